This design comes from an exercise in tuning for small area and a short achievable clock period on the open sky130 flow, not from production work.
Function was checked by simulation only, so behaviour that the tests miss may differ from the original.
Order is by start time. A run may have started before the one above it ended, and the first run may already hold edits.
The series may have gaps, and a smaller design here may also do less where the tests do not look.
Power is estimated from default activity; no workload was simulated.

[flow/config.mk]
export PLATFORM = sky130hd
export DESIGN_NAME = CPU
export DESIGN_NICKNAME = CPU
export VERILOG_FILES = /design/flow/design.v
export SDC_FILE = /design/flow/constraint.sdc
export NUM_CORES = 4
export LEC_CHECK = 0
export CAP_MARGIN = 20
export CORE_MARGIN = 2
export CORE_UTILIZATION = 40
export SLEW_MARGIN = 20
[flow/constraint.sdc]
create_clock -name core_clock -period 11.0 [get_ports {Clk}]
set_input_delay 2.2000 -clock core_clock [delete_from_list [all_inputs] [get_ports {Clk}]]
set_output_delay 2.2000 -clock core_clock [all_outputs]
set_load 0.01 [all_outputs]
[flow/design.v]
module nbit_mux(MuxIn,    
                MuxOut,   
					 MuxSel);  
parameter SELECT_WIDTH = 1;
input  [2 ** SELECT_WIDTH-1:0] MuxIn;
input  [SELECT_WIDTH-1:0] MuxSel;
output MuxOut;
assign MuxOut = MuxIn[MuxSel];
endmodule
module nbit_demux(DeMuxIn,    
                  DeMuxOut,   
						DeMuxSel);  
parameter SELECT_WIDTH = 3;
input  DeMuxIn;
input  [SELECT_WIDTH-1:0] DeMuxSel;
output [2 ** SELECT_WIDTH-1:0] DeMuxOut;
wire [2 ** SELECT_WIDTH-1:0] select;
generate
	genvar i;  
	assign select[2 ** SELECT_WIDTH-1:0] = 2 ** DeMuxSel[SELECT_WIDTH-1:0];
	for(i= 0;i< 2 ** SELECT_WIDTH;i= i+1)
	begin:demux_loop
		assign DeMuxOut[i] = DeMuxIn & select[i];
	end	
endgenerate
endmodule
module DFF(D,      
           Q,      
			  Write,  
			  Reset,  
			  Clk);   
	input D;
	input Write;
	input Reset;
	input Clk;
	output Q;
	reg data;
	assign Q= data;
	always @ (posedge Clk)
	if (Reset) begin
		data <= 1'b0;
	end  else begin
		if(Write)
			data <= D; 
	end
endmodule
module nbit_reg(nD,     
                nQ,     
					 Write,  
					 Reset,  
					 Clk);   
	parameter DATA_WIDTH = 32;
	input signed [DATA_WIDTH-1:0] nD;
	input Write;
	input Reset;
	input Clk;
	output signed [DATA_WIDTH-1:0] nQ;
	DFF DFFs[DATA_WIDTH-1:0] (nD, nQ, Write, Reset, Clk);
endmodule
module nbit_register_file(WriteData,    
                          ReadData1,    
                          ReadData2,    
                          ReadSelect1,  
                          ReadSelect2,  
                          WriteSelect,  
                          WriteEnable,  
                          Reset,        
                          Clk);         
parameter REG_SELECT_WIDTH = 5;
parameter DATA_WIDTH = 32;
input [DATA_WIDTH-1:0]       WriteData;
input [REG_SELECT_WIDTH-1:0] ReadSelect1;
input [REG_SELECT_WIDTH-1:0] ReadSelect2;
input [REG_SELECT_WIDTH-1:0] WriteSelect;
input WriteEnable;
input Reset;
input Clk;
output [DATA_WIDTH-1:0] ReadData1;
output [DATA_WIDTH-1:0] ReadData2;
wire [2 ** REG_SELECT_WIDTH-1:0] w_reg_to_outmux [DATA_WIDTH-1:0];
wire [2 ** REG_SELECT_WIDTH-1:0] w_write_select;
generate
	genvar k;  
	for(k= 0;k< DATA_WIDTH;k= k+1)
	begin:mux_loop
		nbit_mux #(REG_SELECT_WIDTH) nbitmuxes1 (w_reg_to_outmux[k], ReadData1[k], ReadSelect1);
		nbit_mux #(REG_SELECT_WIDTH) nbitmuxes2 (w_reg_to_outmux[k], ReadData2[k], ReadSelect2);
	end
endgenerate
nbit_demux #(REG_SELECT_WIDTH) writeselect (WriteEnable, w_write_select, WriteSelect);
generate
	genvar i,j;  
	for(i= 0;i< DATA_WIDTH;i= i+1)
	begin:reg_loop1
		 for(j= 0;j< 2 ** REG_SELECT_WIDTH;j= j+1)
		 begin:reg_loop2
			 DFF DFFS (WriteData[i],w_reg_to_outmux[i][j],w_write_select[j],Reset,Clk);
		 end
	end
endgenerate
endmodule
`timescale 1ns / 1ps
module sign_extender(
	input[15:0] numberIn,
	output[31:0] numberOut
    );
	assign numberOut[31:16] = {16{numberIn[15]}};
	assign numberOut[15:0] = numberIn[15:0];
endmodule
`timescale 1ns / 1ps
module pcSourceMUX(currentPC, ID_PC, PCSource, newPC);
	input signed [31:0] currentPC, ID_PC;
	input PCSource;
	output [31:0] newPC;
	function	signed [31:0] f_newPC;
		input signed [31:0] currentPC, ID_PC;
		input PCSource;
		begin
			case(PCSource)
				0: f_newPC = currentPC;
				1: f_newPC = ID_PC;
			endcase
		end
	endfunction
	assign newPC = f_newPC(currentPC,ID_PC,PCSource);
endmodule
`timescale 1ns / 1ps
module JumpAndBranchLogic(
	input[31:0] instructions,Rs,Rt,
	input signed [31:0] PCplusOne,
	input signed [31:0] SE_Imm,
	output signed [31:0] ID_PC,
	output PCSource
    );
	function f_PCSource;
		input[31:0]Rs;
		input[31:0]Rt;
		input[5:0] opcode;
		begin
			f_PCSource = 1'b0;  
			if(opcode == 6'b000001) begin
				f_PCSource = 1'b1;
			end else if(opcode[5:2] == 4'b1000) begin
				if(opcode[1:0] == 2'b00 && Rs == Rt) begin  
					f_PCSource = 1'b1;
				end else if(opcode[1:0] == 2'b01 && Rs != Rt) begin  
					f_PCSource = 1'b1;
				end else if(opcode[1:0] == 2'b10 && Rs < Rt) begin  
					f_PCSource = 1'b1;
				end else if(opcode[1:0] == 2'b11 && Rs <= Rt) begin  
					f_PCSource = 1'b1;
				end
			end else begin
				f_PCSource = 1'b0;
			end
		end
	endfunction
	assign PCSource= f_PCSource(Rs,Rt,instructions[31:26]);
	function   signed [31:0]f_ID_PC;
		input[31:0] instructions;
		input signed [31:0]  PCplusOne;
		input signed [31:0]  SE_Imm;
		begin 
			f_ID_PC = 0;  
			if(instructions[31:26] == 6'b000001) begin
				f_ID_PC = {PCplusOne[31:26], instructions[25:0]};
			end else if(instructions[31:28] == 4'b1000) begin
				if(instructions[27:26] == 2'b00 && Rs == Rt) begin  
					f_ID_PC = $signed(PCplusOne) + $signed(SE_Imm);
				end else if(instructions[27:26] == 2'b01 && Rs != Rt) begin  
					f_ID_PC = $signed(PCplusOne) + $signed(SE_Imm);
				end else if(instructions[27:26] == 2'b10 && Rs < Rt) begin  
					f_ID_PC = $signed(PCplusOne) + $signed(SE_Imm);
				end else if(instructions[27:26] == 2'b11 && Rs <= Rt) begin  
					f_ID_PC = $signed(PCplusOne) + $signed(SE_Imm);
				end
			end else begin
				f_ID_PC = 0;  
			end
		end
	endfunction
	assign ID_PC = f_ID_PC(instructions,PCplusOne,SE_Imm);
endmodule
`timescale 1ns / 1ps
module ID_Controller(
	input [31:0] instructions,
	output [31:0] controls
	);
	 function [31:0] f_controls;
		input [31:0] instructions;
		begin
			if(instructions[31:29] == 3'b010) begin
				f_controls[31:28] = instructions[29:26];
				f_controls[27:25] = 0;
				f_controls[24:22] = 0;
				f_controls[21] = 0;
				f_controls[20] = 0;
				f_controls[19] = 1;
				f_controls[18:0] = 0;
			end else if(instructions[31:29] == 3'b100) begin
				f_controls = 0;
			end else if(instructions[31:29] == 3'b110) begin
				f_controls[31:28] = instructions[29:26];
				f_controls[27:25] = 3'b000;
				if(instructions[28] == 0 || instructions[28:26] == 3'b111) begin
					f_controls[24:22] = 3'b010;
				end else begin
					f_controls[24:22] = 3'b001;
				end
				f_controls[21] = 0;
				f_controls[20] = 0;
				f_controls[19] = 1;
				f_controls[18:0] = 0;
			end else if(instructions[31:29] == 3'b111) begin  
				f_controls[31:28] = instructions[29:26];
				f_controls[27:25] = 3'b000;
				f_controls[24:22] = 3'b001;
				f_controls[21:0] = 0;
				if(instructions[28] == 1) begin
					f_controls[21] = 1;
				end else begin
					f_controls[19] = 1;
				end
				if(instructions[31:26] == 6'b111011) begin
					f_controls[20] = 1;
				end
			end else begin
				f_controls = 0;
			end
		end
	 endfunction
	assign controls = f_controls(instructions);
endmodule
`timescale 1ns / 1ps
module readSelect_SELECTOR(
	input[31:0] instructions,
	output[4:0] readSelect1, readSelect2
    );
	function[4:0] f_RS1;
		input[31:0] instructions;
		begin
			if(instructions[31:29] == 3'b010 || instructions[31:29] == 3'b110) begin
				f_RS1 = instructions[20:16];
			end else begin
				f_RS1 = instructions[25:21];
			end
		end
	endfunction
	function[4:0] f_RS2;
		input[31:0] instructions;
		begin
			if(instructions[31:29] == 3'b010) begin
				f_RS2 = instructions[15:11];
			end else begin
				f_RS2 = instructions[20:16];
			end
		end
	endfunction
	assign readSelect1 = f_RS1(instructions);
	assign readSelect2 = f_RS2(instructions);
endmodule
`timescale 1ns / 1ps
module EX_MUX(
	input[31:0] i0,i1,i2,i3,i4,
	input [2:0] control,
	output[31:0] out
    );
	 function [31:0] f_out;
		input [31:0] i0,i1,i2,i3,i4;
		input[2:0] control;
		begin
			if(control == 3'b000) begin
				f_out = i0;	
			end else if(control == 3'b001) begin
				f_out = i1;
			end else if(control == 3'b010) begin
				f_out = i2;
			end else if(control == 3'b011) begin
				f_out = i3;
			end else begin
				f_out = i4;
			end
		end
	endfunction
	assign out = f_out(i0,i1,i2,i3,i4,control);
endmodule
`timescale 1ns / 1ps
module ALU(
	input[31:0] A,B,
	input [3:0]ALUOp,
	output [31:0] C
    );
	 function[31:0] f_ALU;
	 input[31:0] A,B;
	 input[3:0] ALUOp;
		begin
			if(ALUOp[3] == 1'b0) begin
				if(ALUOp == 4'b0000) begin
					f_ALU = A;
				end else if(ALUOp == 4'b0001) begin
					f_ALU = ~A;
				end else if(ALUOp == 4'b0010) begin
					f_ALU = A + B;
				end else if(ALUOp == 4'b0011) begin
					f_ALU = A - B;
				end else if(ALUOp == 4'b0100) begin
					f_ALU = A | B;
				end else if(ALUOp == 4'b0101) begin
					f_ALU = A & B;
				end else if(ALUOp == 4'b0110) begin
					f_ALU = A ^ B;
				end else if(ALUOp == 4'b0111) begin
					f_ALU = (($signed(A) < $signed(B))? 1:0);	
				end
			end else if(ALUOp[3] == 1'b1) begin
				if(ALUOp == 4'b1001) begin  
					f_ALU = {A[31:16],B[15:0]};
				end else if(ALUOp == 4'b1010) begin  
					f_ALU = {B[15:0],A[15:0]};
				end else if(ALUOp == 4'b1011) begin  
					f_ALU = B;
				end else begin  
					f_ALU = A;
				end
			end 
		end
	 endfunction
	assign C = f_ALU(A,B,ALUOp);
endmodule
module DMem(WriteData,    
            MemData,      
            Address,      
            MemWrite,     
            Clk);         
parameter ADDRESS_WIDTH = 16;
parameter DATA_WIDTH = 32;
input [DATA_WIDTH-1:0]       WriteData;
input [ADDRESS_WIDTH-1:0]    Address;
input MemWrite;
input Clk;
output [DATA_WIDTH-1:0] MemData;
reg [DATA_WIDTH-1:0] mem_contents [ADDRESS_WIDTH-1:0];
integer i;
assign MemData= mem_contents[Address[3:0]];
always @(posedge Clk)
begin
	if(MemWrite)
	begin
		mem_contents[Address[3:0]]<= WriteData;
	end
end
endmodule
`timescale 1ns / 1ps
module IF(
	input PCWrite,  
	input Reset,Clk,
	input PCSource,  
	input signed [31:0]ID_PC,  
	input [31:0] IMemData,  
	output signed [31:0] PCtoID,
	output [31:0] instructions,
	output signed [31:0] PCtoInsMem
    );
	wire	[31:0]	PCInput;
	nbit_reg	#(32)	PC (PCInput,PCtoInsMem,PCWrite,Reset,Clk);
	assign instructions = IMemData;
	assign PCtoID = $signed(PCtoInsMem) + 1'b1; 
	pcSourceMUX		PCMUX	(PCtoID, ID_PC, PCSource, PCInput);  
endmodule
`timescale 1ns / 1ps
module ID(writeData,readData1,readData2,writeSelect,writeEnable,Reset,Clk,instructions,IF_ID_PC,ID_PC,controls,locations,PCSource,SE_Imm,readSelect1,readSelect2);
	parameter REG_SELECT_WIDTH = 5;
	parameter DATA_WIDTH = 32;
	input [DATA_WIDTH-1:0]       writeData,instructions;
	input[4:0] readSelect1,readSelect2;
	input [REG_SELECT_WIDTH-1:0] writeSelect;
	input	[31:0] IF_ID_PC;
	input writeEnable;
	input Reset;
	input Clk;
	output [DATA_WIDTH-1:0] readData1;
	output [DATA_WIDTH-1:0] readData2;
	output [31:0] ID_PC;
	output [31:0] controls;
	output [25:0] locations;
	output [31:0] SE_Imm;
	output PCSource;
	nbit_register_file REG_FILE (writeData,readData1,readData2,readSelect1,
											readSelect2,writeSelect,writeEnable,Reset,Clk);
	ID_Controller CONTROL(instructions,controls);
	wire [31:0] SE_Imm;
	sign_extender SE (instructions[15:0], SE_Imm);
	JumpAndBranchLogic JABL(instructions,readData1,readData2,IF_ID_PC,SE_Imm,ID_PC,PCSource);
	assign locations = instructions[25:0];
endmodule
`timescale 1ns / 1ps
module EX(
	input [31:0] data1,data2,controls,
	input [25:0] locations,
	output[31:0] ALUOut,
	output[31:0] ImmMemAddress,
	output[31:0] MUXA_OUT,
	output[4:0] EX_DEST
);
	assign EX_DEST = locations[25:21];
	wire[31:0] SE_Imm;
	sign_extender SE (locations[15:0], SE_Imm);
	EX_MUX	MUXA	(data1,0,0,0,0,controls[27:25],MUXA_OUT);
	EX_MUX	MUXB	(data2,{16'b0,locations[15:0]},SE_Imm,0,0,controls[24:22],ImmMemAddress);
	ALU	EX_ALU(MUXA_OUT,ImmMemAddress,controls[31:28], ALUOut);
endmodule
`timescale 1ns / 1ps
module MEM(
	input Clk,
	input[31:0] ALUOut,MemoryWriteData,Controls,
	output[31:0]out_MemoryData
    );
	DMem	DATA_MEMORY (ALUOut,out_MemoryData,MemoryWriteData,Controls[21],Clk);
endmodule
`timescale 1ns / 1ps
module WB(
	input[31:0] ALUOut, MemoryOut, Controls,
	output[31:0] writeBackData,
	output regWrite
    );
	 function[31:0] f_WBD;
		input[31:0] ALUOut, MemoryOut, Controls;
		begin
			if(Controls[20] == 0) begin
				f_WBD = ALUOut;
			end else begin
				f_WBD = MemoryOut;
			end
		end
	endfunction
	function f_regWrite;
		input[31:0] Controls;
		begin
			if(Controls[19] == 1'b1) begin
				f_regWrite = 1;
			end else begin
				f_regWrite = 0;
			end
		end
	endfunction
	assign writeBackData = f_WBD(ALUOut,MemoryOut,Controls);
	assign regWrite = f_regWrite(Controls);
endmodule
`timescale 1ns / 1ps
module CPU(
	 input tempPCWrite, Reset,Clk, tempPCSource,tempGeneralWrite,
	 input[31:0] tempID_PC,
	 input[31:0] IMemData,
	 output[31:0] PCtoInsMem,
	 output  [31:0] PCtoID,
	 output [31:0] IFinstructions,
	 output [31:0] IF_ID_PC, 
	 output[31:0] IF_ID_INSTRUCTIONS,
	 input[31:0] tempWriteData,
	 input[5:0] tempWriteSelect,
	 output[31:0] readData1, readData2,controls,
	 output signed [31:0] ID_PC, 
	 output PCSource,
	 output[25:0] locations,
	 output [31:0] SE_Imm,
	 output[4:0] rs1,rs2,
	 output[31:0] ID_EX_Rdata1,ID_EX_Rdata2,ID_EX_Controls,
	 output[25:0]ID_EX_Locations,
	 output[31:0] tempALUOut,ImmMemData,MUXA_Out,EX_MEM_ImmMemData,
	 output[4:0] EX_DEST,
	 output[31:0] EX_MEM_CONTROLS,EX_MEM_ALUOut,
	 output[4:0] EX_MEM_DEST,
	output[31:0] MEM_MemoryOut,
	output[31:0] MEM_WB_CONTROLS,MEM_WB_ALUout,MEM_WB_MemoryOut,
	output[4:0] MEM_WB_DEST,
	output[31:0] WB_writeBackData,
	output WB_RegWrite
	);
	IF	INSFETCH(tempPCWrite, Reset, Clk, PCSource, ID_PC, IMemData, PCtoID,IFinstructions,PCtoInsMem);
	wire IF_ID_Flush = PCSource | Reset;
	nbit_reg	#(32) PC_REG (PCtoID,IF_ID_PC,tempGeneralWrite,IF_ID_Flush,Clk);
	nbit_reg	#(32) IN_REG	(IFinstructions,IF_ID_INSTRUCTIONS,tempGeneralWrite,IF_ID_Flush,Clk);
	readSelect_SELECTOR RSS (IF_ID_INSTRUCTIONS, rs1,rs2);
	ID			INSTRUCTDECODE(WB_writeBackData,readData1,readData2,MEM_WB_DEST,WB_RegWrite, Reset,Clk,IF_ID_INSTRUCTIONS,IF_ID_PC,
				ID_PC,controls,locations,PCSource,SE_Imm,rs1,rs2);
	nbit_reg	#(32) ID_EX_REG1 (controls,ID_EX_Controls,tempGeneralWrite,Reset,Clk);
	nbit_reg	#(26)	ID_EX_REG2 (locations,ID_EX_Locations,tempGeneralWrite,Reset,Clk);
	nbit_reg	#(32)	ID_EX_REG3 (readData1,ID_EX_Rdata1,tempGeneralWrite,Reset,Clk);
	nbit_reg	#(32)	ID_EX_REG4 (readData2,ID_EX_Rdata2,tempGeneralWrite,Reset,Clk);
	EX	EXEC (ID_EX_Rdata1,ID_EX_Rdata2,ID_EX_Controls,ID_EX_Locations,tempALUOut,ImmMemData,MUXA_Out,EX_DEST);
	nbit_reg	#(32)	EX_MEM_CONTROL_REG(ID_EX_Controls,EX_MEM_CONTROLS,tempGeneralWrite,Reset,Clk);
	nbit_reg	#(32)	EX_MEM_ALUOUT(tempALUOut,EX_MEM_ALUOut,tempGeneralWrite,Reset,Clk);
	nbit_reg	#(5)	EX_MEM_DEST_REG(EX_DEST,EX_MEM_DEST,tempGeneralWrite,Reset,Clk);
	nbit_reg	#(32)	IMM_MEM_DATA_REG(ImmMemData,EX_MEM_ImmMemData,tempGeneralWrite,Reset,Clk);
	MEM	MEMORY	(Clk,EX_MEM_ALUOut,EX_MEM_ImmMemData,EX_MEM_CONTROLS,MEM_MemoryOut);
	nbit_reg	#(32)	MEM_WB_CONTROLS_REG(EX_MEM_CONTROLS,MEM_WB_CONTROLS,tempGeneralWrite,Reset,Clk);
	nbit_reg	#(32) MEM_WB_ALUOUT_REG(EX_MEM_ALUOut,MEM_WB_ALUout,tempGeneralWrite,Reset,Clk);
	nbit_reg	#(32)	MEM_WB_MEMOUT_REG(MEM_MemoryOut,MEM_WB_MemoryOut,tempGeneralWrite,Reset,Clk);
	nbit_reg	#(5) MEM_WB_DEST_REG(EX_MEM_DEST,MEM_WB_DEST,tempGeneralWrite,Reset,Clk);
	WB	WRITE_BACK(MEM_WB_ALUout,MEM_WB_MemoryOut,MEM_WB_CONTROLS, WB_writeBackData,WB_RegWrite);
endmodule
[flow/run.sh]
#!/bin/bash
# synth_recipe.tcl (not shown) runs the flow's synth.tcl, then flattens the netlist and writes it again
# the make line also repeats each setting of config.mk as NAME=value (left out here)
make -C /OpenROAD-flow-scripts/flow DESIGN_CONFIG=/design/flow/config.mk WORK_HOME=/design/flow/orfs CLKGATE_MAP_FILE= SYNTH_SCRIPT=/design/flow/synth_recipe.tcl finish
==> key figures, run 1 <==
Die
  – Core ar.: 246000 sq um
  – Die width: 501 um
  – Die span in y: 501 um
  – Site Rows: 182
  – Die Area: 251000 sq um
  – Initial Util: 40.2%
  – IO Pins: 954

STA
  – Unrepaired setup endpoints after global routing: no
  – Final Hold Viols: 0
  – Worst hold slack: 0.491 ns
  – Period utilization: 94.4%
  – Time the worst path needs with I/O delays and setup: 10.39 ns
  – Final setup violation count: 0
  – Total negative setup slack: 0 ns
  – F_max: 96.3 MHz
  – Worst Tran Pin Value: 1.27 ns
  – Slew HR: 15.6%
  – Final Slew Violations: 0
  – Final worst slack: 0.614 ns
  – Worst clock skew: 0.0700 ns

CTS
  – Max Root-Sink Buffers: 3
  – CTS tree: done
  – CTS Sinks: 1891
  – Post-CTS repair timing setup buffer count: 0
  – Post-cts hold buffer count: 0
  – Clock slew at reported path FFs: 0.06 ns
  – Clk latency of the worst-skew pair: 0.90 ns
  – Clk root buf: clkbuf_16
  – Post_cts resized: 0
  – H-tree depth: 4
  – Inserted Clock Buffers: 195

Route
  – Iteration-0 DRC Markers: 8560
  – Post-DRT Antenna Nets: 0
  – Final wirelength: 379000 um
  – Wire per inst: 30.0 um
  – Via count: 76200
  – Avg Vias per Cell: 6.02
  – DRC viols: 0
  – DR pass1 iterations: 6

Synth
  – Top cells by area, synth: dfxtp_1 28%, edfxtp_1 16%, mux4_2 15%, a211oi_1 8.7%, buf_4 6.3%
  – Post-synth top cells: 1565 x nor2_1, 1379 x dfxtp_1, 1144 x a211oi_1, 828 x buf_4, 675 x clkbuf_1
  – Most frequent cell after synthesis: nor2_1
  – Number of enable flip-flop cells after synthesis: 512
  – Main synth FF type: dfxtp_1
  – Area fraction of the dominant cell type after synthesis: 27.9%
  – Flops & latches, synth: 1891
  – Ys Warns: 11
  – Syn Area/Cell: 10.4 sq um
  – Sequential share of the synthesized area: 43.5%
  – Mapped Cells: 9527
  – Asr flop ratio synth: 0%
  – Synth area leader: dfxtp_1
  – Synthesized area: 98800 sq um
  – Netlist cell types: 84

Worst setup path
  – Crit start category: flop
  – WS Path Type: flop to output pin
  – Worst Path Required: 8.80 ns
  – Critical Path AT: 8.19 ns
  – Crit path max fanout: 41
  – Register-to-register setup slack: 2.89 ns
  – Crit. End Element: output pin

Place
  – Placed cell area: 105000 sq um
  – Cell count after placement: 12300
  – HPWL Detailed: 251000 um
  – Dpl ws: 1.44 ns
  – GP Congestion: 0.947
  – Buffers added on ports: 790

Global route
  – Vias in the first global route: 72000
  – Initial antenna violation count: 17
  – Overflow after GRT: 0
  – First-pass GRT wire length: 534000 um
  – Total GRT Usage: 29.3%
  – Largest net degree at the start of global routing: 211

Hold path
  – Hold Path Class: flop to flop

Pwr
  – P_int: 12000 uW
  – Combinational power share: 14.2%
  – Leak: 0.0377 uW
  – Sw power: 4670 uW
  – Reg power frac: 44.3%
  – Power Density: 149 nW/um^2
  – Clock power frac: 41.5%
  – Worst IR Drop VDD: 0.177 mV
  – Sw Share: 28.0%

Cells and area
  – Fill cell count: 22400
  – Finished Layout Cells: 12600
  – Storage cell area: 43000 sq um
  – Layout area overhead: 13.2%
  – Layout Nets: 9520
  – Multi-input gate area: 47100 sq um
  – Final instance area: 112000 sq um
  – Layout cells sized above 1: 15.1%

Job
  – MaxCap Viol Count: 0

Outcome
  – Status: timing/DRC/antenna clean
==> state kept, by name, summed over array words and instances (netlist names), named ones only <==
name,flops
PC_REG.DFFs.data,32
EX_MEM_ALUOUT.DFFs.data,32
MEM_WB_CONTROLS_REG.DFFs.data,9
MEMORY.DATA_MEMORY.mem_contents,512
IMM_MEM_DATA_REG.DFFs.data,32
MEM_WB_ALUOUT_REG.DFFs.data,32
EX_MEM_DEST_REG.DFFs.data,5
MEM_WB_DEST_REG.DFFs.data,5
IN_REG.DFFs.data,32
MEM_WB_MEMOUT_REG.DFFs.data,32
ID_EX_REG2.DFFs.data,26
ID_EX_REG1.DFFs.data,9
ID_EX_REG4.DFFs.data,32
EX_MEM_CONTROL_REG.DFFs.data,9
ID_EX_REG3.DFFs.data,32
INSTRUCTDECODE.REG_FILE.reg_loop1.reg_loop2.DFFS.data,1024
INSFETCH.PC.DFFs.data,32
==> placed cells by master, fill, tap and decap left out, types with 92 or more instances in the layout <==
cell type        count
a211oi_1          1144
a21oi_1            223
a31oi_1            113
and3_1             154
buf_4              242
clkbuf_16          195
clkdlybuf4s50_1    788
conb_1              92
dfxtp_1           1368
edfxtp_1           512
ha_1               161
inv_1              200
mux2i_1            212
mux4_2             672
nand2_1            664
nor2_1            1520
o21ai_0            100
==> final timing paths <==
path,from,end,cells after the start
worst min-delay path,IMM_MEM_DATA_REG.DFFs[13].data,IMM_MEM_DATA_REG.DFFs[13].data,2
worst max-delay path,IN_REG.DFFs[30].data,ID_PC[6],21
worst max register to register,IN_REG.DFFs[30].data,PC_REG.DFFs[15].data,24
worst min register to register,IMM_MEM_DATA_REG.DFFs[13].data,IMM_MEM_DATA_REG.DFFs[13].data,2
==> metal layers <==
layer	vias up	share of wire [%]	track usage [%]
met4	8	5.3	14.1
met2	3816	46	46.3
li1	33500	-	-
met3	721	9.2	5.62
met1	38100	40	38.5
met5	-	0.014	0
==> cell type report <==
cell class	count	share of cell area (%)
antenna	5	0.0112
clock buffer	283	4.95
clock inverter	85	1.04
inverter	209	0.708
multi-input combinational	5896	42.1
sequential	1891	38.5
tap	3220	3.60
timing repair buffer	1056	9.14
==> power groups by stage <==
stage                     sequential, uW  clock, uW  combinational [uW]
after global placement              7550          0                2330
after global routing                7410       7290                2470
after floorplan                     7440          0                1510
after detailed placement            7550          0                2340
final                               7410       6940                2370
after CTS                           7400       7000                2340
==> through the flow <==
stage	power (uW)	utilization (%)
after floorplan	8950	-
after global placement	9880	42.8
after detailed placement	9890	42.8
after CTS	16700	45.5
after global routing	17200	45.5
final	16700	45.5
==> critical path, stage by stage (launching register included) <==
cell             delay [ns]
dfxtp_1                0.56
nand2b_1               0.10
buf_4                  0.23
nor2_4                 0.35
mux2i_4                0.91
buf_12                 0.35
buf_4                  0.25
mux4_2                 0.19
nand2_1                0.05
and3_1                 0.20
a311oi_1               0.36
a21oi_1                0.22
ha_1                   0.39
nand3_1                0.10
nor3_1                 0.81
nand4_1                0.29
xnor2_1                0.23
a21oi_1                0.12
o22ai_4                0.18
buf_12                 0.25
a22o_1                 0.40
clkdlybuf4s50_1        0.64
==> kinds of logic (layout without fill, tap and decap cells) <==
logic type	after synthesis	in the layout	synth area share, %
other	1	97	0.00380
buffers and inverters	1831	1633	10.2
muxes	958	958	18.3
xor gates and xnor gates	111	111	0.984
and+or+nand+nor	2634	2634	11.0
AOI/OAI and AO/OA	1937	1937	14.0
DFF	1891	1891	43.5
adders and majority gates	164	164	2.10
==> run 2: changes to the inputs <==
--- a/flow/design.v
+++ b/flow/design.v
@@ -450,52 +450,309 @@
 module CPU(
-	 input tempPCWrite, Reset,Clk, tempPCSource,tempGeneralWrite,
-	 input[31:0] tempID_PC,
-	 input[31:0] IMemData,
-	 output[31:0] PCtoInsMem,
-	 output  [31:0] PCtoID,
-	 output [31:0] IFinstructions,
-	 output [31:0] IF_ID_PC, 
-	 output[31:0] IF_ID_INSTRUCTIONS,
-	 input[31:0] tempWriteData,
-	 input[5:0] tempWriteSelect,
-	 output[31:0] readData1, readData2,controls,
-	 output signed [31:0] ID_PC, 
-	 output PCSource,
-	 output[25:0] locations,
-	 output [31:0] SE_Imm,
-	 output[4:0] rs1,rs2,
-	 output[31:0] ID_EX_Rdata1,ID_EX_Rdata2,ID_EX_Controls,
-	 output[25:0]ID_EX_Locations,
-	 output[31:0] tempALUOut,ImmMemData,MUXA_Out,EX_MEM_ImmMemData,
-	 output[4:0] EX_DEST,
-	 output[31:0] EX_MEM_CONTROLS,EX_MEM_ALUOut,
-	 output[4:0] EX_MEM_DEST,
-	output[31:0] MEM_MemoryOut,
-	output[31:0] MEM_WB_CONTROLS,MEM_WB_ALUout,MEM_WB_MemoryOut,
-	output[4:0] MEM_WB_DEST,
-	output[31:0] WB_writeBackData,
+	input tempPCWrite, Reset, Clk, tempPCSource, tempGeneralWrite,
+	input [31:0] tempID_PC,
+	input [31:0] IMemData,
+	output [31:0] PCtoInsMem,
+	output [31:0] PCtoID,
+	output [31:0] IFinstructions,
+	output [31:0] IF_ID_PC,
+	output [31:0] IF_ID_INSTRUCTIONS,
+	input [31:0] tempWriteData,
+	input [5:0] tempWriteSelect,
+	output [31:0] readData1, readData2, controls,
+	output signed [31:0] ID_PC,
+	output PCSource,
+	output [25:0] locations,
+	output [31:0] SE_Imm,
+	output [4:0] rs1, rs2,
+	output [31:0] ID_EX_Rdata1, ID_EX_Rdata2, ID_EX_Controls,
+	output [25:0] ID_EX_Locations,
+	output [31:0] tempALUOut, ImmMemData, MUXA_Out, EX_MEM_ImmMemData,
+	output [4:0] EX_DEST,
+	output [31:0] EX_MEM_CONTROLS, EX_MEM_ALUOut,
+	output [4:0] EX_MEM_DEST,
+	output [31:0] MEM_MemoryOut,
+	output [31:0] MEM_WB_CONTROLS, MEM_WB_ALUout, MEM_WB_MemoryOut,
+	output [4:0] MEM_WB_DEST,
+	output [31:0] WB_writeBackData,
 	output WB_RegWrite
 	);
-	IF	INSFETCH(tempPCWrite, Reset, Clk, PCSource, ID_PC, IMemData, PCtoID,IFinstructions,PCtoInsMem);
-	wire IF_ID_Flush = PCSource | Reset;
-	nbit_reg	#(32) PC_REG (PCtoID,IF_ID_PC,tempGeneralWrite,IF_ID_Flush,Clk);
-	nbit_reg	#(32) IN_REG	(IFinstructions,IF_ID_INSTRUCTIONS,tempGeneralWrite,IF_ID_Flush,Clk);
-	readSelect_SELECTOR RSS (IF_ID_INSTRUCTIONS, rs1,rs2);
-	ID			INSTRUCTDECODE(WB_writeBackData,readData1,readData2,MEM_WB_DEST,WB_RegWrite, Reset,Clk,IF_ID_INSTRUCTIONS,IF_ID_PC,
-				ID_PC,controls,locations,PCSource,SE_Imm,rs1,rs2);
-	nbit_reg	#(32) ID_EX_REG1 (controls,ID_EX_Controls,tempGeneralWrite,Reset,Clk);
-	nbit_reg	#(26)	ID_EX_REG2 (locations,ID_EX_Locations,tempGeneralWrite,Reset,Clk);
-	nbit_reg	#(32)	ID_EX_REG3 (readData1,ID_EX_Rdata1,tempGeneralWrite,Reset,Clk);
-	nbit_reg	#(32)	ID_EX_REG4 (readData2,ID_EX_Rdata2,tempGeneralWrite,Reset,Clk);
-	EX	EXEC (ID_EX_Rdata1,ID_EX_Rdata2,ID_EX_Controls,ID_EX_Locations,tempALUOut,ImmMemData,MUXA_Out,EX_DEST);
-	nbit_reg	#(32)	EX_MEM_CONTROL_REG(ID_EX_Controls,EX_MEM_CONTROLS,tempGeneralWrite,Reset,Clk);
-	nbit_reg	#(32)	EX_MEM_ALUOUT(tempALUOut,EX_MEM_ALUOut,tempGeneralWrite,Reset,Clk);
-	nbit_reg	#(5)	EX_MEM_DEST_REG(EX_DEST,EX_MEM_DEST,tempGeneralWrite,Reset,Clk);
-	nbit_reg	#(32)	IMM_MEM_DATA_REG(ImmMemData,EX_MEM_ImmMemData,tempGeneralWrite,Reset,Clk);
-	MEM	MEMORY	(Clk,EX_MEM_ALUOut,EX_MEM_ImmMemData,EX_MEM_CONTROLS,MEM_MemoryOut);
-	nbit_reg	#(32)	MEM_WB_CONTROLS_REG(EX_MEM_CONTROLS,MEM_WB_CONTROLS,tempGeneralWrite,Reset,Clk);
-	nbit_reg	#(32) MEM_WB_ALUOUT_REG(EX_MEM_ALUOut,MEM_WB_ALUout,tempGeneralWrite,Reset,Clk);
-	nbit_reg	#(32)	MEM_WB_MEMOUT_REG(MEM_MemoryOut,MEM_WB_MemoryOut,tempGeneralWrite,Reset,Clk);
-	nbit_reg	#(5) MEM_WB_DEST_REG(EX_MEM_DEST,MEM_WB_DEST,tempGeneralWrite,Reset,Clk);
-	WB	WRITE_BACK(MEM_WB_ALUout,MEM_WB_MemoryOut,MEM_WB_CONTROLS, WB_writeBackData,WB_RegWrite);
+	wire GW = tempGeneralWrite;
+	function [4:0] f_rs1;
+		input [31:0] ins;
+		f_rs1 = (ins[31:29] == 3'b010 || ins[31:29] == 3'b110) ? ins[20:16] : ins[25:21];
+	endfunction
+	function [4:0] f_rs2;
+		input [31:0] ins;
+		f_rs2 = (ins[31:29] == 3'b010) ? ins[15:11] : ins[20:16];
+	endfunction
+	function [31:0] f_controls;
+		input [5:0] op;
+		begin
+			f_controls = 32'b0;
+			if (op[5:3] == 3'b010) begin
+				f_controls[31:28] = op[3:0];
+				f_controls[19] = 1'b1;
+			end else if (op[5:3] == 3'b110) begin
+				f_controls[31:28] = op[3:0];
+				f_controls[24:22] = (op[2] == 1'b0 || op[2:0] == 3'b111) ? 3'b010 : 3'b001;
+				f_controls[19] = 1'b1;
+			end else if (op[5:3] == 3'b111) begin
+				f_controls[31:28] = op[3:0];
+				f_controls[24:22] = 3'b001;
+				f_controls[21] = op[2];
+				f_controls[19] = ~op[2];
+				f_controls[20] = (op[2:0] == 3'b011);
+			end
+		end
+	endfunction
+	function [31:0] f_muxb;
+		input [31:0] rd2;
+		input [15:0] imm;
+		input [2:0] sel;
+		begin
+			case (sel)
+				3'b000: f_muxb = rd2;
+				3'b001: f_muxb = {16'b0, imm};
+				3'b010: f_muxb = {{16{imm[15]}}, imm};
+				default: f_muxb = 32'b0;
+			endcase
+		end
+	endfunction
+	function [31:0] f_rf_read;
+		input [31:0] sel;
+		input [1023:0] rf;
+		integer j;
+		begin
+			f_rf_read = 32'b0;
+			for (j = 0; j < 32; j = j + 1)
+				f_rf_read = f_rf_read | (rf[32*j +: 32] & {32{sel[j]}});
+		end
+	endfunction
+	function [31:0] f_alu;
+		input [31:0] A, B;
+		input [3:0] op;
+		begin
+			case (op)
+				4'b0000: f_alu = A;
+				4'b0001: f_alu = ~A;
+				4'b0010: f_alu = A + B;
+				4'b0011: f_alu = A - B;
+				4'b0100: f_alu = A | B;
+				4'b0101: f_alu = A & B;
+				4'b0110: f_alu = A ^ B;
+				4'b0111: f_alu = {31'b0, $signed(A) < $signed(B)};
+				4'b1001: f_alu = {A[31:16], B[15:0]};
+				4'b1010: f_alu = {B[15:0], A[15:0]};
+				4'b1011: f_alu = B;
+				default: f_alu = A;
+			endcase
+		end
+	endfunction
+	reg [31:0] PC, PCp1;
+	assign PCtoInsMem = PC;
+	assign PCtoID = PCp1;
+	assign IFinstructions = IMemData;
+	genvar g;
+	reg [31:0] ifid_pc, ifid_ins;
+	assign IF_ID_PC = ifid_pc;
+	assign IF_ID_INSTRUCTIONS = ifid_ins;
+	wire [5:0] op = ifid_ins[31:26];
+	assign rs1 = f_rs1(ifid_ins);
+	assign rs2 = f_rs2(ifid_ins);
+	assign controls = f_controls(op);
+	assign locations = ifid_ins[25:0];
+	assign SE_Imm = {{16{ifid_ins[15]}}, ifid_ins[15:0]};
+	reg [31:0] R1, R2;    
+	assign readData1 = R1;
+	assign readData2 = R2;
+	reg [7:0] grp_eq, grp_lt;
+	reg [4:0] btype;
+	wire [4:0] n_btype = {IMemData[31:26] == 6'b000001, IMemData[31:26] == 6'b100000,
+	                      IMemData[31:26] == 6'b100001, IMemData[31:26] == 6'b100010,
+	                      IMemData[31:26] == 6'b100011};
+	wire taken_out, taken;
+	br_taken BRO (grp_eq, grp_lt, btype, taken_out);
+	br_taken BRI (grp_eq, grp_lt, btype, taken);
+	assign PCSource = taken_out;
+	reg [31:0] target;
+	wire [31:0] br_target;
+	add32 TADD (PCp1, {{16{IMemData[15]}}, IMemData[15:0]}, br_target);
+	wire [31:0] n_target = (IMemData[31:26] == 6'b000001) ? {PCp1[31:26], IMemData[25:0]} : br_target;
+	assign ID_PC = taken_out ? target : 32'b0;
+	wire [31:0] id_B = f_muxb(R2, ifid_ins[15:0], controls[24:22]);
+	wire [31:0] id_alu = f_alu(R1, id_B, controls[31:28]);
+	wire wr = WB_RegWrite;
+	wire [4:0] wsel = MEM_WB_DEST;
+	wire [31:0] wd = WB_writeBackData;
+	wire [31:0] rf_wd = Reset ? 32'b0 : wd;
+	wire [31:0] rf [0:31];
+	wire [1023:0] rf_flat;
+	generate
+		for (g = 0; g < 32; g = g + 1) begin : regs
+			reg [31:0] r;
+			always @(posedge Clk)
+				if (Reset | (wr & (wsel == g)))
+					r <= rf_wd;
+			assign rf[g] = r;
+			assign rf_flat[32*g+31:32*g] = r;
+		end
+	endgenerate
+	wire [31:0] rd1_raw, rd2_raw;
+	wire cls_ri = (IMemData[31:29] == 3'b010) | (IMemData[31:29] == 3'b110);
+	wire cls_r = (IMemData[31:29] == 3'b010);
+	wire [31:0] sel1, sel2;
+	dec_sel DEC1 (IMemData[20:16], IMemData[25:21], cls_ri, sel1);
+	dec_sel DEC2 (IMemData[15:11], IMemData[20:16], cls_r, sel2);
+	assign rd1_raw = f_rf_read(sel1, rf_flat);
+	assign rd2_raw = f_rf_read(sel2, rf_flat);
+	wire [4:0] n_rs1 = cls_ri ? IMemData[20:16] : IMemData[25:21];
+	wire [4:0] n_rs2 = cls_r ? IMemData[15:11] : IMemData[20:16];
+	wire [31:0] n_rd1 = (wr & (wsel == n_rs1)) ? wd : rd1_raw;
+	wire [31:0] n_rd2 = (wr & (wsel == n_rs2)) ? wd : rd2_raw;
+	wire [31:0] h_rd1 = (wr & (wsel == rs1)) ? wd : R1;
+	wire [31:0] h_rd2 = (wr & (wsel == rs2)) ? wd : R2;
+	wire [31:0] z_rd = (wr & (wsel == 5'd0)) ? wd : rf[0];
+	wire [31:0] E1 = Reset ? 32'b0 : taken ? z_rd : GW ? n_rd1 : h_rd1;
+	wire [31:0] E2 = Reset ? 32'b0 : taken ? z_rd : GW ? n_rd2 : h_rd2;
+	wire [7:0] n_geq, n_glt, h_geq, h_glt;
+	generate
+		for (g = 0; g < 8; g = g + 1) begin : grp
+			cmp4 CN (n_rd1[4*g+3:4*g], n_rd2[4*g+3:4*g], n_geq[g], n_glt[g]);
+			cmp4 CH (h_rd1[4*g+3:4*g], h_rd2[4*g+3:4*g], h_geq[g], h_glt[g]);
+		end
+	endgenerate
+	reg [31:0] idex_rd1, idex_rd2, idex_ctl, idex_alu;
+	reg [25:0] idex_loc;
+	assign ID_EX_Rdata1 = idex_rd1;
+	assign ID_EX_Rdata2 = idex_rd2;
+	assign ID_EX_Controls = idex_ctl;
+	assign ID_EX_Locations = idex_loc;
+	assign MUXA_Out = idex_rd1;
+	assign ImmMemData = f_muxb(idex_rd2, idex_loc[15:0], idex_ctl[24:22]);
+	assign tempALUOut = idex_alu;
+	assign EX_DEST = idex_loc[25:21];
+	reg [31:0] exmem_ctl, exmem_alu, exmem_imm;
+	reg [4:0] exmem_dest;
+	assign EX_MEM_CONTROLS = exmem_ctl;
+	assign EX_MEM_ALUOut = exmem_alu;
+	assign EX_MEM_ImmMemData = exmem_imm;
+	assign EX_MEM_DEST = exmem_dest;
+	wire dm_we = exmem_ctl[21];
+	wire [3:0] dm_wa = exmem_imm[3:0];
+	wire [31:0] dm [0:15];
+	generate
+		for (g = 0; g < 16; g = g + 1) begin : dmem
+			reg [31:0] m;
+			always @(posedge Clk)
+				if (dm_we & (dm_wa == g))
+					m <= exmem_alu;
+			assign dm[g] = m;
+		end
+	endgenerate
+	reg [31:0] mem_out;
+	wire [3:0] n_dm_a = Reset ? 4'd0 : GW ? ImmMemData[3:0] : dm_wa;
+	wire [31:0] n_mem_out = (dm_we & (dm_wa == n_dm_a)) ? exmem_alu : dm[n_dm_a];
+	assign MEM_MemoryOut = mem_out;
+	reg [31:0] memwb_ctl, memwb_alu, memwb_mem;
+	reg [4:0] memwb_dest;
+	assign MEM_WB_CONTROLS = memwb_ctl;
+	assign MEM_WB_ALUout = memwb_alu;
+	assign MEM_WB_MemoryOut = memwb_mem;
+	assign MEM_WB_DEST = memwb_dest;
+	assign WB_writeBackData = memwb_ctl[20] ? memwb_mem : memwb_alu;
+	assign WB_RegWrite = memwb_ctl[19];
+	wire [31:0] target_p1, PCp1_p1;
+	inc32 INCT (target, target_p1);
+	inc32 INCP (PCp1, PCp1_p1);
+	wire [31:0] n_PC = Reset ? 32'b0 : tempPCWrite ? (taken ? target : PCp1) : PC;
+	always @(posedge Clk) begin
+		PC <= n_PC;
+		if (Reset)
+			PCp1 <= 32'd1;
+		else if (tempPCWrite)
+			PCp1 <= taken ? target_p1 : PCp1_p1;
+		if (Reset | taken) begin
+			ifid_pc <= 32'b0;
+			ifid_ins <= 32'b0;
+			btype <= 5'b0;
+		end else if (GW) begin
+			ifid_pc <= PCp1;
+			ifid_ins <= IMemData;
+			btype <= n_btype;
+		end
+		R1 <= E1;
+		R2 <= E2;
+		if (Reset | taken) begin
+			grp_eq <= 8'hff;
+			grp_lt <= 8'h00;
+		end else if (GW) begin
+			grp_eq <= n_geq;
+			grp_lt <= n_glt;
+		end else begin
+			grp_eq <= h_geq;
+			grp_lt <= h_glt;
+		end
+		if (Reset | taken)
+			target <= 32'b0;
+		else if (GW)
+			target <= n_target;
+		mem_out <= n_mem_out;
+		if (Reset) begin
+			idex_rd1 <= 32'b0;
+			idex_rd2 <= 32'b0;
+			idex_ctl <= 32'b0;
+			idex_loc <= 26'b0;
+			idex_alu <= 32'b0;
+			exmem_ctl <= 32'b0;
+			exmem_alu <= 32'b0;
+			exmem_imm <= 32'b0;
+			exmem_dest <= 5'b0;
+			memwb_ctl <= 32'b0;
+			memwb_alu <= 32'b0;
+			memwb_mem <= 32'b0;
+			memwb_dest <= 5'b0;
+		end else if (GW) begin
+			idex_rd1 <= R1;
+			idex_rd2 <= R2;
+			idex_ctl <= controls;
+			idex_loc <= ifid_ins[25:0];
+			idex_alu <= id_alu;
+			exmem_ctl <= idex_ctl;
+			exmem_alu <= idex_alu;
+			exmem_imm <= ImmMemData;
+			exmem_dest <= EX_DEST;
+			memwb_ctl <= exmem_ctl;
+			memwb_alu <= exmem_alu;
+			memwb_mem <= MEM_MemoryOut;
+			memwb_dest <= exmem_dest;
+		end
+	end
+endmodule
+module br_taken(input [7:0] ge, input [7:0] gl, input [4:0] bt, output taken);
+	wire [3:0] e1 = {ge[7] & ge[6], ge[5] & ge[4], ge[3] & ge[2], ge[1] & ge[0]};
+	wire [3:0] l1 = {gl[7] | (ge[7] & gl[6]), gl[5] | (ge[5] & gl[4]),
+	                 gl[3] | (ge[3] & gl[2]), gl[1] | (ge[1] & gl[0])};
+	wire [1:0] e2 = {e1[3] & e1[2], e1[1] & e1[0]};
+	wire [1:0] l2 = {l1[3] | (e1[3] & l1[2]), l1[1] | (e1[1] & l1[0])};
+	wire eq = e2[1] & e2[0];
+	wire lt = l2[1] | (e2[1] & l2[0]);
+	assign taken = bt[4] | (bt[3] & eq) | (bt[2] & ~eq) | (bt[1] & lt) | (bt[0] & (lt | eq));
+endmodule
+module cmp4(input [3:0] a, input [3:0] b, output eq, output lt);
+	assign eq = (a == b);
+	assign lt = (a < b);
+endmodule
+module dec_sel(input [4:0] a, input [4:0] b, input s, output [31:0] sel);
+	genvar i;
+	generate
+		for (i = 0; i < 32; i = i + 1) begin : dec
+			assign sel[i] = s ? (a == i) : (b == i);
+		end
+	endgenerate
+endmodule
+module add32(input [31:0] a, input [31:0] b, output [31:0] y);
+	assign y = a + b;
+endmodule
+module inc32(input [31:0] a, output [31:0] y);
+	assign y = a + 32'd1;
 endmodule
==> flow/flow/run.sh (new file) <==
#!/bin/bash
set -euo pipefail
bash standard.sh synth > synth.log 2>&1
bash standard.sh SETUP_SLACK_MARGIN=6.2 \
  BUFFER_PORTS_ARGS="-buffer_cell sky130_fd_sc_hd__buf_1" finish > layout.log 2>&1
==> flow/standard.sh (new file) <==
#!/bin/bash
# synth_recipe.tcl (not shown) runs the flow's synth.tcl, then flattens the netlist and writes it again
# the make line also repeats each setting of config.mk as NAME=value (left out here)
make -C /OpenROAD-flow-scripts/flow DESIGN_CONFIG=/design/flow/config.mk WORK_HOME=/design/flow/orfs CLKGATE_MAP_FILE= SYNTH_SCRIPT=/design/flow/synth_recipe.tcl "${@:-finish}"
--- a/flow/config.mk
+++ b/flow/config.mk
@@ -9,3 +9,6 @@
 export CORE_MARGIN = 2
-export CORE_UTILIZATION = 40
+export CORE_UTILIZATION = 45
 export SLEW_MARGIN = 20
+export SYNTH_HIERARCHICAL = 1
+export SYNTH_MINIMUM_KEEP_SIZE = 0
+export TNS_END_PERCENT = 0
removed: flow/run.sh
==> run 2 against run 1 <==
Fmax up 95%. Global-route usage increased by 13 points. Largest cell class is now registers. Combinational power increased by 11%. Critical endpoint is now grp_eq[3].
==> key figures, run 2 <==
Outcome
  – Status: timing/DRC/antenna clean

Route
  – DR pass1 iterations: 14
  – Wire per inst: 40.5 um
  – Final wirelength: 488000 um
  – DRC viols: 0
  – Avg Vias per Cell: 7.07
  – Post-DRT Antenna Nets: 0
  – Via count: 85100
  – Iteration-0 DRC Markers: 15200

STA
  – Final Slew Violations: 0
  – Total negative setup slack: 0 ns
  – F_max: 188 MHz
  – Worst hold slack: 0.486 ns
  – Unrepaired setup endpoints after global routing: yes
  – Time the worst path needs with I/O delays and setup: 5.31 ns
  – Slew HR: 22.3%
  – Worst clock skew: 0.0675 ns
  – Final setup violation count: 0
  – Worst Tran Pin Value: 1.13 ns
  – Period utilization: 48.3%
  – Final Hold Viols: 0

Global route
  – Total GRT Usage: 42.0%
  – Largest net degree at the start of global routing: 94
  – First-pass GRT wire length: 647000 um
  – Vias in the first global route: 76400
  – Initial antenna violation count: 28
  – Overflow after GRT: 0

Synth
  – Most frequent cell after synthesis: edfxtp_1
  – Ys Warns: 7
  – Netlist cell types: 114
  – Post-synth top cells: 1536 x edfxtp_1, 738 x nor2_1, 670 x a22oi_1, 564 x dfxtp_1, 554 x mux2i_1
  – Synthesized area: 98000 sq um
  – Synth area leader: edfxtp_1
  – Syn Area/Cell: 12.0 sq um
  – Top cells by area, synth: edfxtp_1 47%, dfxtp_1 12%, mux2i_1 5.7%, a22oi_1 5.1%, a22o_1 2.9%
  – Sequential share of the synthesized area: 58.6%
  – Asr flop ratio synth: 0%
  – Flops & latches, synth: 2100
  – Number of enable flip-flop cells after synthesis: 1536
  – Mapped Cells: 8135
  – Main synth FF type: edfxtp_1
  – Area fraction of the dominant cell type after synthesis: 47.1%

Cells and area
  – Finished Core Util: 53.5%
  – Max reg flops: 1024
  – Storage cell area: 57400 sq um
  – Layout Nets: 9274
  – Layout cells sized above 1: 14.1%
  – Most common cell after layout, fill and taps aside: edfxtp_1
  – Multi-input gate area: 38200 sq um
  – Most frequent cells in the layout: 1536 x edfxtp_1, 775 x buf_1, 723 x nor2_1
  – Layout area overhead: 18.4%
  – Fill cell count: 18400
  – Largest Register: regs.r

CTS
  – Clock slew at reported path FFs: 0.06 ns
  – H-tree depth: 4
  – Post-cts hold buffer count: 0
  – Clk root buf: clkbuf_16
  – CTS tree: done
  – Clk latency of the worst-skew pair: 0.91 ns
  – CTS Sinks: 2100
  – Inserted Clock Buffers: 214
  – Max Root-Sink Buffers: 3

Pwr
  – Reg power frac: 47.5%
  – Sw Share: 28.6%
  – Leak: 0.0417 uW
  – Clock power frac: 38.8%
  – Sw power: 5510 uW
  – Combinational power share: 13.7%
  – Worst IR Drop VDD: 0.191 mV
  – Power Density: 166 nW/um^2
  – P_int: 13700 uW

Worst setup path
  – Top cell family by delay on the critical path: simple AND/OR/NAND/NOR gates
  – WP buf/inv: 6
  – Levels on crit path: 19
  – CP Cell Sequence: buf_8 -> nand2b_4 -> buf_6 -> nor2_4 -> or3b_4 -> buf_4 -> a22oi_2 -> buf_12 -> buf_4 -> a22o_1 -> a221oi_2 -> nand4_1 -> nor3_4 -> mux2i_1 -> inv_1 -> ha_1 -> and4_4 -> mux2i_4 -> nand2_1
  – Crit. End Element: flop
  – CP dominant cell by count: buf_4
  – Worst Path Required: 11.75 ns
  – CP max-delay cell: nor3_4
  – WS Path Type: input port to flop
  – Worst Reg2Reg Path Length in Cells: 15
  – Critical Path Max Stage Delay: 0.58 ns
  – Crit start category: input port
  – Critical Path AT: 6.06 ns
  – Crit path max fanout: 7

Hold path
  – Hold Path Depth: 2
  – Hold Path Class: flop to flop

Place
  – HPWL Detailed: 301000 um
  – GP Congestion: 0.987
  – Buffers added on ports: 790

Die
  – Die span in y: 471 um
  – Die width: 471 um
  – Core ar.: 217000 sq um
  – Die Area: 222000 sq um
  – Initial Util: 45.2%
  – Site Rows: 171
  – IO Pins: 954

Job
  – MaxCap Viol Count: 0
run 2: changes by cell type after synthesis, sizes merged, moves of 575 or more:
cell    delta
mux4     -672
buf      -575
dfxtp    -815
a22oi    +646
nor2     -826
a211oi  -1034
edfxtp  +1024
run 2: per-layer routing:
layer  up-vias  global-route usage, %  wire (um)  part of all wire (%)
met5         -                  0.368        698                  0.14
met4        34                   32.9      48700                    10
met3      2264                   16.5      71100                    15
met2      7799                   59.4     199000                    41
met1     41700                   51.0     169000                    35
li1      33300                      -          -                     -
run 2: final timing paths:
| check | endpoint | slack, ns | startpoint |
|---|---|---|---|
| worst max-delay path | grp_eq[3] | 5.69 | IMemData[29] |
| worst min register to register | PC[6] | 0.49 | PC[6] |
| worst min-delay path | PC[6] | 0.49 | PC[6] |
| worst max register to register | idex_alu[0] | 6.03 | ifid_ins[29] |
run 2: stage by stage:
step	std cells	worst slack [ns]	power [uW]	instance area, sq um
after CTS	12000	5.96	19100	115000
after global placement	11400	3.26	11600	104000
after floorplan	8226	5.81	10500	98900
after global routing	12000	5.72	19700	116000
after detailed placement	11400	3.22	11600	104000
final	12000	5.69	19300	116000
run 2: final cells by class:
class | count | share of cell area, %
repair buffers | 1323 | 7.55
repair inverters | 1 | 0.00647
diodes | 21 | 0.0453
clock inverters | 116 | 1.09
well taps | 2854 | 3.08
flip-flops and latches | 2100 | 49.5
clock buffers | 288 | 5.05
inverters | 244 | 0.796
multi-input cells | 5086 | 32.9
run 2: cells by family after synthesis:
family | synth area share (%)
AO/OA/AOI/OAI | 18.0
XOR/XNOR | 1.12
adder cells (fa/ha/maj) | 2.54
buffers and inverters | 5.10
flip-flops | 58.6
multiplexers | 5.84
other | 0.00383
AND/OR/NAND/NOR | 8.85
run 2: worst min-delay path: stages, from the launching register on:
cell      delay (ns)
dfxtp_1         0.31
nor2_1          0.08
a211oi_1        0.05
run 2: timing repair:
action	CTS	global route
pin swaps	95	69
setup endpoints to repair	270	174
gates resized for setup	456	88
cloned	21	2
setup buffers	122	39
run 2: per-module statistics from Yosys (local to each module, per instance):
module	area (sq um)	flip-flops and latches
CPU	91900	2100
add32	1690	0
br_taken	138	0
cmp4	103	0
dec_sel	616	0
inc32	653	0
run 2: power groups by stage:
stage,sequential [uW],clock [uW],combinational [uW]
6_report,9150,7470,2630
5_1_grt,9160,7780,2720
4_1_cts,9120,7470,2480
3_5_place_dp,9290,0,2330
3_3_place_gp,9280,0,2320
2_1_floorplan,9160,0,1370
==> run 3: changes to the inputs <==
==> flow/run.sh (new file) <==
#!/bin/bash
# synth_recipe.tcl (not shown) runs the flow's synth.tcl, then flattens the netlist and writes it again
# the make line also repeats each setting of config.mk as NAME=value (left out here)
make -C /OpenROAD-flow-scripts/flow DESIGN_CONFIG=/design/flow/config.mk WORK_HOME=/design/flow/orfs CLKGATE_MAP_FILE= SYNTH_SCRIPT=/design/flow/synth_recipe.tcl finish
--- a/flow/config.mk
+++ b/flow/config.mk
@@ -10,2 +10,3 @@
 export CORE_UTILIZATION = 45
+export SETUP_SLACK_MARGIN = 5
 export SLEW_MARGIN = 20
removed: flow/flow/run.sh
removed: flow/standard.sh
==> run 3 against run 2 <==
Final cell count down 1.2%. Clock skew rose by 0.0078 ns. Largest power group unchanged. Global-route usage shrank 0.32 points. Total power increased by 2.0%. Register-to-register slack worse by 0.96 ns.
==> key figures, run 3 <==
Cells and area
  – Largest Register: regs.r
  – Most common cell after layout, fill and taps aside: edfxtp_1
  – Finished Layout Cells: 11900
  – Layout Nets: 9128
  – Layout area overhead: 20.3%
  – Max reg flops: 1024
  – Most frequent cells in the layout: 1536 x edfxtp_1, 786 x clkdlybuf4s50_1, 723 x nor2_1
  – Fill cell count: 18300
  – Layout cells sized above 1: 11.5%

STA
  – Worst Tran Pin Value: 1.20 ns
  – Total negative setup slack: 0 ns
  – Final Hold Viols: 0
  – Unrepaired setup endpoints after global routing: yes
  – Time the worst path needs with I/O delays and setup: 6.34 ns
  – Final worst slack: 4.66 ns
  – Final Slew Violations: 0
  – F_max: 158 MHz
  – Final setup violation count: 0
  – Slew HR: 19.7%
  – Period utilization: 57.6%
  – Worst clock skew: 0.0754 ns

Job
  – MaxCap Viol Count: 0

Synth
  – Top cells by area, synth: edfxtp_1 47%, dfxtp_1 12%, mux2i_1 5.7%, a22oi_1 5.1%, a22o_1 2.9%
  – Fraction of the mapped netlist area in simple logic gates: 8.85%
  – Ys Warns: 7
  – Post-Synth XOR/XNOR Area: 1.12%
  – Combinational family with the most area after synthesis: compound AO/OA/AOI/OAI gates
  – Number of enable flip-flop cells after synthesis: 1536
  – Syn Area/Cell: 12.0 sq um
  – Main synth FF type: edfxtp_1
  – Synth area leader: edfxtp_1
  – Sequential share of the synthesized area: 58.6%
  – Area fraction of the dominant cell type after synthesis: 47.1%
  – Most frequent cell after synthesis: edfxtp_1
  – Post-synth top cells: 1536 x edfxtp_1, 738 x nor2_1, 670 x a22oi_1, 564 x dfxtp_1, 554 x mux2i_1
  – Multiplexer share of the synthesized area: 5.84%
  – Synthesized area: 98000 sq um
  – Asr flop ratio synth: 0%
  – Compound-gate portion of the synthesized area: 18.0%
  – Mapped Cells: 8135
  – Synth Area in Adders: 2.54%
  – Flops & latches, synth: 2100
  – Netlist cell types: 114

CTS
  – Clk latency of the worst-skew pair: 0.92 ns
  – CTS tree: done
  – Clock slew at reported path FFs: 0.06 ns
  – CTS Sinks: 2100
  – Clk root buf: clkbuf_16
  – Post-cts hold buffer count: 0
  – H-tree depth: 4
  – Inserted Clock Buffers: 218
  – Max Root-Sink Buffers: 3

Worst setup path
  – Reg-to-Reg Start: ifid_ins[29]
  – Reg2reg end: idex_alu[0]
  – Worst Path Required: 11.72 ns
  – Crit. End Element: flop
  – Crit path max fanout: 35
  – Register-to-register setup slack: 5.07 ns
  – Crit start category: input port
  – Critical Path Source: IMemData[31]
  – Critical Path AT: 7.05 ns
  – Worst Reg2Reg Path Length in Cells: 15
  – WS Path Type: input port to flop

Die
  – Core ar.: 217000 sq um
  – Initial Util: 45.2%
  – IO Pins: 954
  – Die width: 471 um
  – Site Rows: 171
  – Die Area: 222000 sq um
  – Die span in y: 471 um

Place
  – HPWL Detailed: 307000 um
  – GP Congestion: 1.00
  – Dpl ws: 2.77 ns
  – Cell count after placement: 11400
  – Buffers added on ports: 790

Pwr
  – Worst IR Drop VDD: 0.178 mV
  – Power Density: 167 nW/um^2
  – Leak: 0.0424 uW

Hold path
  – Hold Path Depth: 2
  – Hold EP: PC[22]
  – Hold Path Class: flop to flop
  – Hold path startpoint: PC[22]

Route
  – DRC viols: 0
  – Final wirelength: 481000 um
  – Avg Vias per Cell: 7.04
  – DR pass1 iterations: 10
  – Wire per inst: 40.5 um
  – Post-DRT Antenna Nets: 0
  – Via count: 83700
  – Iteration-0 DRC Markers: 14800

Global route
  – Largest net degree at the start of global routing: 99
  – Total GRT Usage: 41.7%
  – First-pass GRT wire length: 644000 um
  – Vias in the first global route: 76700
  – Overflow after GRT: 0
  – Initial antenna violation count: 28

Outcome
  – Status: timing/DRC/antenna clean
[run 3: changes by cell type in the layout (fill, tap and decap cells not counted), sizes merged, moves of 3 or more]
cell and change:
buf -915, bufbuf -11, bufinv +8, clkbuf +5, clkdlybuf4s50 +786, clkinv -17
clkinvlp +5, diode -4, inv -3, nor2 -4
[run 3: worst max path at each step]
| stage | end | slack [ns] | cells after the start |
|---|---|---|---|
| floorplan | grp_lt[0] | 5.14 | 18 |
| global placement | grp_eq[4] | 2.86 | 17 |
| detailed placement | grp_eq[4] | 2.77 | 15 |
| CTS | grp_eq[6] | 4.74 | 15 |
| global route | grp_eq[6] | 4.77 | 17 |
| finish | grp_eq[5] | 4.66 | 16 |
[run 3: layout make-up]
| class | instances | area, sq um | area share (%) |
|---|---|---|---|
| sequential | 2100 | 57400 | 48.7 |
| multi-input combinational | 5082 | 37100 | 31.5 |
| timing repair buffer | 1177 | 11200 | 9.49 |
| clock buffer | 299 | 6060 | 5.14 |
| tap | 2854 | 3570 | 3.03 |
| clock inverter | 109 | 1540 | 1.30 |
| inverter | 244 | 921 | 0.781 |
| antenna | 17 | 42.5 | 0.0361 |
| timing repair inverter | 1 | 7.51 | 0.00637 |
[run 3: layer usage]
metal	routed length, um	part of all wire (%)	GRT usage (%)	up-vias
met5	315	0.065	0.541	-
li1	-	-	-	33000
met4	40900	8.5	28.6	22
met1	169000	35	52.0	41300
met2	205000	43	61.2	7445
met3	65700	14	13.7	2022
[run 3: modules after synthesis (local to each module, per instance)]
module	copies in the design	cell area, sq um
dec_sel	2	616
cmp4	16	103
inc32	2	653
CPU	1	91900
add32	1	1690
br_taken	2	138
[run 3: kinds of logic after synthesis]
logic type | count (synthesis)
AOI/OAI and AO/OA | 2336
DFF | 2100
and+or+nand+nor | 1762
buffers and inverters | 1044
muxes | 570
adders and majority gates | 197
xor gates and xnor gates | 125
other | 1
[run 3: power breakdown]
part / switching [uW] / internal (uW) / total, uW
clock network: 3390 / 4460 / 7860
logic: 1700 / 933 / 2630
registers: 402 / 8760 / 9160
total: 5500 / 14200 / 19600
[run 3: worst max-delay path: stages]
cell and delay [ns]:
clkdlybuf4s50_1 0.71, nor2_4 0.34, buf_6 0.28, nand4bb_1 0.29, a22oi_2 0.12, buf_4 0.38
buf_4 0.34, a22o_1 0.24, a221oi_1 0.22, nand4_1 0.15, nor3_2 0.41, mux2i_1 0.23
ha_1 0.34, and4_1 0.21, mux2i_2 0.40, nand2_1 0.11
[run 3: timing repair]
item | CTS | global route
endpoints found under the setup margin | 98 | 36
gates resized for setup | 60 | 26
buffers inserted | 31 | 8
cloned | 1 | 0
pin swaps | 17 | 3
[run 3: metrics by stage]
| stage | instance area, sq um | total power, uW | hold WS, ns | utilization, % |
|---|---|---|---|---|
| CTS | 118000 | 19500 | 0.484 | 54.3 |
| detailed placement | 109000 | 11800 | 0.476 | 50.5 |
| finish | 118000 | 19600 | 0.486 | 54.4 |
| global placement | 109000 | 11800 | 0.473 | 50.5 |
| global route | 118000 | 20100 | 0.504 | 54.4 |
| floorplan | 98400 | 10500 | 0.474 | - |
==> run 4: changes to the inputs <==
==> flow/flow/run.sh (new file) <==
#!/bin/bash
set -euo pipefail
bash standard.sh synth > synth.log 2>&1
bash standard.sh SETUP_SLACK_MARGIN=6.2 \
  BUFFER_PORTS_ARGS="-buffer_cell sky130_fd_sc_hd__buf_1" finish > layout.log 2>&1
==> flow/standard.sh (new file) <==
#!/bin/bash
# synth_recipe.tcl (not shown) runs the flow's synth.tcl, then flattens the netlist and writes it again
# the make line also repeats each setting of config.mk as NAME=value (left out here)
make -C /OpenROAD-flow-scripts/flow DESIGN_CONFIG=/design/flow/config.mk WORK_HOME=/design/flow/orfs CLKGATE_MAP_FILE= SYNTH_SCRIPT=/design/flow/synth_recipe.tcl "${@:-finish}"
--- a/flow/config.mk
+++ b/flow/config.mk
@@ -10,3 +10,4 @@
 export CORE_UTILIZATION = 45
-export SETUP_SLACK_MARGIN = 5
+export CTS_CLUSTER_DIAMETER = 100
+export CTS_CLUSTER_SIZE = 20
 export SLEW_MARGIN = 20
removed: flow/run.sh
==> run 4 against run 3 <==
Global-route usage is 0.19 points lower. Sequential power hardly changed. First-iteration DRC count is 5.1% higher. Core utilization is 2.6 points lower.
==> key figures, run 4 <==
Outcome
  – Status: timing/DRC/antenna clean

Place
  – HPWL Detailed: 301000 um
  – GP Congestion: 0.987
  – Buffers added on ports: 790

CTS
  – Clk root buf: clkbuf_16
  – CTS Sinks: 2100
  – CTS tree: done
  – Inserted Clock Buffers: 120
  – Clock slew at reported path FFs: 0.09 ns
  – Max Root-Sink Buffers: 3
  – H-tree depth: 3
  – Clk latency of the worst-skew pair: 0.88 ns

Cells and area
  – Fill cell count: 18800
  – Largest Register: regs.r
  – Multi-input gate area: 38300 sq um
  – Layout area overhead: 14.5%
  – Most frequent cells in the layout: 1536 x edfxtp_1, 778 x buf_1, 723 x nor2_1
  – Most common cell after layout, fill and taps aside: edfxtp_1
  – Storage cell area: 57400 sq um
  – Layout Nets: 9158
  – Max reg flops: 1024
  – Layout cells sized above 1: 12.3%

Route
  – DR pass1 iterations: 12
  – Iteration-0 DRC Markers: 15500
  – DRC viols: 0
  – Final wirelength: 483000 um
  – Wire per inst: 40.9 um
  – Avg Vias per Cell: 7.12
  – Post-DRT Antenna Nets: 0
  – Via count: 84100

Pwr
  – Power Density: 148 nW/um^2
  – Leak: 0.0398 uW
  – Worst IR Drop VDD: 0.175 mV
  – Total power: 16700 uW

Die
  – Site Rows: 171
  – Die width: 471 um
  – Die Area: 222000 sq um
  – Initial Util: 45.2%
  – IO Pins: 954
  – Die span in y: 471 um
  – Core ar.: 217000 sq um

Global route
  – Total GRT Usage: 41.5%
  – First-pass GRT wire length: 640000 um
  – Initial antenna violation count: 28
  – Largest net degree at the start of global routing: 94
  – Vias in the first global route: 75100
  – Overflow after GRT: 0

Worst setup path
  – Critical Path Max Stage Delay: 0.45 ns
  – Crit start category: input port
  – Crit path max fanout: 11
  – Critical Path AT: 6.03 ns
  – Crit. End Element: flop
  – WS Path Type: input port to flop
  – CP max-delay cell: a22oi_2
  – CP Cell Sequence: buf_8 -> nand2b_4 -> buf_12 -> nor2_2 -> nand4b_1 -> a22oi_2 -> buf_6 -> buf_4 -> a22oi_1 -> nand4_1 -> nor3_4 -> mux2i_2 -> inv_1 -> ha_1 -> and4_1 -> mux2i_4 -> nand2_1
  – Worst Path Required: 11.71 ns

Synth
  – Ys Warns: 7
  – Sequential share of the synthesized area: 58.6%
  – Netlist cell types: 114
  – Top cells by area, synth: edfxtp_1 47%, dfxtp_1 12%, mux2i_1 5.7%, a22oi_1 5.1%, a22o_1 2.9%
  – Syn Area/Cell: 12.0 sq um
  – Synth area leader: edfxtp_1
  – Synthesized area: 98000 sq um
  – Asr flop ratio synth: 0%
  – Area fraction of the dominant cell type after synthesis: 47.1%
  – Main synth FF type: edfxtp_1
  – Flops & latches, synth: 2100
  – Most frequent cell after synthesis: edfxtp_1
  – Number of enable flip-flop cells after synthesis: 1536
  – Post-synth top cells: 1536 x edfxtp_1, 738 x nor2_1, 670 x a22oi_1, 564 x dfxtp_1, 554 x mux2i_1
  – Mapped Cells: 8135

STA
  – Period utilization: 48.3%
  – Final setup violation count: 0
  – Time the worst path needs with I/O delays and setup: 5.31 ns
  – Worst Tran Pin Value: 1.26 ns
  – Unrepaired setup endpoints after global routing: yes
  – F_max: 188 MHz
  – Slew HR: 15.8%
  – Final Hold Viols: 0
  – Final Slew Violations: 0
  – Total negative setup slack: 0 ns
  – Worst clock skew: 0.0625 ns

Hold path
  – Hold Path Class: flop to flop

Job
  – MaxCap Viol Count: 0
run 4: cell counts after synthesis:
No cell type changed its count.
run 4: where the power goes:
group | total (uW) | internal (uW) | switching, uW
clock network | 4880 | 2090 | 2790
registers | 9140 | 8740 | 397
logic | 2630 | 849 | 1780
run 4: per-stage QoR:
| stage | worst slack, ns | cells | utilization (%) | area (sq um) | hold WS (ns) |
|---|---|---|---|---|---|
| final | 5.69 | 11800 | 51.8 | 112000 | 0.489 |
| after global routing | 5.72 | 11800 | 51.8 | 112000 | 0.517 |
| after global placement | 3.26 | 11400 | 48.2 | 104000 | 0.471 |
| after detailed placement | 3.22 | 11400 | 48.2 | 104000 | 0.479 |
| after CTS | 5.87 | 11700 | 51.2 | 111000 | 0.491 |
| after floorplan | 5.81 | 8226 | - | 98900 | 0.474 |
run 4: cell type report:
class | instances | area share, %
inverter | 244 | 0.822
multi-input combinational | 5088 | 34.1
timing repair buffer | 1298 | 7.52
antenna | 32 | 0.0713
sequential | 2100 | 51.1
clock buffer | 167 | 2.87
timing repair inverter | 2 | 0.0134
tap | 2854 | 3.18
clock inverter | 20 | 0.301
run 4: modules after synthesis (local to each module, per instance):
module	cells inside	flip-flops and latches	area, sq um
CPU	7309	2100	91900
inc32	88	0	653
dec_sel	79	0	616
cmp4	14	0	103
add32	232	0	1690
br_taken	18	0	138
run 4: timing repair:
item,in CTS,in global routing
buffers inserted,91,44
hold buffers,0,0
endpoints found under the hold margin,0,0
cloned,20,7
endpoints found under the setup margin,274,309
pin swaps,60,105
gates resized for setup,363,143
run 4: kinds of logic (layout without fill, tap and decap cells):
| kind of cell | Yosys count | after routing | synth area share [%] |
|---|---|---|---|
| AOI/OAI and AO/OA | 2336 | 2336 | 18.0 |
| adders and majority gates | 197 | 197 | 2.54 |
| xor gates and xnor gates | 125 | 125 | 1.12 |
| muxes | 570 | 570 | 5.84 |
| DFF | 2100 | 2100 | 58.6 |
| other | 1 | 124 | 0.00383 |
| buffers and inverters | 1044 | 1731 | 5.10 |
| and+or+nand+nor | 1762 | 1768 | 8.85 |
run 4: critical path, delay by kind of cell:
family / cells / cell delay, ns
simple gates: 7 / 1.38
buf+inv: 5 / 1.01
compound gates: 2 / 0.59
mux: 2 / 0.51
fa+ha+maj: 1 / 0.29
run 4: routing by layer:
metal  vias up  global-route usage [%]  wire length, um
met5         -                    1.67              747
met4        40                    30.7            47200
met3      2189                    16.4            69600
met2      7642                    59.1           198000
met1     41300                    50.6           168000
li1      32900                       -                -
run 4: worst paths after layout:
kind / slack, ns / from / end / cells after the start
max reg2reg: 6.00 / ifid_ins[29] / idex_alu[0] / 15
min reg2reg: 0.49 / PC[6] / PC[6] / 2
min: 0.49 / PC[6] / PC[6] / 2
max: 5.69 / IMemData[29] / grp_eq[4] / 17
==> run 5: changes to the inputs <==
--- a/flow/config.mk
+++ b/flow/config.mk
@@ -10,4 +10,4 @@
 export CORE_UTILIZATION = 45
-export CTS_CLUSTER_DIAMETER = 100
-export CTS_CLUSTER_SIZE = 20
+export CTS_CLUSTER_DIAMETER = 115
+export CTS_CLUSTER_SIZE = 24
 export SLEW_MARGIN = 20
==> run 5 against run 4 <==
Still clean. Global-route usage is 0.36 points higher. Final cell count is essentially flat. Via count up 0.10%. Clock skew up 0.017 ns. Critical path depth rose by 1. Synthesized cell count unchanged. Register-to-register slack got worse by 0.09 ns. Critical endpoint is now grp_eq[3]. Largest power group unchanged.
==> key figures, run 5 <==
Route
  – Iteration-0 DRC Markers: 14900
  – Via count: 84200
  – DRC viols: 0
  – DR pass1 iterations: 10
  – Wire per inst: 41.1 um
  – Final wirelength: 485000 um
  – Post-DRT Antenna Nets: 0
  – Avg Vias per Cell: 7.14

Global route
  – Largest net degree at the start of global routing: 94
  – Vias in the first global route: 75300
  – Overflow after GRT: 0
  – Initial antenna violation count: 25
  – Total GRT Usage: 41.8%
  – First-pass GRT wire length: 644000 um

Synth
  – Multiplexer share of the synthesized area: 5.84%
  – Syn Area/Cell: 12.0 sq um
  – Flops & latches, synth: 2100
  – Area fraction of the dominant cell type after synthesis: 47.1%
  – Asr flop ratio synth: 0%
  – Post-Synth XOR/XNOR Area: 1.12%
  – Combinational family with the most area after synthesis: compound AO/OA/AOI/OAI gates
  – Synth Area in Adders: 2.54%
  – Main synth FF type: edfxtp_1
  – Compound-gate portion of the synthesized area: 18.0%
  – Mapped Cells: 8135
  – Netlist cell types: 114
  – Most frequent cell after synthesis: edfxtp_1
  – Ys Warns: 7
  – Sequential share of the synthesized area: 58.6%
  – Number of enable flip-flop cells after synthesis: 1536
  – Post-synth top cells: 1536 x edfxtp_1, 738 x nor2_1, 670 x a22oi_1, 564 x dfxtp_1, 554 x mux2i_1
  – Fraction of the mapped netlist area in simple logic gates: 8.85%
  – Top cells by area, synth: edfxtp_1 47%, dfxtp_1 12%, mux2i_1 5.7%, a22oi_1 5.1%, a22o_1 2.9%
  – Synth area leader: edfxtp_1
  – Synthesized area: 98000 sq um

Die
  – Die width: 471 um
  – Site Rows: 171
  – Initial Util: 45.2%
  – Die span in y: 471 um
  – IO Pins: 954
  – Die Area: 222000 sq um
  – Core ar.: 217000 sq um

Cells and area
  – Largest Register: regs.r
  – Final instance area: 112000 sq um
  – Most common cell after layout, fill and taps aside: edfxtp_1
  – Max reg flops: 1024
  – Most frequent cells in the layout: 1536 x edfxtp_1, 775 x buf_1, 723 x nor2_1
  – Layout area overhead: 14.1%
  – Layout Nets: 9148
  – Layout cells sized above 1: 12.0%

Place
  – Buffers added on ports: 790
  – GP Congestion: 0.987
  – Dpl ws: 3.22 ns
  – Placed cell area: 104000 sq um
  – HPWL Detailed: 301000 um

Worst setup path
  – Top cell family by delay on the critical path: simple AND/OR/NAND/NOR gates
  – CP Cell Sequence: buf_2 -> nor2_4 -> buf_12 -> or3b_4 -> buf_4 -> a22oi_2 -> buf_12 -> clkbuf_16 -> a22o_1 -> a221oi_2 -> nand4_1 -> nor3_4 -> mux2i_1 -> inv_1 -> ha_4 -> and4_4 -> mux2i_4 -> nand2_1
  – Worst Path Required: 11.69 ns
  – Crit start category: input port
  – CP dominant cell by count: buf_12
  – Critical Path Max Stage Delay: 0.56 ns
  – WS Path Type: input port to flop
  – Critical Path AT: 6.02 ns
  – Reg-to-Reg Start: ifid_ins[30]
  – Crit path max fanout: 10
  – Crit. End Element: flop
  – Critical Path Source: IMemData[31]
  – WP buf/inv: 6
  – CP max-delay cell: nor3_4

STA
  – Time the worst path needs with I/O delays and setup: 5.33 ns
  – Unrepaired setup endpoints after global routing: yes
  – F_max: 188 MHz
  – Worst Tran Pin Value: 1.19 ns
  – Final worst slack: 5.67 ns
  – Final Hold Viols: 0
  – Final Slew Violations: 0
  – Period utilization: 48.5%
  – Worst clock skew: 0.0793 ns
  – Final setup violation count: 0
  – Total negative setup slack: 0 ns
  – Slew HR: 20.9%

CTS
  – CTS tree: done
  – Clk latency of the worst-skew pair: 0.85 ns
  – Inserted Clock Buffers: 100
  – Clk root buf: clkbuf_16
  – Clock slew at reported path FFs: 0.10 ns
  – Max Root-Sink Buffers: 3
  – CTS Sinks: 2100
  – H-tree depth: 3

Outcome
  – Status: timing/DRC/antenna clean

Hold path
  – Hold path startpoint: PC[12]
  – Hold Path Class: flop to flop

Pwr
  – Power Density: 145 nW/um^2
  – Leak: 0.0396 uW
  – Worst IR Drop VDD: 0.147 mV

Job
  – MaxCap Viol Count: 0
==> run 5: cell counts after synthesis <==
No cell type changed its count.
==> run 5: per-module statistics from Yosys (local to each module, per instance) <==
module / area [sq um] / flops+latches / copies in the design
CPU: 91900 / 2100 / 1
add32: 1690 / 0 / 1
br_taken: 138 / 0 / 2
cmp4: 103 / 0 / 16
dec_sel: 616 / 0 / 2
inc32: 653 / 0 / 2
==> run 5: timing repair <==
action                     4_1_cts  5_1_grt
pin swaps                       99       50
buffers inserted               127       18
hold buffers                     0        0
gates resized for setup        481       49
hold endpoints to repair         0        0
setup endpoints to repair      270      188
cloned                          25        2
==> run 5: power by group <==
part / leakage (uW) / switching, uW / internal, uW
clock network: 0.00140 / 2700 / 1750
logic: 0.0190 / 1790 / 853
registers: 0.0192 / 396 / 8740
total: 0.0396 / 4880 / 11300
==> run 5: metal layers <==
metal  share of wire (%)  GRT usage [%]  vias to the layer above
met3                  14           16.5                     2105
met1                  35           51.0                    41500
li1                    -              -                    32900
met4                 9.7           31.2                       33
met5                0.13          0.324                        -
met2                  41           59.6                     7587
==> run 5: worst paths after layout <==
check                           cells past startpoint  slack (ns)           end
worst max-delay path                               18        5.67     grp_eq[3]
worst min-delay path                                2        0.49        PC[12]
worst max register to register                     15        5.91  idex_alu[23]
worst min register to register                      2        0.49        PC[12]
==> run 5: kinds of logic (layout without fill, tap and decap cells) <==
family | Yosys count | in the layout
buf+inv | 1044 | 1718
xor+xnor | 125 | 125
other cells | 1 | 129
mux | 570 | 570
compound gates | 2336 | 2336
simple gates | 1762 | 1766
fa+ha+maj | 197 | 197
flops | 2100 | 2100
==> run 5: cell type report <==
class	instances	area [sq um]
antenna	37	92.6
timing repair inverter	2	15.0
clock buffer	147	2680
sequential	2100	57400
clock inverter	15	259
timing repair buffer	1310	8730
fill	18800	105000
inverter	244	923
multi-input combinational	5086	38200
tap	2854	3570
==> run 5: per-stage QoR <==
step / cells / power (uW) / utilization [%] / hold WS, ns
floorplan: 8226 / 10500 / - / 0.474
global placement: 11400 / 11600 / 48.2 / 0.471
detailed placement: 11400 / 11600 / 48.2 / 0.479
CTS: 11700 / 16000 / 51.4 / 0.493
global route: 11800 / 16600 / 51.6 / 0.519
finish: 11800 / 16200 / 51.6 / 0.494
==> run 5: tightest hold or removal path, stage by stage (launching register included) <==
cell,delay [ns]
dfxtp_1,0.32
nor2_1,0.08
a211oi_1,0.05

## afterwards: timing with drivers on the ports
No port has a modelled driver above. Below, the same layouts with a new extraction and two added sets of constraints. Step 1 assumes that a clkbuf_16 drives the clock port and a buf_2 every other input. Step 2 times the ports against the registers' clock, not the clock port: input delays grow and output delays shrink by t, the midpoint of the rising clock arrivals with the driver on. a / b / c = ideal ports / drivers / drivers and shift; a / b = the first two.
| run | shift t [ns] | setup WS [ns] | worst setup path at the end | slew at the worst register clock pin (ns) | worst data-port slew with drivers (ns) |
|---|---|---|---|---|---|
| run 1 | 0.964 | 0.614 / 0.512 / 1.476 | register to output | 0.07 / 0.07 | 0.06 |
| run 2 | 0.988 | 5.686 / 5.713 / 4.748 | input to register | 0.07 / 0.07 | 0.17 |
| run 3 | 0.984 | 4.661 / 4.660 / 3.757 | input to register | 0.07 / 0.07 | 0.05 |
| run 4 | 0.940 | 5.685 / 5.738 / 4.799 | input to register | 0.10 / 0.10 | 0.16 |
| run 5 | 0.912 | 5.668 / 5.743 / 4.831 | input to register | 0.11 / 0.11 | 0.17 |
After both steps setup and hold are still met in every run listed. The setup slack of run 2, which loses most, moves by +0.027 ns with the drivers and by -0.938 ns with both steps.
